What follows belongs to an exercise in optimizing a design on an open flow for small area, a short achievable clock period and few clock cycles; a production flow would make more cautious choices. The RTL was checked by simulation tests, not by an equivalence proof against the original design. Runs are listed by start time; runs that overlapped did not see each other's results, and the first one shown may already differ from the original design. Some runs may be left out. An edit can pass the tests and still lose a function that they never use.

==> design.v <==
module ysyx_22041812_Multiplier(
  input         clock,
  input         reset,
  input         io_mul_valid,
  input         io_flush,
  input         io_mulw,
  input  [1:0]  io_mul_op,
  input  [63:0] io_multilicand,
  input  [63:0] io_multiplier,
  output        io_out_valid,
  output [63:0] io_result
);
  reg [1:0] mul_state;  
  reg [63:0] multiplicand_reg;  
  reg [63:0] multiplier_reg;  
  reg [63:0] mid_result_0;  
  reg [63:0] mid_result_1;  
  reg [63:0] mid_result_2;  
  reg [63:0] mid_result_3;  
  reg  out_sign;  
  reg  out_high;  
  reg  is_w;  
  wire  _T = mul_state == 2'h1;  
  reg [4:0] index;  
  wire  wrap_wrap = index == 5'h1f;  
  wire [4:0] _wrap_value_T_1 = index + 5'h1;  
  wire [4:0] _GEN_0 = _T ? _wrap_value_T_1 : index;  
  wire  last = _T & wrap_wrap;  
  wire [31:0] src1_lo = io_multilicand[31:0];  
  wire [63:0] _src1_T_3 = {32'h0,src1_lo};  
  wire [63:0] src1 = io_mulw ? $signed(_src1_T_3) : $signed(io_multilicand);  
  wire [31:0] src2_lo = io_multiplier[31:0];  
  wire [63:0] _src2_T_3 = {32'h0,src2_lo};  
  wire [63:0] src2 = io_mulw ? $signed(_src2_T_3) : $signed(io_multiplier);  
  wire  src1_sign = io_mulw ? src1[31] : src1[63];  
  wire  src2_sign = io_mulw ? src1[31] : src2[63];  
  wire  _T_5 = io_mul_valid & ~io_flush;  
  wire  _T_7 = io_mul_op == 2'h0;  
  wire [63:0] _multiplicand_reg_T = io_mulw ? $signed(_src1_T_3) : $signed(io_multilicand);  
  wire [63:0] _multiplier_reg_T = io_mulw ? $signed(_src2_T_3) : $signed(io_multiplier);  
  wire [63:0] _multiplicand_reg_T_4 = 64'sh0 - $signed(src1);  
  wire [63:0] _multiplicand_reg_T_6 = $signed(src1) < 64'sh0 ? $signed(_multiplicand_reg_T_4) : $signed(src1);  
  wire [63:0] _multiplier_reg_T_4 = 64'sh0 - $signed(src2);  
  wire [63:0] _multiplier_reg_T_6 = $signed(src2) < 64'sh0 ? $signed(_multiplier_reg_T_4) : $signed(src2);  
  wire  _GEN_8 = io_mul_op == 2'h2 ? 1'h0 : src1_sign;  
  wire [63:0] _GEN_10 = io_mul_op == 2'h2 ? _multiplicand_reg_T : _multiplicand_reg_T_6;  
  wire [63:0] _GEN_11 = io_mul_op == 2'h2 ? _multiplier_reg_T : _multiplier_reg_T;  
  wire [1:0] _GEN_20 = last ? 2'h2 : 2'h1;  
  wire [62:0] _GEN_1 = {{31'd0}, multiplicand_reg[31:0]};  
  wire [62:0] _mid_result_0_T_2 = _GEN_1 << index;  
  wire [63:0] _mid_result_0_T_3 = multiplier_reg[0] ? {{1'd0}, _mid_result_0_T_2} : 64'h0;  
  wire [63:0] _mid_result_0_T_5 = mid_result_0 + _mid_result_0_T_3;  
  wire [63:0] _mid_result_1_T_3 = multiplier_reg[32] ? {{1'd0}, _mid_result_0_T_2} : 64'h0;  
  wire [63:0] _mid_result_1_T_5 = mid_result_1 + _mid_result_1_T_3;  
  wire [62:0] _GEN_2 = {{31'd0}, multiplicand_reg[63:32]};  
  wire [62:0] _mid_result_2_T_2 = _GEN_2 << index;  
  wire [63:0] _mid_result_2_T_3 = multiplier_reg[0] ? {{1'd0}, _mid_result_2_T_2} : 64'h0;  
  wire [63:0] _mid_result_2_T_5 = mid_result_2 + _mid_result_2_T_3;  
  wire [63:0] _mid_result_3_T_3 = multiplier_reg[32] ? {{1'd0}, _mid_result_2_T_2} : 64'h0;  
  wire [63:0] _mid_result_3_T_5 = mid_result_3 + _mid_result_3_T_3;  
  wire [63:0] _multiplier_reg_T_11 = {1'h0,multiplier_reg[63:33],1'h0,multiplier_reg[31:1]};  
  wire [127:0] _result_u_T = {mid_result_3, 64'h0};  
  wire [95:0] _result_u_T_1 = {mid_result_2, 32'h0};  
  wire [127:0] _GEN_52 = {{32'd0}, _result_u_T_1};  
  wire [127:0] _result_u_T_3 = _result_u_T + _GEN_52;  
  wire [95:0] _result_u_T_4 = {mid_result_1, 32'h0};  
  wire [127:0] _GEN_53 = {{32'd0}, _result_u_T_4};  
  wire [127:0] _result_u_T_6 = _result_u_T_3 + _GEN_53;  
  wire [127:0] _GEN_54 = {{64'd0}, mid_result_0};  
  wire [127:0] _result_u_T_8 = _result_u_T_6 + _GEN_54;  
  wire [127:0] _GEN_24 = 2'h2 == mul_state ? _result_u_T_8 : 128'h0;  
  wire [127:0] _GEN_34 = 2'h1 == mul_state ? 128'h0 : _GEN_24;  
  wire [127:0] _result_s_T = 2'h0 == mul_state ? 128'h0 : _GEN_34;  
  wire [127:0] _result_s_T_3 = 128'sh0 - $signed(_result_s_T);  
  wire [127:0] _result_s_T_5 = out_sign ? $signed(_result_s_T_3) : $signed(_result_s_T);  
  wire [127:0] _GEN_25 = 2'h2 == mul_state ? $signed(_result_s_T_5) : $signed(128'sh0);  
  wire [127:0] _GEN_35 = 2'h1 == mul_state ? $signed(128'sh0) : $signed(_GEN_25);  
  wire [127:0] result_s = 2'h0 == mul_state ? $signed(128'sh0) : $signed(_GEN_35);  
  wire [31:0] _io_result_T_1 = result_s[63:32];  
  wire [31:0] _io_result_T_3 = result_s[31:0];  
  wire [31:0] _io_result_T_4 = out_high ? $signed(_io_result_T_1) : $signed(_io_result_T_3);  
  wire [63:0] _io_result_T_6 = result_s[127:64];  
  wire [63:0] _io_result_T_8 = result_s[63:0];  
  wire [63:0] _io_result_T_9 = out_high ? $signed(_io_result_T_6) : $signed(_io_result_T_8);  
  wire [63:0] _io_result_T_10 = is_w ? $signed({{32{_io_result_T_4[31]}},_io_result_T_4}) : $signed(_io_result_T_9);  
  wire [63:0] _GEN_26 = 2'h2 == mul_state ? $signed(_io_result_T_10) : $signed(64'sh0);  
  wire  _GEN_33 = 2'h1 == mul_state ? 1'h0 : 2'h2 == mul_state;  
  wire [63:0] _GEN_36 = 2'h1 == mul_state ? $signed(64'sh0) : $signed(_GEN_26);  
  assign io_out_valid = 2'h0 == mul_state ? 1'h0 : _GEN_33;  
  assign io_result = 2'h0 == mul_state ? $signed(64'sh0) : $signed(_GEN_36);  
  always @(posedge clock) begin
    if (reset) begin  
      mul_state <= 2'h0;  
    end else if (2'h0 == mul_state) begin  
      mul_state <= {{1'd0}, _T_5};
    end else if (2'h1 == mul_state) begin  
      if (io_flush) begin  
        mul_state <= 2'h0;  
      end else begin
        mul_state <= _GEN_20;
      end
    end else begin
      mul_state <= 2'h0;
    end
    if (reset) begin  
      multiplicand_reg <= 64'h0;  
    end else if (2'h0 == mul_state) begin  
      if (_T_7) begin  
        multiplicand_reg <= _multiplicand_reg_T;  
      end else if (io_mul_op == 2'h1) begin  
        multiplicand_reg <= _multiplicand_reg_T_6;  
      end else begin
        multiplicand_reg <= _GEN_10;
      end
    end
    if (reset) begin  
      multiplier_reg <= 64'h0;  
    end else if (2'h0 == mul_state) begin  
      if (_T_7) begin  
        multiplier_reg <= _multiplier_reg_T;  
      end else if (io_mul_op == 2'h1) begin  
        multiplier_reg <= _multiplier_reg_T_6;  
      end else begin
        multiplier_reg <= _GEN_11;
      end
    end else if (2'h1 == mul_state) begin  
      multiplier_reg <= _multiplier_reg_T_11;  
    end
    if (reset) begin  
      mid_result_0 <= 64'h0;  
    end else if (2'h0 == mul_state) begin  
      if (io_mul_valid & ~io_flush) begin  
        mid_result_0 <= 64'h0;  
      end
    end else if (2'h1 == mul_state) begin  
      mid_result_0 <= _mid_result_0_T_5;  
    end
    if (reset) begin  
      mid_result_1 <= 64'h0;  
    end else if (2'h0 == mul_state) begin  
      if (io_mul_valid & ~io_flush) begin  
        mid_result_1 <= 64'h0;  
      end
    end else if (2'h1 == mul_state) begin  
      mid_result_1 <= _mid_result_1_T_5;  
    end
    if (reset) begin  
      mid_result_2 <= 64'h0;  
    end else if (2'h0 == mul_state) begin  
      if (io_mul_valid & ~io_flush) begin  
        mid_result_2 <= 64'h0;  
      end
    end else if (2'h1 == mul_state) begin  
      mid_result_2 <= _mid_result_2_T_5;  
    end
    if (reset) begin  
      mid_result_3 <= 64'h0;  
    end else if (2'h0 == mul_state) begin  
      if (io_mul_valid & ~io_flush) begin  
        mid_result_3 <= 64'h0;  
      end
    end else if (2'h1 == mul_state) begin  
      mid_result_3 <= _mid_result_3_T_5;  
    end
    if (reset) begin  
      out_sign <= 1'h0;  
    end else if (2'h0 == mul_state) begin  
      if (_T_7) begin  
        out_sign <= 1'h0;  
      end else if (io_mul_op == 2'h1) begin  
        out_sign <= src1_sign ^ src2_sign;  
      end else begin
        out_sign <= _GEN_8;
      end
    end
    if (reset) begin  
      out_high <= 1'h0;  
    end else if (2'h0 == mul_state) begin  
      if (_T_7) begin  
        out_high <= 1'h0;  
      end else begin
        out_high <= 1'h1;
      end
    end
    if (reset) begin  
      is_w <= 1'h0;  
    end else if (2'h0 == mul_state) begin  
      is_w <= io_mulw;  
    end
    if (reset) begin  
      index <= 5'h0;  
    end else if (2'h0 == mul_state) begin  
      if (io_mul_valid & ~io_flush) begin  
        index <= 5'h0;  
      end else begin
        index <= _GEN_0;
      end
    end else begin
      index <= _GEN_0;
    end
  end
endmodule
module ysyx_22041812_Divider(
  input         clock,
  input         reset,
  input  [63:0] io_dividend,
  input  [63:0] io_divisor,
  input         io_div_valid,
  input         io_divw,
  input         io_div_signed,
  input         io_flush,
  output        io_out_valid,
  output [63:0] io_quotient,
  output [63:0] io_remainder
);
  reg [127:0] dividend;  
  reg [127:0] divisor;  
  reg [63:0] result;  
  reg  sign_a;  
  reg  sign_b;  
  reg [1:0] div_state;  
  reg  is_w;  
  reg  is_sign;  
  wire  _counter_enable_T = div_state == 2'h1;  
  wire  _counter_enable_T_1 = ~is_w;  
  wire  counter_enable = div_state == 2'h1 & ~is_w;  
  wire  w_counter_enable = _counter_enable_T & is_w;  
  reg [6:0] index;  
  wire  wrap_wrap = index == 7'h40;  
  wire [6:0] _wrap_value_T_1 = index + 7'h1;  
  wire [6:0] _GEN_0 = wrap_wrap ? 7'h0 : _wrap_value_T_1;  
  wire [6:0] _GEN_1 = counter_enable ? _GEN_0 : index;  
  wire  last_calc = counter_enable & wrap_wrap;  
  reg [5:0] windex;  
  wire  wrap_wrap_1 = windex == 6'h20;  
  wire [5:0] _wrap_value_T_3 = windex + 6'h1;  
  wire [5:0] _GEN_3 = wrap_wrap_1 ? 6'h0 : _wrap_value_T_3;  
  wire [5:0] _GEN_4 = w_counter_enable ? _GEN_3 : windex;  
  wire  w_last_calc = w_counter_enable & wrap_wrap_1;  
  wire  _T_4 = io_div_valid & ~io_flush;  
  wire [31:0] _dividend_T_1 = io_dividend[31:0];  
  wire [31:0] _dividend_T_5 = 32'sh0 - $signed(_dividend_T_1);  
  wire [31:0] _dividend_T_7 = $signed(_dividend_T_1) < 32'sh0 ? $signed(_dividend_T_5) : $signed(_dividend_T_1);  
  wire [127:0] _dividend_T_8 = {96'h0,_dividend_T_7};  
  wire [63:0] _dividend_T_12 = 64'sh0 - $signed(io_dividend);  
  wire [63:0] _dividend_T_14 = $signed(io_dividend) < 64'sh0 ? $signed(_dividend_T_12) : $signed(io_dividend);  
  wire [127:0] _dividend_T_15 = {64'h0,_dividend_T_14};  
  wire [127:0] _dividend_T_16 = io_divw ? _dividend_T_8 : _dividend_T_15;  
  wire [31:0] _divisor_T_1 = io_divisor[31:0];  
  wire [31:0] _divisor_T_5 = 32'sh0 - $signed(_divisor_T_1);  
  wire [31:0] _divisor_T_7 = $signed(_divisor_T_1) < 32'sh0 ? $signed(_divisor_T_5) : $signed(_divisor_T_1);  
  wire [127:0] _divisor_T_8 = {64'h0,_divisor_T_7,32'h0};  
  wire [63:0] _divisor_T_12 = 64'sh0 - $signed(io_divisor);  
  wire [63:0] _divisor_T_14 = $signed(io_divisor) < 64'sh0 ? $signed(_divisor_T_12) : $signed(io_divisor);  
  wire [127:0] _divisor_T_15 = {_divisor_T_14,64'h0};  
  wire [127:0] _divisor_T_16 = io_divw ? _divisor_T_8 : _divisor_T_15;  
  wire [127:0] _dividend_T_18 = {96'h0,io_dividend[31:0]};  
  wire [127:0] _dividend_T_20 = {64'h0,io_dividend};  
  wire [127:0] _dividend_T_21 = io_divw ? _dividend_T_18 : _dividend_T_20;  
  wire [127:0] _divisor_T_18 = {64'h0,io_divisor[31:0],32'h0};  
  wire [127:0] _divisor_T_20 = {io_divisor,64'h0};  
  wire [127:0] _divisor_T_21 = io_divw ? _divisor_T_18 : _divisor_T_20;  
  wire [63:0] _GEN_9 = io_div_valid & ~io_flush ? 64'h0 : result;  
  wire [1:0] _GEN_18 = w_last_calc | last_calc ? 2'h2 : 2'h1;  
  wire [127:0] _mid64_result_T_1 = dividend - divisor;  
  wire [63:0] _GEN_22 = is_w ? _mid64_result_T_1[63:0] : 64'h0;  
  wire [63:0] _GEN_39 = 2'h1 == div_state ? _GEN_22 : 64'h0;  
  wire [63:0] mid64_result = 2'h0 == div_state ? 64'h0 : _GEN_39;  
  wire [127:0] _dividend_T_22 = {64'h0,mid64_result};  
  wire [64:0] _result_T = {result, 1'h0};  
  wire [64:0] _result_T_1 = _result_T | 65'h1;  
  wire [127:0] _GEN_20 = ~mid64_result[63] ? _dividend_T_22 : dividend;  
  wire [64:0] _GEN_21 = ~mid64_result[63] ? _result_T_1 : _result_T;  
  wire [63:0] _divisor_T_23 = {{1'd0}, divisor[63:1]};  
  wire [127:0] _divisor_T_24 = {64'h0,_divisor_T_23};  
  wire [127:0] _GEN_23 = is_w ? _GEN_20 : dividend;  
  wire [64:0] _GEN_24 = is_w ? _GEN_21 : {{1'd0}, result};  
  wire [127:0] _GEN_25 = is_w ? _divisor_T_24 : divisor;  
  wire [127:0] _GEN_28 = _counter_enable_T_1 ? _mid64_result_T_1 : 128'h0;  
  wire [127:0] _GEN_43 = 2'h1 == div_state ? _GEN_28 : 128'h0;  
  wire [127:0] mid128_result = 2'h0 == div_state ? 128'h0 : _GEN_43;  
  wire [127:0] _GEN_26 = ~mid128_result[127] ? mid128_result : _GEN_23;  
  wire [64:0] _GEN_27 = ~mid128_result[127] ? _result_T_1 : _result_T;  
  wire [127:0] _divisor_T_25 = {{1'd0}, divisor[127:1]};  
  wire [64:0] _GEN_30 = _counter_enable_T_1 ? _GEN_27 : _GEN_24;  
  wire [63:0] _io_quotient_T_2 = 64'h0 - result;  
  wire [63:0] _io_quotient_T_5 = sign_a ^ sign_b ? _io_quotient_T_2 : result;  
  wire [127:0] _io_remainder_T_5 = 128'h0 - dividend;  
  wire [127:0] _io_remainder_T_6 = sign_a & sign_b | sign_a & ~sign_b ? _io_remainder_T_5 : dividend;  
  wire [63:0] _io_remainder_T_8 = _io_remainder_T_6[63:0];  
  wire [63:0] _io_remainder_T_10 = dividend[63:0];  
  wire [63:0] _GEN_32 = is_sign ? $signed(_io_quotient_T_5) : $signed(result);  
  wire [63:0] _GEN_33 = is_sign ? $signed(_io_remainder_T_8) : $signed(_io_remainder_T_10);  
  wire [63:0] _GEN_35 = 2'h2 == div_state ? $signed(_GEN_32) : $signed(64'sh0);  
  wire [63:0] _GEN_36 = 2'h2 == div_state ? $signed(_GEN_33) : $signed(64'sh0);  
  wire [64:0] _GEN_41 = 2'h1 == div_state ? _GEN_30 : {{1'd0}, result};  
  wire  _GEN_44 = 2'h1 == div_state ? 1'h0 : 2'h2 == div_state;  
  wire [63:0] _GEN_45 = 2'h1 == div_state ? $signed(64'sh0) : $signed(_GEN_35);  
  wire [63:0] _GEN_46 = 2'h1 == div_state ? $signed(64'sh0) : $signed(_GEN_36);  
  wire [64:0] _GEN_48 = 2'h0 == div_state ? {{1'd0}, _GEN_9} : _GEN_41;  
  wire [64:0] _GEN_64 = reset ? 65'h0 : _GEN_48;  
  assign io_out_valid = 2'h0 == div_state ? 1'h0 : _GEN_44;  
  assign io_quotient = 2'h0 == div_state ? $signed(64'sh0) : $signed(_GEN_45);  
  assign io_remainder = 2'h0 == div_state ? $signed(64'sh0) : $signed(_GEN_46);  
  always @(posedge clock) begin
    if (reset) begin  
      dividend <= 128'h0;  
    end else if (2'h0 == div_state) begin  
      if (io_div_valid & ~io_flush) begin  
        if (io_div_signed) begin  
          dividend <= _dividend_T_16;  
        end else begin
          dividend <= _dividend_T_21;  
        end
      end
    end else if (2'h1 == div_state) begin  
      if (_counter_enable_T_1) begin  
        dividend <= _GEN_26;
      end else begin
        dividend <= _GEN_23;
      end
    end
    if (reset) begin  
      divisor <= 128'h0;  
    end else if (2'h0 == div_state) begin  
      if (io_div_valid & ~io_flush) begin  
        if (io_div_signed) begin  
          divisor <= _divisor_T_16;  
        end else begin
          divisor <= _divisor_T_21;  
        end
      end
    end else if (2'h1 == div_state) begin  
      if (_counter_enable_T_1) begin  
        divisor <= _divisor_T_25;  
      end else begin
        divisor <= _GEN_25;
      end
    end
    result <= _GEN_64[63:0];  
    if (reset) begin  
      sign_a <= 1'h0;  
    end else if (2'h0 == div_state) begin  
      if (io_div_valid & ~io_flush) begin  
        if (io_divw) begin  
          sign_a <= io_dividend[31];
        end else begin
          sign_a <= io_dividend[63];
        end
      end
    end
    if (reset) begin  
      sign_b <= 1'h0;  
    end else if (2'h0 == div_state) begin  
      if (io_div_valid & ~io_flush) begin  
        if (io_divw) begin  
          sign_b <= io_divisor[31];
        end else begin
          sign_b <= io_divisor[63];
        end
      end
    end
    if (reset) begin  
      div_state <= 2'h0;  
    end else if (2'h0 == div_state) begin  
      div_state <= {{1'd0}, _T_4};
    end else if (2'h1 == div_state) begin  
      if (io_flush) begin  
        div_state <= 2'h0;  
      end else begin
        div_state <= _GEN_18;
      end
    end else begin
      div_state <= 2'h0;
    end
    if (reset) begin  
      is_w <= 1'h0;  
    end else if (2'h0 == div_state) begin  
      if (io_div_valid & ~io_flush) begin  
        is_w <= io_divw;  
      end
    end
    if (reset) begin  
      is_sign <= 1'h0;  
    end else if (2'h0 == div_state) begin  
      if (io_div_valid & ~io_flush) begin  
        is_sign <= io_div_signed;  
      end
    end
    if (reset) begin  
      index <= 7'h0;  
    end else if (2'h0 == div_state) begin  
      if (io_div_valid & ~io_flush) begin  
        index <= 7'h0;  
      end else begin
        index <= _GEN_1;
      end
    end else begin
      index <= _GEN_1;
    end
    if (reset) begin  
      windex <= 6'h0;  
    end else if (2'h0 == div_state) begin  
      if (io_div_valid & ~io_flush) begin  
        windex <= 6'h0;  
      end else begin
        windex <= _GEN_4;
      end
    end else begin
      windex <= _GEN_4;
    end
  end
endmodule
module nicore_mdu(
  input         clock,
  input         reset,
  input         flush,
  input         mul_valid,
  input         mulw,
  input  [1:0]  mul_op,
  input  [63:0] multiplicand,
  input  [63:0] multiplier,
  output        mul_out_valid,
  output [63:0] mul_result,
  input         div_valid,
  input         divw,
  input         div_signed,
  input  [63:0] dividend,
  input  [63:0] divisor,
  output        div_out_valid,
  output [63:0] quotient,
  output [63:0] remainder
);
  ysyx_22041812_Multiplier multiplier_unit (
    .clock(clock),
    .reset(reset),
    .io_mul_valid(mul_valid),
    .io_flush(flush),
    .io_mulw(mulw),
    .io_mul_op(mul_op),
    .io_multilicand(multiplicand),
    .io_multiplier(multiplier),
    .io_out_valid(mul_out_valid),
    .io_result(mul_result)
  );
  ysyx_22041812_Divider divider_unit (
    .clock(clock),
    .reset(reset),
    .io_dividend(dividend),
    .io_divisor(divisor),
    .io_div_valid(div_valid),
    .io_divw(divw),
    .io_div_signed(div_signed),
    .io_flush(flush),
    .io_out_valid(div_out_valid),
    .io_quotient(quotient),
    .io_remainder(remainder)
  );
endmodule
==> run.sh <==
#!/bin/bash
# synth_recipe.tcl (not shown) runs the flow's synth.tcl, then flattens the netlist and writes it again
# the make line also repeats each setting of config.mk as NAME=value (left out here)
make -C /OpenROAD-flow-scripts/flow DESIGN_CONFIG=/design/flow/config.mk WORK_HOME=/design/flow/orfs CLKGATE_MAP_FILE= SYNTH_SCRIPT=/design/flow/synth_recipe.tcl finish
==> config.mk <==
export PLATFORM = sky130hd
export DESIGN_NAME = nicore_mdu
export DESIGN_NICKNAME = nicore_mdu
export VERILOG_FILES = /design/flow/design.v
export SDC_FILE = /design/flow/constraint.sdc
export NUM_CORES = 4
export LEC_CHECK = 0
export CAP_MARGIN = 20
export CORE_MARGIN = 2
export CORE_UTILIZATION = 40
export SLEW_MARGIN = 20
==> constraint.sdc <==
create_clock -name core_clock -period 10.0 [get_ports {clock}]
set_input_delay 2.0000 -clock core_clock [delete_from_list [all_inputs] [get_ports {clock}]]
set_output_delay 2.0000 -clock core_clock [all_outputs]
set_load 0.01 [all_outputs]
==> out/results.ini, run 1 <==
[global_route]
grt_pass1_vias=73700
grt_pass1_wl_mm=465
grt_max_degree=199
grtUsageTotal=0.315
antenna_found_initial=6
grt_overflow=0

[critical_path]
crit_slowest_cell=or4b_4
worst-path-max-fanout=15
cp_slowest_stage_delay_ns=0.68
cpMostUsedCell=or3_4
cp-start-kind=register
required_ns=8.00
cp_cell_sequence=fa_1 -> ha_1 -> fa_1 -> a211o_1 -> o2111ai_1 -> a211oi_2 -> o21a_1 -> a221oi_2 -> mux2i_1 -> nand2_1 -> nand4b_4 -> or3_4 -> or3_4 -> or4b_4 -> or3_4 -> o311a_1 -> a211oi_2 -> clkdlybuf4s50_1
worst-setup-path-type=register to primary output
arrival_ns=7.60
crit_path_end_kind=primary output

[timing]
worstMarginPinSlew_ns=1.35
rsz0062_at_grt=true
finalCriticalPeriod_ns=9.60
setup_viol=0
slew_viol_final=0
hold_violations=0
setup_tns_ns=0
finClkSkew_ns=0.0533
fin_crit_sh=0.960
max_freq_ghz=0.104
relSlewSlack=0.0769

[yosys]
syn_inst=10300
avgSynthCellArea_sq_um=7.18
syn_nets=11100
ys_warn_count=2
async_flop_share=0
synth_edf_count=0
synth.distinct_cells=111
yosysTopAreaCell=dfxtp_1
ys_top_cells_by_area=dfxtp_1, ha_1, nor2_1, a21oi_1, xnor2_1
synth_top_cell_area_share=0.198
synth_ff_type=dfxtp_1
synth-seq-cells=733
ys_seq_area_frac=0.198
syn_area_sq_um=74200

[status]
status=finished clean

[floorplan]
die_w_um=435
core_area_sq_um=185000
die_h_um=435
dieArea_sq_um=189000
start_util=0.402
pin_count=460
std_cell_rows=158

[detailed_routing]
viasPerCell=6.11
wl_per_cell_um=24.3
wl_mm=314
drtPass1Iterations=9
drcViolationCount=0
first_iter_violations=7807
ant_nets=0
dr_total_vias=79000

[clocking]
clk_path_buf_depth=3
cts_tree=done
cts_sinks=733
cts_root_buf=clkbuf_16
h-tree-depth=3
path_clk_slew_ns=0.06
worstSkewPairLatency_ns=0.75
cts_made_buffers=93

[finish]
drive_gt1_frac=0.0529
layout.cells.most_common_list=nor2_1, a21oi_1, nand2_1
reg_top3=divider_unit.dividend (128), divider_unit.divisor (128)
area_growth_pct=13.1
finalNetCount=11200
final_common_cell=nor2_1
fillerInstances=18800

[hold_path]
holdCritPathClass=register to register

[placed_design]
portBuffers=459
dp_hpwl_mm=246
place_congestion=1.01

[flow_run]
cap_violations=0

==> what timing repair did <==
item,in CTS,in global routing
hold buffers,0,0
endpoints found under the setup margin,0,18
buffers inserted,0,0
gates resized for setup,0,4
==> path summary, 6_finish.rpt <==
| path | endpoint | startpoint | cells after the start | slack (ns) |
|---|---|---|---|---|
| setup / recovery | mul_result[60] | multiplier_unit.mid_result_1[1] | 18 | 0.40 |
| hold / removal | divider_unit.divisor[15] | divider_unit.divisor[16] | 2 | 0.46 |
| setup reg to reg | multiplier_unit.mid_result_3[62] | multiplier_unit.index[0] | 20 | 1.71 |
| hold reg to reg | divider_unit.divisor[15] | divider_unit.divisor[16] | 2 | 0.46 |
==> worst max-delay path, delay by kind of cell (launching register included) <==
family	cells	cell delay (ns)
flops	1	0.42
fa+ha+maj	3	1.16
buf+inv	1	0.59
simple gates	6	2.26
mux	1	0.28
compound gates	7	2.14
==> cells by family (layout without fill, tap and decap cells) <==
kind of cell / Yosys count / after routing / share of synthesized area
other: 0 / 12 / 0
xor gates and xnor gates: 872 / 872 / 0.103
AOI/OAI and AO/OA: 3373 / 3373 / 0.293
muxes: 214 / 214 / 0.0354
DFF: 733 / 733 / 0.198
and+or+nand+nor: 3642 / 3642 / 0.225
adders and majority gates: 528 / 528 / 0.0961
buffers and inverters: 971 / 1075 / 0.0500
==> layout make-up <==
type	instances	area [sq um]	share of cell area
Antenna cell	12	30.0	0.000358
Clock buffer	129	2660	0.0317
Clock inverter	46	732	0.00872
Inverter	320	1200	0.0143
Multi-Input combinational cell	8629	56000	0.667
Sequential cell	733	14700	0.175
Tap cell	2480	3100	0.0369
Timing Repair Buffer	580	5550	0.0660
==> synthesized netlist by cell type, drive strengths merged (243+ instances only) <==
master / number
nor2: 1378
a21oi: 1018
inv: 320
xor2: 391
nand2: 979
o21ai: 699
dfxtp: 733
a21o: 288
clkbuf: 567
a211oi: 243
nand3: 250
xnor2: 481
ha: 458
==> metrics by stage <==
stage | setup WS (ns) | util | instance area (sq um) | std cells | hold WS [ns]
CTS | 0.0853 | 0.454 | 83900 | 12900 | 0.464
floorplan | 1.07 | - | 74200 | 10300 | 0.429
finish | 0.396 | 0.454 | 84000 | 12900 | 0.462
detailed placement | 0.927 | 0.435 | 80500 | 12700 | 0.450
global route | -0.0609 | 0.454 | 84000 | 12900 | 0.478
global placement | 0.941 | 0.435 | 80500 | 12700 | 0.439
==> layer usage <==
metal  GRT usage  up-vias  share of wire
met1       0.415    37700           0.43
li1            -    37500              -
met2       0.502     3149           0.45
met5           0        -              0
met4       0.168        0          0.059
met3      0.0354      594          0.065
Testbench counts, summed over its fixed seeds: cycles 106,704.
Power of run 1 is not shown: the default activity estimate is doubtful for this run.
==> run 2, diff against run 1 <==
==> design.v (replaced) <==
module nicore_mdu(
  input         clock,
  input         reset,
  input         flush,
  input         mul_valid,
  input         mulw,
  input  [1:0]  mul_op,
  input  [63:0] multiplicand,
  input  [63:0] multiplier,
  output        mul_out_valid,
  output [63:0] mul_result,
  input         div_valid,
  input         divw,
  input         div_signed,
  input  [63:0] dividend,
  input  [63:0] divisor,
  output        div_out_valid,
  output [63:0] quotient,
  output [63:0] remainder
);
  localparam [3:0] S_IDLE   = 4'd0,
                   S_MUL    = 4'd1,
                   S_MCORR  = 4'd2,
                   S_DSETUP = 4'd3,
                   S_DSHIFT = 4'd4,
                   S_DITER  = 4'd5,
                   S_DCORR  = 4'd6,
                   S_DNEGR  = 4'd7,
                   S_DNEGQ  = 4'd8,
                   S_DONE   = 4'd9;
  reg [3:0]  st;
  reg [65:0] H;
  reg [63:0] L;
  reg [64:0] M;
  reg [6:0]  cnt;
  reg [6:0]  tsh;
  reg        prev;
  reg        isdiv, w, hi, sgn, corr, sa, sb, full, psign;
  function [6:0] lzc64(input [63:0] v);
    reg [31:0] z1; reg [31:0] c1;
    reg [15:0] z2; reg [31:0] c2;
    reg [7:0]  z3; reg [23:0] c3;
    reg [3:0]  z4; reg [15:0] c4;
    reg [1:0]  z5; reg [9:0]  c5;
    reg        z6; reg [5:0]  c6;
    integer k;
    begin
      for (k = 0; k < 32; k = k + 1) begin
        z1[k] = ~(v[2*k+1] | v[2*k]);
        c1[k] = ~v[2*k+1];
      end
      for (k = 0; k < 16; k = k + 1) begin
        z2[k] = z1[2*k+1] & z1[2*k];
        c2[2*k +: 2] = z1[2*k+1] ? {1'b1, c1[2*k]} : {1'b0, c1[2*k+1]};
      end
      for (k = 0; k < 8; k = k + 1) begin
        z3[k] = z2[2*k+1] & z2[2*k];
        c3[3*k +: 3] = z2[2*k+1] ? {1'b1, c2[2*(2*k) +: 2]} : {1'b0, c2[2*(2*k+1) +: 2]};
      end
      for (k = 0; k < 4; k = k + 1) begin
        z4[k] = z3[2*k+1] & z3[2*k];
        c4[4*k +: 4] = z3[2*k+1] ? {1'b1, c3[3*(2*k) +: 3]} : {1'b0, c3[3*(2*k+1) +: 3]};
      end
      for (k = 0; k < 2; k = k + 1) begin
        z5[k] = z4[2*k+1] & z4[2*k];
        c5[5*k +: 5] = z4[2*k+1] ? {1'b1, c4[4*(2*k) +: 4]} : {1'b0, c4[4*(2*k+1) +: 4]};
      end
      z6 = z5[1] & z5[0];
      c6 = z5[1] ? {1'b1, c5[4:0]} : {1'b0, c5[9:5]};
      lzc64 = z6 ? 7'd64 : {1'b0, c6};
    end
  endfunction
  reg  [69:0] X;
  reg         d0n, d0m1, d0m2, d1n, d1m1, d1m2;
  reg         cin;
  wire [69:0] Me  = {{5{M[64]}}, M};
  wire [69:0] Me2 = {Me[68:0], 1'b0};
  wire [69:0] pp0 = (({70{d0m1}} & Me) | ({70{d0m2}} & Me2)) ^ {70{d0n}};
  wire [69:0] pp1 = (({70{d1m1}} & Me) | ({70{d1m2}} & Me2)) ^ {70{d1n}};
  wire [69:0] p1s = {pp1[67:0], 2'b00};
  wire [69:0] cs_s = X ^ pp0 ^ p1s;
  wire [69:0] cs_c = {(X[68:0] & pp0[68:0]) | (X[68:0] & p1s[68:0]) | (pp0[68:0] & p1s[68:0]), 1'b0};
  wire [69:0] sum  = cs_s + cs_c + {69'd0, cin};
  wire b0n  = L[1];
  wire b0m1 = L[0] ^ prev;
  wire b0m2 = (L[1] & ~L[0] & ~prev) | (~L[1] & L[0] & prev);
  wire b1n  = L[3];
  wire b1m1 = L[2] ^ L[1];
  wire b1m2 = (L[3] & ~L[2] & ~L[1]) | (~L[3] & L[2] & L[1]);
  wire subM = ~psign ^ sb;    
  always @(*) begin
    X = 70'd0;
    d0n = 1'b0; d0m1 = 1'b0; d0m2 = 1'b0;
    d1n = 1'b0; d1m1 = 1'b0; d1m2 = 1'b0;
    cin = 1'b0;
    case (st)
      S_MUL: begin
        X = {{4{H[65]}}, H};
        d0n = b0n; d0m1 = b0m1; d0m2 = b0m2;
        d1n = b1n; d1m1 = b1m1; d1m2 = b1m2;
      end
      S_MCORR: begin
        X = {{4{H[65]}}, H};
        d0m1 = 1'b1;
      end
      S_DSETUP: begin
        if (sgn & L[63]) begin
          X = {6'h3f, ~L};
          cin = 1'b1;
        end else begin
          d0m1 = 1'b1; d0n = 1'b1;
          cin = 1'b1;
        end
      end
      S_DITER: begin
        X = {{4{H[64]}}, H[64:0], L[63]};
        d0m1 = 1'b1; d0n = subM;
        cin = subM;
      end
      S_DCORR: begin
        X = {{4{H[65]}}, H};
        d0m1 = 1'b1; d0n = sb;
        cin = sb;
      end
      S_DNEGR: begin
        X = ~{{4{H[65]}}, H};
        cin = 1'b1;
      end
      S_DNEGQ: begin
        X = {6'h3f, ~L};
        cin = 1'b1;
      end
      default: ;
    endcase
  end
  wire        sa_n  = sgn & L[63];
  wire        sb_n  = sgn & M[64];
  wire        bzero = (M[63:0] == 64'd0);
  wire        wrapU = ~sgn & (w ? (M[31] & (|M[30:0])) : (M[63] & (|M[62:0])));
  wire        full_n = bzero | wrapU;
  wire [6:0]  lzA   = lzc64(sa_n ? ~L : L);
  wire [6:0]  lzB   = lzc64(sb_n ? ~M[63:0] : M[63:0]);
  wire [6:0]  lzAe  = (sa_n && lzA != 7'd0) ? lzA - 7'd1 : lzA;
  wire [7:0]  dd    = {1'b0, lzB} - {1'b0, lzAe};           
  reg  [6:0]  t_n, n_n;
  always @(*) begin
    if (full_n) begin
      t_n = 7'd0; n_n = w ? 7'd32 : 7'd64;
    end else if (dd[7]) begin
      t_n = 7'd64; n_n = 7'd0;
    end else if (dd[6:0] >= 7'd63) begin
      t_n = 7'd0; n_n = 7'd64;
    end else begin
      t_n = 7'd63 - dd[6:0]; n_n = dd[6:0] + 7'd1;
    end
  end
  wire [63:0] r0 = tsh[0] ? {L[62:0],  L[63]}     : L;
  wire [63:0] r1 = tsh[1] ? {r0[61:0], r0[63:62]} : r0;
  wire [63:0] r2 = tsh[2] ? {r1[59:0], r1[63:60]} : r1;
  wire [63:0] r3 = tsh[3] ? {r2[55:0], r2[63:56]} : r2;
  wire [63:0] r4 = tsh[4] ? {r3[47:0], r3[63:48]} : r3;
  wire [63:0] r5 = tsh[5] ? {r4[31:0], r4[63:32]} : r4;
  reg  [63:0] lowmask;
  integer i;
  always @(*) begin
    for (i = 0; i < 64; i = i + 1) lowmask[i] = ({1'b0, tsh} > i);
  end
  wire negq = sa ^ sb;
  wire psn  = sum[65];
  reg [3:0] post_iter, post_corr, post_negr;
  always @(*) begin
    post_negr = negq ? S_DNEGQ : S_DONE;
    post_corr = sa ? S_DNEGR : post_negr;
    post_iter = psign ? S_DCORR : post_corr;
  end
  wire [63:0] kpre;
  genvar g;
  generate
    for (g = 0; g < 32; g = g + 1) begin : gk
      assign kpre[2*g]   = multiplier[2*g+1];
      assign kpre[2*g+1] = 1'b0;
    end
  endgenerate
  always @(posedge clock) begin
    if (reset) begin
      st <= S_IDLE;
    end else begin
      case (st)
        S_IDLE: begin
          if (mul_valid & ~flush) st <= S_MUL;
          else if (div_valid & ~flush) st <= S_DSETUP;
        end
        S_MUL:    if (flush) st <= S_IDLE;
                  else if (cnt == 7'd1) st <= corr ? S_MCORR : S_DONE;
        S_MCORR:  st <= flush ? S_IDLE : S_DONE;
        S_DSETUP: st <= flush ? S_IDLE : S_DSHIFT;
        S_DSHIFT: if (flush) st <= S_IDLE;
                  else if (cnt == 7'd0) st <= post_corr;
                  else st <= S_DITER;
        S_DITER:  if (flush) st <= S_IDLE;
                  else if (cnt == 7'd1) st <= psn ? S_DCORR : post_corr;
        S_DCORR:  st <= flush ? S_IDLE : post_corr;
        S_DNEGR:  st <= flush ? S_IDLE : post_negr;
        S_DNEGQ:  st <= flush ? S_IDLE : S_DONE;
        default:  st <= S_IDLE;
      endcase
    end
  end
  always @(posedge clock) begin
    case (st)
      S_IDLE: begin
        H <= {2'b00, kpre};
        prev <= 1'b0;
        if (mul_valid) begin
          isdiv <= 1'b0;
          w     <= mulw;
          hi    <= ~mulw & (mul_op != 2'd0);
          corr  <= ~mulw & mul_op[1] & multiplier[63];
          L     <= multiplier;
          M     <= {mul_op[0] & multiplicand[63], multiplicand};
          cnt   <= mulw ? 7'd8 : 7'd16;
        end else begin
          isdiv <= 1'b1;
          w     <= divw;
          sgn   <= div_signed;
          L     <= divw ? {{32{div_signed & dividend[31]}}, dividend[31:0]} : dividend;
          M     <= divw ? {{33{div_signed & divisor[31]}}, divisor[31:0]}
                        : {div_signed & divisor[63], divisor};
        end
      end
      S_MUL: begin
        H    <= sum[69:4];
        L    <= {sum[3:0], L[63:4]};
        prev <= L[3];
        cnt  <= cnt - 7'd1;
      end
      S_MCORR: begin
        H <= sum[65:0];
      end
      S_DSETUP: begin
        sa   <= sa_n;
        sb   <= sb_n;
        full <= full_n;
        tsh  <= t_n;
        cnt  <= n_n;
        if (sa_n) begin
          L <= sum[63:0];
          H <= 66'd0;
        end else begin
          H <= w ? {34'd0, sum[31:0]} : {2'b00, sum[63:0]};
        end
      end
      S_DSHIFT: begin
        psign <= 1'b0;
        if (full) begin
          if (w) L <= {L[31:0], 31'd0, 1'b1};
        end else begin
          H <= {2'b00, r5 & lowmask};
          L <= r5 & ~lowmask;
        end
      end
      S_DITER: begin
        H     <= sum[65:0];
        L     <= {L[62:0], ~psn};
        psign <= psn;
        cnt   <= cnt - 7'd1;
      end
      S_DCORR: H <= sum[65:0];
      S_DNEGR: H <= sum[65:0];
      S_DNEGQ: L <= sum[63:0];
      default: ;
    endcase
  end
  wire done = (st == S_DONE);
  assign mul_out_valid = done & ~isdiv;
  assign div_out_valid = done & isdiv;
  assign mul_result    = w ? {{32{L[63]}}, L[63:32]} : (hi ? H[63:0] : L);
  assign quotient      = L;
  assign remainder     = H[63:0];
endmodule
==> out/results.ini, run 2 <==
[critical_path]
rr_startpoint=st[0]  ; was multiplier_unit.index[0]
worst-setup-path-type=register to register  ; was register to primary output
required_ns=10.30  ; was 8.00 ns
arrival_ns=8.04  ; was 7.60 ns
cp-start-kind=register  ; unchanged
r2r-end=L[48]  ; was multiplier_unit.mid_result_3[62]
r2r_slack_ns=2.26  ; was 1.71 ns
worst-path-max-fanout=45  ; was 15
crit_path_end_kind=register  ; was primary output
reg2reg_depth=17  ; was 20

[timing]
finalCriticalPeriod_ns=7.74  ; was 9.60 ns
slew_viol_final=0  ; unchanged
setup_tns_ns=0  ; unchanged
fin_crit_sh=0.774  ; was 0.960
finClkSkew_ns=0.0491  ; was 0.0533 ns
hold_violations=0  ; unchanged
setup_viol=0  ; unchanged
relSlewSlack=0.180  ; was 0.0769
rsz0062_at_grt=false  ; was true
worstMarginPinSlew_ns=1.22  ; was 1.35 ns
max_freq_ghz=0.129  ; was 0.104 GHz

[finish]
area_growth_pct=18.0  ; was 13.1%
multiInputGateArea_sq_um=23900  ; was 56,000 sq um
finalNetCount=4576  ; was 11.2k
drive_gt1_frac=0.0962  ; was 0.0529
fillerInstances=8007  ; was 18.8k
final_common_cell=clkdlybuf4s50_1  ; was nor2_1
ff_latch_area_sq_um=6660  ; was 14,700 sq um
final_cell_area_sq_um=38900  ; was 84,000 sq um
stdcell_count=5194  ; was 12.9k
max_flop_register=H
largest_register_ff_count=66
layout.cells.most_common_list=clkdlybuf4s50_1, o21ai_0, nand2_1  ; was nor2_1, a21oi_1, nand2_1
final_util=0.475  ; was 0.454
reg_top3=H (66), M (65), L (64)  ; was divider_unit.dividend (128), divider_unit.divisor (128)

[clocking]
post_cts_buffers=0  ; unchanged
path_clk_slew_ns=0.06  ; about the same
worstSkewPairLatency_ns=0.63  ; was 0.75 ns
clk_path_buf_depth=3  ; unchanged
cts_resized=0  ; unchanged
h-tree-depth=1  ; was 3
cts_tree=done  ; unchanged
cts_made_buffers=29  ; was 93
cts_root_buf=clkbuf_16  ; unchanged
ctsHoldBuffers=0  ; unchanged
cts_sinks=223  ; was 733

[placed_design]
place_area_sq_um=37800  ; was 80,500 sq um
portBuffers=459  ; unchanged
dp_cells=5133  ; was 12.7k
dp_hpwl_mm=131  ; was 246 mm
place_congestion=1.12  ; was 1.01

[detailed_routing]
dr_total_vias=36300  ; was 79.0k
ant_nets=0  ; unchanged
viasPerCell=7.00  ; was 6.11
wl_per_cell_um=34.2  ; was 24.3 um
first_iter_violations=5729  ; was 7,807
drtPass1Iterations=9  ; unchanged
drcViolationCount=0  ; unchanged
wl_mm=178  ; was 314 mm

[yosys]
synth_most_common_cell=o21ai_0  ; was nor2_1
synth_top_cell_area_share=0.200  ; was 0.198
synth_ff_type=edfxtp_1  ; was dfxtp_1
synth_commonest_cells=o21ai_0, nand2_1, clkbuf_1, a21oi_1, nor2_1  ; was nor2_1, a21oi_1, nand2_1, dfxtp_1, o21ai_0
synth.distinct_cells=97  ; was 111
ys_top_cells_by_area=edfxtp_1, mux4_2, o21ai_0, ha_1, a22oi_1  ; was dfxtp_1, ha_1, nor2_1, a21oi_1, xnor2_1
avgSynthCellArea_sq_um=8.33  ; was 7.18 sq um
ys_warn_count=1  ; was 2
synth_edf_count=219  ; was 0
synth-seq-cells=223  ; was 733
syn_nets=4431  ; was 11.1k
syn_inst=3951  ; was 10.3k
yosysTopAreaCell=edfxtp_1  ; was dfxtp_1
async_flop_share=0  ; unchanged
syn_area_sq_um=32900  ; was 74,200 sq um
ys_seq_area_frac=0.202  ; was 0.198

[status]
status=finished clean  ; unchanged

[floorplan]
pin_count=460  ; unchanged
start_util=0.402  ; about the same
core_area_sq_um=81800  ; was 185,000 sq um
dieArea_sq_um=84600  ; was 189,000 sq um
std_cell_rows=105  ; was 158
die_w_um=291  ; was 435 um
die_h_um=291  ; was 435 um

[global_route]
grt_max_degree=120  ; was 199
grt_overflow=0  ; unchanged
grt_pass1_vias=33800  ; was 73.7k
grtUsageTotal=0.404  ; was 0.315
grt_pass1_wl_mm=250  ; was 465 mm
antenna_found_initial=8  ; was 6

[hold_path]
holdPathEnd=cnt[0]  ; was divider_unit.divisor[15]
hold_depth=1  ; was 2
holdCritPathClass=register to register  ; unchanged
min_from=cnt[0]  ; was divider_unit.divisor[16]

[flow_run]
cap_violations=0  ; unchanged

## run 2: cell count changes after synthesis, moves of 196 or more
cell / delta
a21o_1: -235
o21ai_0: -321
dfxtp_1: -729
xnor2_1: -362
nor2_1: -1157
edfxtp_1: +219
ha_1: -312
nand3_1: -196
nand2_1: -620
clkbuf_1: -267
a21oi_1: -721
xor2_1: -300
## run 2: final cells by class
cell class / instances / area share
Multi-Input combinational cell: 3132 / 0.614
Clock inverter: 15 / 0.00702
Timing Repair Buffer: 569 / 0.140
Sequential cell: 223 / 0.171
Clock buffer: 37 / 0.0194
Antenna cell: 7 / 0.000451
Inverter: 141 / 0.0137
Tap cell: 1070 / 0.0345
## run 2: through the flow
step                      hold WS (ns)  worst slack [ns]
final                            0.679              2.26
after global routing             0.759              1.90
after CTS                        0.681              2.49
after detailed placement         0.672              2.57
after global placement           0.670              2.56
after floorplan                  0.613             0.296
## run 2: logic make-up (layout without fill, tap and decap cells)
kind of cell / Yosys count / after routing / synth area share
XOR/XNOR: 211 / 211 / 0.0564
multiplexers: 290 / 290 / 0.136
other: 0 / 7 / 0
AND/OR/NAND/NOR: 999 / 999 / 0.145
AO/OA/AOI/OAI: 1418 / 1418 / 0.286
adder cells (fa/ha/maj): 214 / 214 / 0.0968
buffers and inverters: 596 / 762 / 0.0778
flip-flops: 223 / 223 / 0.202
## run 2: critical path, cell delays in order (launching register included)
cell and delay (ns):
dfxtp_1 0.76, nand3_1 0.46, inv_2 0.56, nand2b_1 0.31, o221ai_4 0.41, buf_4 0.71
xnor2_1 0.21, fa_1 0.50, ha_1 0.40, and2_1 0.27, and3_1 0.30, a221oi_1 0.71
o22ai_1 0.27, nor2_1 0.28, o21bai_1 0.13, xor2_1 0.24, a2111oi_0 0.70, a21oi_1 0.09
## run 2: how the worst max path moves through the flow
stage | from | to | slack [ns] | depth (start not counted)
final | st[0] | L[48] | 2.26 | 17
after global routing | st[0] | L[56] | 1.90 | 17
after CTS | st[0] | L[48] | 2.49 | 17
after detailed placement | st[0] | L[48] | 2.57 | 17
after global placement | st[0] | L[48] | 2.56 | 17
after floorplan | st[0] | L[0] | 0.30 | 4
## run 2: per-layer routing
layer	track usage	routed length, um	vias up	share of wire
met5	0.00340	62	-	0.00035
met4	0.243	13200	6	0.074
met3	0.129	24300	597	0.14
met2	0.580	72800	2928	0.41
met1	0.527	67100	17600	0.38
li1	-	-	15200	-
Testbench counts for the RTL of run 2, summed over its fixed seeds: cycles 42,515.
Power of run 2 is not shown: the default activity estimate is doubtful for this run.
==> run 3, diff against run 2 <==
==> design.v (replaced) <==
module nicore_mdu(
  input         clock,
  input         reset,
  input         flush,
  input         mul_valid,
  input         mulw,
  input  [1:0]  mul_op,
  input  [63:0] multiplicand,
  input  [63:0] multiplier,
  output        mul_out_valid,
  output [63:0] mul_result,
  input         div_valid,
  input         divw,
  input         div_signed,
  input  [63:0] dividend,
  input  [63:0] divisor,
  output        div_out_valid,
  output [63:0] quotient,
  output [63:0] remainder
);
  reg sMUL, sMCORR, sDSETUP, sDSHIFT, sDITER, sDCORR, sDNEGR, sDNEGQ, sDONE;
  reg [65:0] H;
  reg [63:0] L;
  reg [64:0] M;
  reg [6:0]  cnt;
  reg [6:0]  tsh;
  reg        prev;
  reg        isdiv, w, hi, sgn, corr, sa, sb, full, noit;
  reg cx_H, cx_HL, cx_nH, cx_nL;
  reg c0n, c0m1, c0m2, c1n, c1m1, c1m2, ccin, cinj0, cskip;
  function [6:0] lzc64(input [63:0] v);
    reg [31:0] z1; reg [31:0] c1;
    reg [15:0] z2; reg [31:0] c2;
    reg [7:0]  z3; reg [23:0] c3;
    reg [3:0]  z4; reg [15:0] c4;
    reg [1:0]  z5; reg [9:0]  c5;
    reg        z6; reg [5:0]  c6;
    integer k;
    begin
      for (k = 0; k < 32; k = k + 1) begin
        z1[k] = ~(v[2*k+1] | v[2*k]);
        c1[k] = ~v[2*k+1];
      end
      for (k = 0; k < 16; k = k + 1) begin
        z2[k] = z1[2*k+1] & z1[2*k];
        c2[2*k +: 2] = z1[2*k+1] ? {1'b1, c1[2*k]} : {1'b0, c1[2*k+1]};
      end
      for (k = 0; k < 8; k = k + 1) begin
        z3[k] = z2[2*k+1] & z2[2*k];
        c3[3*k +: 3] = z2[2*k+1] ? {1'b1, c2[2*(2*k) +: 2]} : {1'b0, c2[2*(2*k+1) +: 2]};
      end
      for (k = 0; k < 4; k = k + 1) begin
        z4[k] = z3[2*k+1] & z3[2*k];
        c4[4*k +: 4] = z3[2*k+1] ? {1'b1, c3[3*(2*k) +: 3]} : {1'b0, c3[3*(2*k+1) +: 3]};
      end
      for (k = 0; k < 2; k = k + 1) begin
        z5[k] = z4[2*k+1] & z4[2*k];
        c5[5*k +: 5] = z4[2*k+1] ? {1'b1, c4[4*(2*k) +: 4]} : {1'b0, c4[4*(2*k+1) +: 4]};
      end
      z6 = z5[1] & z5[0];
      c6 = z5[1] ? {1'b1, c5[4:0]} : {1'b0, c5[9:5]};
      lzc64 = z6 ? 7'd64 : {1'b0, c6};
    end
  endfunction
  function [2:0] booth(input [2:0] b);
    booth = {b[2], b[1] ^ b[0], (b[2] & ~b[1] & ~b[0]) | (~b[2] & b[1] & b[0])};
  endfunction
  wire [69:0] Hs  = {{4{H[65]}}, H};
  wire [69:0] X   = ({70{cx_H}}  &  Hs)
                  | ({70{cx_HL}} &  {{4{H[64]}}, H[64:0], L[63]})
                  | ({70{cx_nH}} & ~Hs)
                  | ({70{cx_nL}} &  {6'h3f, ~L});
  wire [69:0] Me  = {{5{M[64]}}, M};
  wire [69:0] Me2 = {Me[68:0], 1'b0};
  wire [69:0] pp0 = (({70{c0m1}} & Me) | ({70{c0m2}} & Me2)) ^ {70{c0n}};
  wire [69:0] pp1 = (({70{c1m1}} & Me) | ({70{c1m2}} & Me2)) ^ {70{c1n}};
  wire        inj1 = sMUL & c1n;
  wire        inj0 = (sMUL & c0n) | cinj0;
  wire [69:0] p1s = {pp1[67:0], inj1, inj1};
  wire [69:0] cs_s = X ^ pp0 ^ p1s;
  wire [69:0] cs_c = {(X[68:0] & pp0[68:0]) | (X[68:0] & p1s[68:0]) | (pp0[68:0] & p1s[68:0]), inj0};
  wire [70:0] sumx = {cs_s, 1'b1} + {cs_c, ccin};
  wire [69:0] sum  = sumx[70:1];
  wire        psn  = sum[65];
  wire        bzero  = (M[63:0] == 64'd0);
  wire        wrapU  = ~sgn & (w ? (M[31] & (|M[30:0])) : (M[63] & (|M[62:0])));
  wire        full_n = bzero | wrapU;
  wire [6:0]  lzAp   = lzc64(L);
  wire [6:0]  lzAn   = lzc64({~L[62:0], 1'b1});
  wire [6:0]  lzBp   = lzc64(M[63:0]);
  wire [6:0]  lzBn   = lzc64(~M[63:0]);
  wire [6:0]  lzA    = sa ? lzAn : lzAp;
  wire [6:0]  lzB    = sb ? lzBn : lzBp;
  wire [7:0]  dd     = {1'b0, lzB} - {1'b0, lzA};    
  wire        dbig   = dd[6] | (&dd[5:0]);
  reg  [6:0]  t_n, n_n;
  reg         noit_n;
  always @(*) begin
    noit_n = 1'b0;
    if (full_n) begin
      t_n = 7'd0; n_n = w ? 7'd31 : 7'd63;
    end else if (dd[7]) begin
      t_n = 7'd64; n_n = 7'd0; noit_n = 1'b1;
    end else if (dbig) begin
      t_n = 7'd0; n_n = 7'd63;
    end else begin
      t_n = {1'b0, ~dd[5:0]}; n_n = dd[6:0];
    end
  end
  wire [63:0] r0 = tsh[0] ? {L[62:0],  L[63]}     : L;
  wire [63:0] r1 = tsh[1] ? {r0[61:0], r0[63:62]} : r0;
  wire [63:0] r2 = tsh[2] ? {r1[59:0], r1[63:60]} : r1;
  wire [63:0] r3 = tsh[3] ? {r2[55:0], r2[63:56]} : r2;
  wire [63:0] r4 = tsh[4] ? {r3[47:0], r3[63:48]} : r3;
  wire [63:0] r5 = tsh[5] ? {r4[31:0], r4[63:32]} : r4;
  reg  [63:0] lowmask;
  integer i;
  always @(*) begin
    for (i = 0; i < 64; i = i + 1) lowmask[i] = ({1'b0, tsh} > i);
  end
  wire idle      = ~(sMUL | sMCORR | sDSETUP | sDSHIFT | sDITER | sDCORR | sDNEGR | sDNEGQ | sDONE);
  wire start_mul = idle & mul_valid & ~flush;
  wire start_div = idle & ~mul_valid & div_valid & ~flush;
  wire go        = ~flush;
  wire negq      = sa ^ sb;
  wire [6:0] cnt_m    = cnt - (cskip ? 7'd4 : 7'd1);
  wire       mul_last = (cnt_m == 7'd0);
  wire       cnt_z    = (cnt == 7'd0);
  wire       cnt_1    = (cnt == 7'd1);
  wire goto_post = go & ((sDSHIFT & noit) | (sDITER & cnt_z & ~psn));
  wire nMUL   = start_mul | (sMUL & go & ~mul_last);
  wire nMCORR = sMUL & go & mul_last & corr;
  wire nDSETUP = start_div;
  wire nDSHIFT = sDSETUP & go;
  wire nDITER = go & ((sDSHIFT & ~noit) | (sDITER & ~cnt_z));
  wire nDCORR = go & sDITER & cnt_z & psn;
  wire nDNEGR = goto_post & sa;
  wire post_q = (goto_post & ~sa) | (go & (sDNEGR | sDCORR));    
  wire nDNEGQ = post_q & negq;
  wire nDONE  = (sMUL & go & mul_last & ~corr) | (sMCORR & go) | (post_q & ~negq) | (go & sDNEGQ);
  wire [16:0] mwin = start_mul ? {multiplier[15:0], 1'b0}
                   : (cskip ? L[31:15] : L[19:3]);
  wire [2:0]  nb0  = booth(mwin[2:0]);
  wire [2:0]  nb1  = booth(mwin[4:2]);
  wire [6:0]  cnt_mn = start_mul ? (mulw ? 7'd8 : 7'd16) : cnt_m;
  wire        skip_n = (mwin == 17'd0 || mwin == {17{1'b1}}) && (cnt_mn >= 7'd4);
  wire psign_n = sDITER & psn;
  wire subM_n  = ~psign_n ^ sb;
  wire sa_in   = div_signed & (divw ? dividend[31] : dividend[63]);
  wire sb_in   = div_signed & (divw ? divisor[31] : divisor[63]);
  always @(posedge clock) begin
    if (reset) begin
      sMUL <= 1'b0; sMCORR <= 1'b0; sDSETUP <= 1'b0; sDSHIFT <= 1'b0; sDITER <= 1'b0;
      sDCORR <= 1'b0; sDNEGR <= 1'b0; sDNEGQ <= 1'b0; sDONE <= 1'b0;
    end else begin
      sMUL <= nMUL; sMCORR <= nMCORR; sDSETUP <= nDSETUP; sDSHIFT <= nDSHIFT; sDITER <= nDITER;
      sDCORR <= nDCORR; sDNEGR <= nDNEGR; sDNEGQ <= nDNEGQ; sDONE <= nDONE;
    end
  end
  always @(posedge clock) begin
    cx_H  <= nMUL | nMCORR | (nDCORR & ~sa);
    cx_HL <= nDITER;
    cx_nH <= nDNEGR | (nDCORR & sa);
    cx_nL <= nDNEGQ | (nDSETUP & sa_in);
    c0m1  <= (nMUL & nb0[1]) | nMCORR | nDITER | nDCORR | (nDSETUP & ~sa_in);
    c0m2  <= nMUL & nb0[0];
    c0n   <= (nMUL & nb0[2]) | (nDITER & subM_n) | (nDCORR & (sb ^ sa)) | (nDSETUP & ~sa_in);
    c1m1  <= nMUL & nb1[1];
    c1m2  <= nMUL & nb1[0];
    c1n   <= nMUL & nb1[2];
    ccin  <= (nMUL & nb1[2]) | (nDITER & subM_n) | (nDCORR & (sb | sa)) | nDSETUP | nDNEGR | nDNEGQ;
    cinj0 <= nDCORR & sa & ~sb;
    cskip <= nMUL & skip_n;
  end
  always @(posedge clock) begin
    if (idle) begin
      H    <= 66'd0;
      prev <= 1'b0;
      cnt  <= mulw ? 7'd8 : 7'd16;
      if (mul_valid) begin
        isdiv <= 1'b0;
        w     <= mulw;
        hi    <= ~mulw & (mul_op != 2'd0);
        corr  <= ~mulw & mul_op[1] & multiplier[63];
        L     <= multiplier;
        M     <= {mul_op[0] & multiplicand[63], multiplicand};
      end else begin
        isdiv <= 1'b1;
        w     <= divw;
        sgn   <= div_signed;
        sa    <= sa_in;
        sb    <= sb_in;
        L     <= divw ? {{32{div_signed & dividend[31]}}, dividend[31:0]} : dividend;
        M     <= divw ? {{33{div_signed & divisor[31]}}, divisor[31:0]}
                      : {div_signed & divisor[63], divisor};
      end
    end
    if (sMUL) begin
      if (cskip) begin
        H    <= {{16{H[65]}}, H[65:16]};
        L    <= {H[15:0], L[63:16]};
        prev <= L[15];
      end else begin
        H    <= sum[69:4];
        L    <= {sum[3:0], L[63:4]};
        prev <= L[3];
      end
      cnt <= cnt_m;
    end
    if (sMCORR | sDCORR | sDNEGR) H <= sum[65:0];
    if (sDSETUP) begin
      full <= full_n;
      noit <= noit_n;
      tsh  <= t_n;
      cnt  <= n_n;
      if (sa) begin
        L <= sum[63:0];
        H <= 66'd0;
      end else begin
        H <= w ? {34'd0, sum[31:0]} : {2'b00, sum[63:0]};
      end
    end
    if (sDSHIFT) begin
      if (full) begin
        if (w) L <= {L[31:0], 31'd0, 1'b1};
      end else begin
        H <= {2'b00, r5 & lowmask};
        L <= r5 & ~lowmask;
      end
    end
    if (sDITER) begin
      H     <= sum[65:0];
      L     <= {L[62:0], ~psn};
      cnt   <= cnt - 7'd1;
    end
    if (sDNEGQ) L <= sum[63:0];
  end
  assign mul_out_valid = sDONE & ~isdiv;
  assign div_out_valid = sDONE & isdiv;
  assign mul_result    = w ? {{32{L[63]}}, L[63:32]} : (hi ? H[63:0] : L);
  assign quotient      = L;
  assign remainder     = H[63:0];
endmodule
--- a/config.mk
+++ b/config.mk
@@ -5,7 +5,9 @@
 export SDC_FILE = /design/flow/constraint.sdc
 export NUM_CORES = 4
 export LEC_CHECK = 0
+export ABC_AREA = 1
 export CAP_MARGIN = 20
 export CORE_MARGIN = 2
-export CORE_UTILIZATION = 40
+export CORE_UTILIZATION = 30
+export SETUP_SLACK_MARGIN = 5
 export SLEW_MARGIN = 20
==> out/results.ini, run 3 <==
[status]
status=finished clean  ; unchanged

[clocking]
h-tree-depth=2  ; was 1
ctsHoldBuffers=0  ; unchanged
clk_path_buf_depth=3  ; unchanged
path_clk_slew_ns=0.06  ; about the same
cts_tree=done  ; unchanged
worstSkewPairLatency_ns=0.65  ; was 0.63 ns
cts_root_buf=clkbuf_16  ; unchanged
cts_made_buffers=35  ; was 29
cts_sinks=239  ; was 223

[yosys]
ys_seq_area_frac=0.147  ; was 0.202
yosysTopAreaCell=nand2_1  ; was edfxtp_1
ys_top_cells_by_area=nand2_1, o21ai_0, nand3_1, dfxtp_1, inv_1  ; was edfxtp_1, mux4_2, o21ai_0, ha_1, a22oi_1
avgSynthCellArea_sq_um=5.60  ; was 8.33 sq um
synth_edf_count=87  ; was 219
syn_area_sq_um=38500  ; was 32,900 sq um
synth_top_cell_area_share=0.188  ; was 0.200
synth.distinct_cells=55  ; was 97
synth_most_common_cell=nand2_1  ; was o21ai_0
ys_warn_count=1  ; unchanged
async_flop_share=0  ; unchanged
syn_nets=7288  ; was 4,431
synth-seq-cells=239  ; was 223
synth_ff_type=dfxtp_1  ; was edfxtp_1
syn_inst=6866  ; was 3,951
synth_commonest_cells=nand2_1, inv_1, o21ai_0, nand3_1, a21oi_1  ; was o21ai_0, nand2_1, clkbuf_1, a21oi_1, nor2_1

[detailed_routing]
dr_total_vias=56000  ; was 36.3k
wl_mm=332  ; was 178 mm
wl_per_cell_um=37.5  ; was 34.2 um
first_iter_violations=8941  ; was 5,729
drtPass1Iterations=7  ; was 9
ant_nets=0  ; unchanged
viasPerCell=6.32  ; was 7.00
drcViolationCount=0  ; unchanged

[finish]
area_growth_pct=24.8  ; was 18.0%
layout.cells.most_common_list=nand2_1, inv_1, o21ai_0  ; was clkdlybuf4s50_1, o21ai_0, nand2_1
finalNetCount=7554  ; was 4,576
reg_top3=H (66), M (65), L (64)  ; unchanged
largest_register_ff_count=66  ; unchanged
final_common_cell=nand2_1  ; was clkdlybuf4s50_1
drive_gt1_frac=0.0862  ; was 0.0962
max_flop_register=H  ; unchanged

[critical_path]
rr_startpoint=L[15]  ; was st[0]
worst-setup-path-type=register to register  ; unchanged
r2r-end=H[7]  ; was L[48]
cp-start-kind=register  ; unchanged
crit_path_end_kind=register  ; unchanged
required_ns=10.57  ; was 10.30 ns
arrival_ns=5.68  ; was 8.04 ns
worst-path-max-fanout=8  ; was 45
r2r_slack_ns=4.89  ; was 2.26 ns
reg2reg_depth=13  ; was 17

[placed_design]
portBuffers=459  ; unchanged
dp_slack_ns=3.53  ; was 2.57 ns
place_congestion=1.16  ; was 1.12
dp_hpwl_mm=257  ; was 131 mm

[floorplan]
die_h_um=362  ; was 291 um
die_w_um=362  ; was 291 um
start_util=0.302  ; was 0.402
pin_count=460  ; unchanged
core_area_sq_um=127000  ; was 81,800 sq um
std_cell_rows=131  ; was 105
dieArea_sq_um=131000  ; was 84,600 sq um

[hold_path]
holdPathEnd=sMCORR  ; was cnt[0]
min_from=corr  ; was cnt[0]
holdCritPathClass=register to register  ; unchanged
hold_depth=2  ; was 1

[timing]
holdWs_ns=0.582  ; was 0.679 ns
finalWorstSetupSlack_ns=4.89  ; was 2.26 ns
finalCriticalPeriod_ns=5.11  ; was 7.74 ns
rsz0062_at_grt=true  ; was false
hold_violations=0  ; unchanged
fin_crit_sh=0.511  ; was 0.774
max_freq_ghz=0.196  ; was 0.129 GHz
slew_viol_final=0  ; unchanged
worstMarginPinSlew_ns=1.29  ; was 1.22 ns
setup_tns_ns=0  ; unchanged
finClkSkew_ns=0.0417  ; was 0.0491 ns
setup_viol=0  ; unchanged
relSlewSlack=0.134  ; was 0.180

[global_route]
grt_max_degree=115  ; was 120
grtUsageTotal=0.487  ; was 0.404
grt_pass1_vias=50900  ; was 33.8k
antenna_found_initial=49  ; was 8
grt_overflow=0  ; unchanged
grt_pass1_wl_mm=439  ; was 250 mm

[flow_run]
cap_violations=0  ; unchanged

[run 3: area by class of cell]
cell class	count	area, sq um
antenna	38	95.1
clock buffer	45	995
clock inverter	17	185
fill	14400	79300
inverter	787	3070
multi-input combinational	5364	29000
sequential	239	5720
tap	1662	2080
timing repair buffer	704	6820
timing repair inverter	1	7.51
[run 3: how the worst max path moves through the flow]
stage,from,endpoint,slack [ns],depth (start not counted)
after floorplan,sDSETUP,H[1],5.98,11
final,L[15],H[7],4.89,13
after global placement,L[0],H[49],3.53,22
after CTS,hi,mul_result[21],4.96,6
after global routing,sMUL,c0m1,4.87,18
after detailed placement,cx_nL,L[49],3.53,21
[run 3: timing repair]
action	CTS	global route
cloned	2	2
setup buffers	17	33
resized for setup	169	207
endpoints found under the setup margin	210	125
pin swaps	2	15
[run 3: through the flow]
| step | cells | util | area (sq um) |
|---|---|---|---|
| floorplan | 6866 | - | 38500 |
| global placement | 8698 | 0.350 | 44500 |
| detailed placement | 8698 | 0.350 | 44500 |
| CTS | 8779 | 0.366 | 46600 |
| global route | 8823 | 0.376 | 47900 |
| finish | 8857 | 0.377 | 48000 |
[run 3: critical path: stages (launching register included)]
cell and delay, ns:
dfxtp_2 0.75, inv_1 0.49, o21ai_0 1.08, nor2_1 0.08, a31oi_1 0.82, nand2_1 0.18, nand3_1 0.17, nand2_1 0.06
o21a_1 0.23, nand2_1 0.07, o21ai_0 0.35, a21oi_1 0.55, nand2_1 0.10, nand2_1 0.07
[run 3: per-layer routing]
metal  vias to the layer above  global-route usage  wire length (um)
met1                     26600               0.567            119000
met5                         -                   0               109
met2                      4420               0.715            135000
li1                      23600                   -                 -
met3                      1284               0.154             39800
met4                        16               0.440             38000
[run 3: cells by family (layout without fill, tap and decap cells)]
group,Yosys count,count (layout),synth area share
simple gates,3222,3222,0.347
compound gates,1803,1803,0.268
buf+inv,1263,1554,0.131
flops,239,239,0.147
xor+xnor,168,168,0.0383
fa+ha+maj,156,156,0.0644
mux,15,15,0.00390
other cells,0,38,0
Testbench counts for the RTL of run 3, summed over its fixed seeds: cycles 39,640.
Power of run 3 is not shown: the default activity estimate is doubtful for this run.
==> run 4, diff against run 3 <==
==> design.v (replaced) <==
module nicore_mdu(
  input         clock,
  input         reset,
  input         flush,
  input         mul_valid,
  input         mulw,
  input  [1:0]  mul_op,
  input  [63:0] multiplicand,
  input  [63:0] multiplier,
  output        mul_out_valid,
  output [63:0] mul_result,
  input         div_valid,
  input         divw,
  input         div_signed,
  input  [63:0] dividend,
  input  [63:0] divisor,
  output        div_out_valid,
  output [63:0] quotient,
  output [63:0] remainder
);
  reg sMUL, sDSETUP, sDSHIFT, sDITER, sDCORR, sDNEGR, sDNEGQ, sDONE;
  reg [65:0] H;
  reg [65:0] L;
  reg [64:0] M;
  reg [6:0]  cnt;
  reg [6:0]  tsh;
  reg        prev;
  reg        isdiv, w, hi, sgn, sa, sb, full, noit;
  reg cx_H, cx_HL, cx_nH, cx_nL;
  reg c0n, c0m1, c0m2, c1n, c1m1, c1m2, c2n, c2m1, c2m2, ccin, cinj0, cskip;
  function [6:0] lzc64(input [63:0] v);
    reg [31:0] z1; reg [31:0] c1;
    reg [15:0] z2; reg [31:0] c2;
    reg [7:0]  z3; reg [23:0] c3;
    reg [3:0]  z4; reg [15:0] c4;
    reg [1:0]  z5; reg [9:0]  c5;
    reg        z6; reg [5:0]  c6;
    integer k;
    begin
      for (k = 0; k < 32; k = k + 1) begin
        z1[k] = ~(v[2*k+1] | v[2*k]);
        c1[k] = ~v[2*k+1];
      end
      for (k = 0; k < 16; k = k + 1) begin
        z2[k] = z1[2*k+1] & z1[2*k];
        c2[2*k +: 2] = z1[2*k+1] ? {1'b1, c1[2*k]} : {1'b0, c1[2*k+1]};
      end
      for (k = 0; k < 8; k = k + 1) begin
        z3[k] = z2[2*k+1] & z2[2*k];
        c3[3*k +: 3] = z2[2*k+1] ? {1'b1, c2[2*(2*k) +: 2]} : {1'b0, c2[2*(2*k+1) +: 2]};
      end
      for (k = 0; k < 4; k = k + 1) begin
        z4[k] = z3[2*k+1] & z3[2*k];
        c4[4*k +: 4] = z3[2*k+1] ? {1'b1, c3[3*(2*k) +: 3]} : {1'b0, c3[3*(2*k+1) +: 3]};
      end
      for (k = 0; k < 2; k = k + 1) begin
        z5[k] = z4[2*k+1] & z4[2*k];
        c5[5*k +: 5] = z4[2*k+1] ? {1'b1, c4[4*(2*k) +: 4]} : {1'b0, c4[4*(2*k+1) +: 4]};
      end
      z6 = z5[1] & z5[0];
      c6 = z5[1] ? {1'b1, c5[4:0]} : {1'b0, c5[9:5]};
      lzc64 = z6 ? 7'd64 : {1'b0, c6};
    end
  endfunction
  function [2:0] booth(input [2:0] b);
    booth = {b[2], b[1] ^ b[0], (b[2] & ~b[1] & ~b[0]) | (~b[2] & b[1] & b[0])};
  endfunction
  wire [71:0] Hs  = {{6{H[65]}}, H};
  wire [71:0] X   = ({72{cx_H}}  &  Hs)
                  | ({72{cx_HL}} &  {{6{H[64]}}, H[64:0], L[63]})
                  | ({72{cx_nH}} & ~Hs)
                  | ({72{cx_nL}} &  {8'hff, ~L[63:0]});
  wire [71:0] Me  = {{7{M[64]}}, M};
  wire [71:0] Me2 = {Me[70:0], 1'b0};
  wire [71:0] pp0 = (({72{c0m1}} & Me) | ({72{c0m2}} & Me2)) ^ {72{c0n}};
  wire [71:0] pp1 = (({72{c1m1}} & Me) | ({72{c1m2}} & Me2)) ^ {72{c1n}};
  wire [71:0] pp2 = (({72{c2m1}} & Me) | ({72{c2m2}} & Me2)) ^ {72{c2n}};
  wire        inj1 = sMUL & c1n;
  wire        inj2 = sMUL & c2n;
  wire [71:0] p1s = {pp1[69:0], inj1, inj1 | cinj0};
  wire [71:0] p2s = {pp2[67:0], {4{inj2}}};
  wire [71:0] s1  = pp0 ^ p1s ^ p2s;
  wire [71:0] c1  = {(pp0[70:0] & p1s[70:0]) | (pp0[70:0] & p2s[70:0]) | (p1s[70:0] & p2s[70:0]), inj1};
  wire [71:0] cs_s = X ^ s1 ^ c1;
  wire [71:0] cs_c = {(X[70:0] & s1[70:0]) | (X[70:0] & c1[70:0]) | (s1[70:0] & c1[70:0]), inj2};
  wire [72:0] sumx = {cs_s, 1'b1} + {cs_c, ccin};
  wire [71:0] sum  = sumx[72:1];
  wire        psn  = sum[65];
  wire        bzero  = (M[63:0] == 64'd0);
  wire        wrapU  = ~sgn & (w ? (M[31] & (|M[30:0])) : (M[63] & (|M[62:0])));
  wire        full_n = bzero | wrapU;
  wire [6:0]  lzAp   = lzc64(L[63:0]);
  wire [6:0]  lzAn   = lzc64({~L[62:0], 1'b1});
  wire [6:0]  lzBp   = lzc64(M[63:0]);
  wire [6:0]  lzBn   = lzc64(~M[63:0]);
  wire [6:0]  lzA    = sa ? lzAn : lzAp;
  wire [6:0]  lzB    = sb ? lzBn : lzBp;
  wire [7:0]  dd     = {1'b0, lzB} - {1'b0, lzA};    
  wire        dbig   = dd[6] | (&dd[5:0]);
  reg  [6:0]  t_n, n_n;
  reg         noit_n;
  always @(*) begin
    noit_n = 1'b0;
    if (full_n) begin
      t_n = 7'd0; n_n = w ? 7'd31 : 7'd63;
    end else if (dd[7]) begin
      t_n = 7'd64; n_n = 7'd0; noit_n = 1'b1;
    end else if (dbig) begin
      t_n = 7'd0; n_n = 7'd63;
    end else begin
      t_n = {1'b0, ~dd[5:0]}; n_n = dd[6:0];
    end
  end
  wire [63:0] r0 = tsh[0] ? {L[62:0],  L[63]}     : L[63:0];
  wire [63:0] r1 = tsh[1] ? {r0[61:0], r0[63:62]} : r0;
  wire [63:0] r2 = tsh[2] ? {r1[59:0], r1[63:60]} : r1;
  wire [63:0] r3 = tsh[3] ? {r2[55:0], r2[63:56]} : r2;
  wire [63:0] r4 = tsh[4] ? {r3[47:0], r3[63:48]} : r3;
  wire [63:0] r5 = tsh[5] ? {r4[31:0], r4[63:32]} : r4;
  reg  [63:0] lowmask;
  integer i;
  always @(*) begin
    for (i = 0; i < 64; i = i + 1) lowmask[i] = ({1'b0, tsh} > i);
  end
  wire idle      = ~(sMUL | sDSETUP | sDSHIFT | sDITER | sDCORR | sDNEGR | sDNEGQ | sDONE);
  wire start_mul = idle & mul_valid & ~flush;
  wire start_div = idle & ~mul_valid & div_valid & ~flush;
  wire go        = ~flush;
  wire negq      = sa ^ sb;
  wire [6:0] cnt_m    = cnt - (cskip ? 7'd3 : 7'd1);
  wire       mul_last = (cnt_m == 7'd0);
  wire       cnt_z    = (cnt == 7'd0);
  wire       cnt_1    = (cnt == 7'd1);
  wire goto_post = go & ((sDSHIFT & noit) | (sDITER & cnt_z & ~psn));
  wire nMUL   = start_mul | (sMUL & go & ~mul_last);
  wire nDSETUP = start_div;
  wire nDSHIFT = sDSETUP & go;
  wire nDITER = go & ((sDSHIFT & ~noit) | (sDITER & ~cnt_z));
  wire nDCORR = go & sDITER & cnt_z & psn;
  wire nDNEGR = goto_post & sa;
  wire post_q = (goto_post & ~sa) | (go & (sDNEGR | sDCORR));    
  wire nDNEGQ = post_q & negq;
  wire nDONE  = (sMUL & go & mul_last) | (post_q & ~negq) | (go & sDNEGQ);
  wire [18:0] mwin = start_mul ? {multiplier[17:0], 1'b0}
                   : (cskip ? L[35:17] : L[23:5]);
  wire [2:0]  nb0  = booth(mwin[2:0]);
  wire [2:0]  nb1  = booth(mwin[4:2]);
  wire [2:0]  nb2  = booth(mwin[6:4]);
  wire [6:0]  cnt_mn = start_mul ? (mulw ? 7'd6 : 7'd11) : cnt_m;
  wire        skip_n = (mwin == 19'd0 || mwin == {19{1'b1}}) && (cnt_mn >= 7'd3);
  wire psign_n = sDITER & psn;
  wire subM_n  = ~psign_n ^ sb;
  wire sa_in   = div_signed & (divw ? dividend[31] : dividend[63]);
  wire sb_in   = div_signed & (divw ? divisor[31] : divisor[63]);
  always @(posedge clock) begin
    if (reset) begin
      sMUL <= 1'b0; sDSETUP <= 1'b0; sDSHIFT <= 1'b0; sDITER <= 1'b0;
      sDCORR <= 1'b0; sDNEGR <= 1'b0; sDNEGQ <= 1'b0; sDONE <= 1'b0;
    end else begin
      sMUL <= nMUL; sDSETUP <= nDSETUP; sDSHIFT <= nDSHIFT; sDITER <= nDITER;
      sDCORR <= nDCORR; sDNEGR <= nDNEGR; sDNEGQ <= nDNEGQ; sDONE <= nDONE;
    end
  end
  always @(posedge clock) begin
    cx_H  <= nMUL | (nDCORR & ~sa);
    cx_HL <= nDITER;
    cx_nH <= nDNEGR | (nDCORR & sa);
    cx_nL <= nDNEGQ | (nDSETUP & sa_in);
    c0m1  <= (nMUL & nb0[1]) | nDITER | nDCORR | (nDSETUP & ~sa_in);
    c0m2  <= nMUL & nb0[0];
    c0n   <= (nMUL & nb0[2]) | (nDITER & subM_n) | (nDCORR & (sb ^ sa)) | (nDSETUP & ~sa_in);
    c1m1  <= nMUL & nb1[1];
    c1m2  <= nMUL & nb1[0];
    c1n   <= nMUL & nb1[2];
    c2m1  <= nMUL & nb2[1];
    c2m2  <= nMUL & nb2[0];
    c2n   <= nMUL & nb2[2];
    ccin  <= (nMUL & nb0[2]) | (nDITER & subM_n) | (nDCORR & (sb | sa)) | nDSETUP | nDNEGR | nDNEGQ;
    cinj0 <= nDCORR & sa & ~sb;
    cskip <= nMUL & skip_n;
  end
  always @(posedge clock) begin
    if (idle) begin
      H    <= 66'd0;
      prev <= 1'b0;
      cnt  <= mulw ? 7'd6 : 7'd11;
      if (mul_valid) begin
        isdiv <= 1'b0;
        w     <= mulw;
        hi    <= ~mulw & (mul_op != 2'd0);
        L     <= {{2{mul_op == 2'd1 & multiplier[63]}}, multiplier};
        M     <= {mul_op[0] & multiplicand[63], multiplicand};
      end else begin
        isdiv <= 1'b1;
        w     <= divw;
        sgn   <= div_signed;
        sa    <= sa_in;
        sb    <= sb_in;
        L     <= {2'b00, divw ? {{32{div_signed & dividend[31]}}, dividend[31:0]} : dividend};
        M     <= divw ? {{33{div_signed & divisor[31]}}, divisor[31:0]}
                      : {div_signed & divisor[63], divisor};
      end
    end
    if (sMUL) begin
      if (cskip) begin
        H    <= {{18{H[65]}}, H[65:18]};
        L    <= {H[17:0], L[65:18]};
        prev <= L[17];
      end else begin
        H    <= sum[71:6];
        L    <= {sum[5:0], L[65:6]};
        prev <= L[5];
      end
      cnt <= cnt_m;
    end
    if (sDCORR | sDNEGR) H <= sum[65:0];
    if (sDSETUP) begin
      full <= full_n;
      noit <= noit_n;
      tsh  <= t_n;
      cnt  <= n_n;
      if (sa) begin
        L[63:0] <= sum[63:0];
        H <= 66'd0;
      end else begin
        H <= w ? {34'd0, sum[31:0]} : {2'b00, sum[63:0]};
      end
    end
    if (sDSHIFT) begin
      if (full) begin
        if (w) L[63:0] <= {L[31:0], 31'd0, 1'b1};
      end else begin
        H <= {2'b00, r5 & lowmask};
        L[63:0] <= r5 & ~lowmask;
      end
    end
    if (sDITER) begin
      H     <= sum[65:0];
      L[63:0] <= {L[62:0], ~psn};
      cnt   <= cnt - 7'd1;
    end
    if (sDNEGQ) L[63:0] <= sum[63:0];
  end
  assign mul_out_valid = sDONE & ~isdiv;
  assign div_out_valid = sDONE & isdiv;
  assign mul_result    = w ? {{32{L[61]}}, L[61:30]} : (hi ? {H[61:0], L[65:64]} : L[63:0]);
  assign quotient      = L[63:0];
  assign remainder     = H[63:0];
endmodule
==> flow/run.sh (new file) <==
#!/bin/bash
# The standard layout, with a small buffer (buf_1) on every input and output
# port instead of the resizer's default choice. Everything else, synthesis
# included, is the standard flow (standard.sh).
set -euo pipefail
export BUFFER_PORTS_ARGS="-buffer_cell sky130_fd_sc_hd__buf_1"
bash standard.sh finish > standard.log 2>&1
==> standard.sh (new file) <==
#!/bin/bash
# synth_recipe.tcl (not shown) runs the flow's synth.tcl, then flattens the netlist and writes it again
# the make line also repeats each setting of config.mk as NAME=value (left out here)
make -C /OpenROAD-flow-scripts/flow DESIGN_CONFIG=/design/flow/config.mk WORK_HOME=/design/flow/orfs CLKGATE_MAP_FILE= SYNTH_SCRIPT=/design/flow/synth_recipe.tcl "${@:-finish}"
removed: run.sh
==> out/results.ini, run 4 <==
[detailed_routing]
drtPass1Iterations=9  ; was 7
dr_total_vias=59800  ; was 56.0k
first_iter_violations=10300  ; was 8,941
viasPerCell=6.16  ; was 6.32
drcViolationCount=0  ; unchanged
wl_per_cell_um=34.0  ; was 37.5 um
wl_mm=330  ; was 332 mm
ant_nets=0  ; unchanged

[placed_design]
place_congestion=1.13  ; was 1.16
place_area_sq_um=45900  ; was 44,500 sq um
dp_hpwl_mm=258  ; was 257 mm
portBuffers=459  ; unchanged
dp_cells=9522  ; was 8,698

[finish]
final_cell_area_sq_um=50400  ; was 48,000 sq um
drive_gt1_frac=0.104  ; was 0.0862
stdcell_count=9713  ; was 8,857
layout.cells.most_common_list=nand2_1, inv_1, nand3_1  ; was nand2_1, inv_1, o21ai_0
finalNetCount=8254  ; was 7,554
area_growth_pct=16.6  ; was 24.8%
fillerInstances=16400  ; was 14.4k
reg_top3=H (66), L (66), M (65)  ; was H (66), M (65), L (64)
final_common_cell=nand2_1  ; unchanged

[yosys]
ys_seq_area_frac=0.133  ; was 0.147
avgSynthCellArea_sq_um=5.72  ; was 5.60 sq um
syn_area_sq_um=43200  ; was 38,500 sq um
ys_top_cells_by_area=nand2_1, inv_1, nand3_1, o21ai_0, dfxtp_1  ; was nand2_1, o21ai_0, nand3_1, dfxtp_1, inv_1
synth_ff_type=dfxtp_1  ; unchanged
synth_commonest_cells=nand2_1, inv_1, nand3_1, o21ai_0, a21oi_1  ; was nand2_1, inv_1, o21ai_0, nand3_1, a21oi_1
yosysTopAreaCell=nand2_1  ; unchanged
synth-seq-cells=242  ; was 239
syn_inst=7559  ; was 6,866
syn_nets=8058  ; was 7,288
synth_top_cell_area_share=0.184  ; was 0.188
ys_warn_count=1  ; unchanged
synth_edf_count=88  ; was 87
synth.distinct_cells=60  ; was 55
async_flop_share=0  ; unchanged
synth_most_common_cell=nand2_1  ; unchanged

[flow_run]
cap_violations=0  ; unchanged

[timing]
setup_viol=0  ; unchanged
finalCriticalPeriod_ns=5.08  ; was 5.11 ns
setup_tns_ns=0  ; unchanged
finClkSkew_ns=0.0668  ; was 0.0417 ns
max_freq_ghz=0.197  ; was 0.196 GHz
rsz0062_at_grt=true  ; unchanged
slew_viol_final=0  ; unchanged
holdWs_ns=0.653  ; was 0.582 ns
worstMarginPinSlew_ns=1.36  ; was 1.29 ns
relSlewSlack=0.0830  ; was 0.134
hold_violations=0  ; unchanged
fin_crit_sh=0.508  ; was 0.511

[clocking]
path_clk_slew_ns=0.06  ; about the same
cts_tree=done  ; unchanged
cts_sinks=242  ; was 239
cts_root_buf=clkbuf_16  ; unchanged
clk_path_buf_depth=3  ; unchanged
worstSkewPairLatency_ns=0.66  ; was 0.65 ns
cts_made_buffers=38  ; was 35
h-tree-depth=2  ; unchanged

[global_route]
grt_pass1_vias=53100  ; was 50.9k
use_met3=0.163  ; was 0.154
antenna_found_initial=42  ; was 49
grt_max_degree=88  ; was 115
grt_overflow=0  ; unchanged
grt_most_used_layer=met2  ; unchanged
grt_pass1_wl_mm=436  ; was 439 mm
grtUsageMet2=0.574  ; was 0.715
grtUsageTotal=0.425  ; was 0.487
grtUsageMet1=0.558  ; was 0.567

[floorplan]
std_cell_rows=139  ; was 131
start_util=0.301  ; was 0.302
dieArea_sq_um=147000  ; was 131,000 sq um
core_area_sq_um=143000  ; was 127,000 sq um
pin_count=460  ; unchanged
die_h_um=383  ; was 362 um
die_w_um=383  ; was 362 um

[status]
status=finished clean  ; unchanged

[critical_path]
required_ns=8.00  ; was 10.57 ns
arrival_ns=3.08  ; was 5.68 ns
reg2reg_depth=17  ; was 13
worst-setup-path-type=register to primary output  ; was register to register
cp-start-kind=register  ; unchanged
crit_path_end_kind=primary output  ; was register
worst-path-max-fanout=64  ; was 8

[hold_path]
hold_depth=2  ; unchanged
holdCritPathClass=register to register  ; unchanged

run 4: changes by cell type after synthesis, sizes merged, moves of 54 or more:
cell / change
inv: +246
xor2: +65
o211ai: +56
nand2: +187
o22ai: +64
fa: +74
buf: +54
run 4: cells by family after synthesis:
logic type,share of synthesized area
flip-flops,0.133
AO/OA/AOI/OAI,0.244
multiplexers,0.000463
XOR/XNOR,0.0480
buffers and inverters,0.154
AND/OR/NAND/NOR,0.328
adder cells (fa/ha/maj),0.0925
run 4: per-layer routing:
metal	share of wire	routed length (um)	vias to the layer above
met2	0.38	127000	4870
li1	-	-	25300
met5	0.0011	366	-
met4	0.076	25100	18
met1	0.40	131000	28700
met3	0.14	47800	987
run 4: what timing repair did:
item                                   in CTS  in global routing
endpoints found under the hold margin       0                  0
setup endpoints to repair                 186                144
resized for setup                         187                336
hold buffers                                0                  0
buffers inserted                           22                 62
pin swaps                                   0                  9
gates cloned                                2                 10
run 4: final timing paths:
path | startpoint | to | slack [ns]
max | w | mul_result[28] | 4.92
min | sDITER | H[13] | 0.65
max reg2reg | L[48] | tsh[4] | 5.02
min reg2reg | sDITER | H[13] | 0.65
run 4: per-stage QoR:
| step | worst slack (ns) | util |
|---|---|---|
| floorplan | 5.55 | - |
| global placement | 3.79 | 0.320 |
| detailed placement | 3.95 | 0.320 |
| CTS | 4.90 | 0.336 |
| global route | 4.83 | 0.351 |
| finish | 4.92 | 0.351 |
run 4: final cells by class:
class | instances | area (sq um) | area share
multi-input cells | 5706 | 32500 | 0.645
flip-flops and latches | 242 | 5780 | 0.115
repair buffers | 722 | 4210 | 0.0837
inverters | 1044 | 4120 | 0.0817
well taps | 1903 | 2380 | 0.0473
clock buffers | 44 | 993 | 0.0197
clock inverters | 22 | 315 | 0.00626
diodes | 29 | 72.6 | 0.00144
repair inverters | 1 | 7.51 | 0.000149
run 4: worst max-delay path, stage by stage, from the launching register on:
cell      delay [ns]
edfxtp_1        0.41
inv_2           0.10
buf_4           0.62
o21ai_0         0.38
a21oi_1         0.50
a21oi_1         0.20
buf_1           0.19
Testbench counts for the RTL of run 4, summed over its fixed seeds: cycles 34,900.
Power of run 4 is not shown: the default activity estimate is doubtful for this run.
==> run 5, diff against run 4 <==
==> design.v (replaced) <==
module nicore_mdu(
  input         clock,
  input         reset,
  input         flush,
  input         mul_valid,
  input         mulw,
  input  [1:0]  mul_op,
  input  [63:0] multiplicand,
  input  [63:0] multiplier,
  output        mul_out_valid,
  output [63:0] mul_result,
  input         div_valid,
  input         divw,
  input         div_signed,
  input  [63:0] dividend,
  input  [63:0] divisor,
  output        div_out_valid,
  output [63:0] quotient,
  output [63:0] remainder
);
  reg sMUL, sMCORR, sDSETUP, sDSHIFT, sDITER, sDCORR, sDNEGR, sDNEGQ, sDONE;
  reg [65:0] H;
  reg [63:0] L;
  reg [64:0] M;
  reg [6:0]  cnt;
  reg [6:0]  tsh;
  reg        prev;
  reg        isdiv, w, hi, sgn, corr, sa, sb, full, noit;
  reg cx_H, cx_HL, cx_nH, cx_nL;
  reg c0n, c0m1, c0m2, c1n, c1m1, c1m2, ccin, cinj0, cskip;
  function [6:0] lzc64(input [63:0] v);
    reg [31:0] z1; reg [31:0] c1;
    reg [15:0] z2; reg [31:0] c2;
    reg [7:0]  z3; reg [23:0] c3;
    reg [3:0]  z4; reg [15:0] c4;
    reg [1:0]  z5; reg [9:0]  c5;
    reg        z6; reg [5:0]  c6;
    integer k;
    begin
      for (k = 0; k < 32; k = k + 1) begin
        z1[k] = ~(v[2*k+1] | v[2*k]);
        c1[k] = ~v[2*k+1];
      end
      for (k = 0; k < 16; k = k + 1) begin
        z2[k] = z1[2*k+1] & z1[2*k];
        c2[2*k +: 2] = z1[2*k+1] ? {1'b1, c1[2*k]} : {1'b0, c1[2*k+1]};
      end
      for (k = 0; k < 8; k = k + 1) begin
        z3[k] = z2[2*k+1] & z2[2*k];
        c3[3*k +: 3] = z2[2*k+1] ? {1'b1, c2[2*(2*k) +: 2]} : {1'b0, c2[2*(2*k+1) +: 2]};
      end
      for (k = 0; k < 4; k = k + 1) begin
        z4[k] = z3[2*k+1] & z3[2*k];
        c4[4*k +: 4] = z3[2*k+1] ? {1'b1, c3[3*(2*k) +: 3]} : {1'b0, c3[3*(2*k+1) +: 3]};
      end
      for (k = 0; k < 2; k = k + 1) begin
        z5[k] = z4[2*k+1] & z4[2*k];
        c5[5*k +: 5] = z4[2*k+1] ? {1'b1, c4[4*(2*k) +: 4]} : {1'b0, c4[4*(2*k+1) +: 4]};
      end
      z6 = z5[1] & z5[0];
      c6 = z5[1] ? {1'b1, c5[4:0]} : {1'b0, c5[9:5]};
      lzc64 = z6 ? 7'd64 : {1'b0, c6};
    end
  endfunction
  function [2:0] booth(input [2:0] b);
    booth = {b[2], b[1] ^ b[0], (b[2] & ~b[1] & ~b[0]) | (~b[2] & b[1] & b[0])};
  endfunction
  wire [69:0] Hs  = {{4{H[65]}}, H};
  wire [69:0] X   = ({70{cx_H}}  &  Hs)
                  | ({70{cx_HL}} &  {{4{H[64]}}, H[64:0], L[63]})
                  | ({70{cx_nH}} & ~Hs)
                  | ({70{cx_nL}} &  {6'h3f, ~L});
  wire [69:0] Me  = {{5{M[64]}}, M};
  wire [69:0] Me2 = {Me[68:0], 1'b0};
  wire [69:0] pp0 = (({70{c0m1}} & Me) | ({70{c0m2}} & Me2)) ^ {70{c0n}};
  wire [69:0] pp1 = (({70{c1m1}} & Me) | ({70{c1m2}} & Me2)) ^ {70{c1n}};
  wire        inj1 = sMUL & c1n;
  wire        inj0 = (sMUL & c0n) | cinj0;
  wire [69:0] p1s = {pp1[67:0], inj1, inj1};
  wire [69:0] cs_s = X ^ pp0 ^ p1s;
  wire [69:0] cs_c = {(X[68:0] & pp0[68:0]) | (X[68:0] & p1s[68:0]) | (pp0[68:0] & p1s[68:0]), inj0};
  wire [70:0] sumx = {cs_s, 1'b1} + {cs_c, ccin};
  wire [69:0] sum  = sumx[70:1];
  wire        psn  = sum[65];
  wire        bzero  = (M[63:0] == 64'd0);
  wire        wrapU  = ~sgn & (w ? (M[31] & (|M[30:0])) : (M[63] & (|M[62:0])));
  wire        full_n = bzero | wrapU;
  wire [6:0]  lzAp   = lzc64(L);
  wire [6:0]  lzAn   = lzc64({~L[62:0], 1'b1});
  wire [6:0]  lzBp   = lzc64(M[63:0]);
  wire [6:0]  lzBn   = lzc64(~M[63:0]);
  wire [6:0]  lzA    = sa ? lzAn : lzAp;
  wire [6:0]  lzB    = sb ? lzBn : lzBp;
  wire [7:0]  dd     = {1'b0, lzB} - {1'b0, lzA};    
  wire        dbig   = dd[6] | (&dd[5:0]);
  reg  [6:0]  t_n, n_n;
  reg         noit_n;
  always @(*) begin
    noit_n = 1'b0;
    if (full_n) begin
      t_n = 7'd0; n_n = w ? 7'd31 : 7'd63;
    end else if (dd[7]) begin
      t_n = 7'd64; n_n = 7'd0; noit_n = 1'b1;
    end else if (dbig) begin
      t_n = 7'd0; n_n = 7'd63;
    end else begin
      t_n = {1'b0, ~dd[5:2], 2'b00}; n_n = {dd[6:2], 2'b11};
    end
  end
  wire [63:0] r1 = L;
  wire [63:0] r2 = tsh[2] ? {r1[59:0], r1[63:60]} : r1;
  wire [63:0] r3 = tsh[3] ? {r2[55:0], r2[63:56]} : r2;
  wire [63:0] r4 = tsh[4] ? {r3[47:0], r3[63:48]} : r3;
  wire [63:0] r5 = tsh[5] ? {r4[31:0], r4[63:32]} : r4;
  reg  [63:0] lowmask;
  integer i;
  always @(*) begin
    for (i = 0; i < 64; i = i + 1) lowmask[i] = ({1'b0, tsh} > i);
  end
  wire idle      = ~(sMUL | sMCORR | sDSETUP | sDSHIFT | sDITER | sDCORR | sDNEGR | sDNEGQ | sDONE);
  wire start_mul = idle & mul_valid & ~flush;
  wire start_div = idle & ~mul_valid & div_valid & ~flush;
  wire go        = ~flush;
  wire negq      = sa ^ sb;
  wire [6:0] cnt_m    = cnt - (cskip ? 7'd4 : 7'd1);
  wire       mul_last = (cnt_m == 7'd0);
  wire       cnt_z    = (cnt == 7'd0);
  wire       cnt_1    = (cnt == 7'd1);
  wire goto_post = go & ((sDSHIFT & noit) | (sDITER & cnt_z & ~psn));
  wire nMUL   = start_mul | (sMUL & go & ~mul_last);
  wire nMCORR = sMUL & go & mul_last & corr;
  wire nDSETUP = start_div;
  wire nDSHIFT = sDSETUP & go;
  wire nDITER = go & ((sDSHIFT & ~noit) | (sDITER & ~cnt_z));
  wire nDCORR = go & sDITER & cnt_z & psn;
  wire nDNEGR = goto_post & sa;
  wire post_q = (goto_post & ~sa) | (go & (sDNEGR | sDCORR));    
  wire nDNEGQ = post_q & negq;
  wire nDONE  = (sMUL & go & mul_last & ~corr) | (sMCORR & go) | (post_q & ~negq) | (go & sDNEGQ);
  wire [16:0] mwin = start_mul ? {multiplier[15:0], 1'b0}
                   : (cskip ? L[31:15] : L[19:3]);
  wire [2:0]  nb0  = booth(mwin[2:0]);
  wire [2:0]  nb1  = booth(mwin[4:2]);
  wire [6:0]  cnt_mn = start_mul ? (mulw ? 7'd8 : 7'd16) : cnt_m;
  wire        skip_n = (mwin == 17'd0 || mwin == {17{1'b1}}) && (cnt_mn >= 7'd4);
  wire psign_n = sDITER & psn;
  wire subM_n  = ~psign_n ^ sb;
  wire sa_in   = div_signed & (divw ? dividend[31] : dividend[63]);
  wire sb_in   = div_signed & (divw ? divisor[31] : divisor[63]);
  always @(posedge clock) begin
    if (reset) begin
      sMUL <= 1'b0; sMCORR <= 1'b0; sDSETUP <= 1'b0; sDSHIFT <= 1'b0; sDITER <= 1'b0;
      sDCORR <= 1'b0; sDNEGR <= 1'b0; sDNEGQ <= 1'b0; sDONE <= 1'b0;
    end else begin
      sMUL <= nMUL; sMCORR <= nMCORR; sDSETUP <= nDSETUP; sDSHIFT <= nDSHIFT; sDITER <= nDITER;
      sDCORR <= nDCORR; sDNEGR <= nDNEGR; sDNEGQ <= nDNEGQ; sDONE <= nDONE;
    end
  end
  always @(posedge clock) begin
    cx_H  <= nMUL | nMCORR | (nDCORR & ~sa);
    cx_HL <= nDITER;
    cx_nH <= nDNEGR | (nDCORR & sa);
    cx_nL <= nDNEGQ | (nDSETUP & sa_in);
    c0m1  <= (nMUL & nb0[1]) | nMCORR | nDITER | nDCORR | (nDSETUP & ~sa_in);
    c0m2  <= nMUL & nb0[0];
    c0n   <= (nMUL & nb0[2]) | (nDITER & subM_n) | (nDCORR & (sb ^ sa)) | (nDSETUP & ~sa_in);
    c1m1  <= nMUL & nb1[1];
    c1m2  <= nMUL & nb1[0];
    c1n   <= nMUL & nb1[2];
    ccin  <= (nMUL & nb1[2]) | (nDITER & subM_n) | (nDCORR & (sb | sa)) | nDSETUP | nDNEGR | nDNEGQ;
    cinj0 <= nDCORR & sa & ~sb;
    cskip <= nMUL & skip_n;
  end
  always @(posedge clock) begin
    if (idle) begin
      H    <= 66'd0;
      prev <= 1'b0;
      cnt  <= mulw ? 7'd8 : 7'd16;
      if (mul_valid) begin
        isdiv <= 1'b0;
        w     <= mulw;
        hi    <= ~mulw & (mul_op != 2'd0);
        corr  <= ~mulw & mul_op[1] & multiplier[63];
        L     <= multiplier;
        M     <= {mul_op[0] & multiplicand[63], multiplicand};
      end else begin
        isdiv <= 1'b1;
        w     <= divw;
        sgn   <= div_signed;
        sa    <= sa_in;
        sb    <= sb_in;
        L     <= divw ? {{32{div_signed & dividend[31]}}, dividend[31:0]} : dividend;
        M     <= divw ? {{33{div_signed & divisor[31]}}, divisor[31:0]}
                      : {div_signed & divisor[63], divisor};
      end
    end
    if (sMUL) begin
      if (cskip) begin
        H    <= {{16{H[65]}}, H[65:16]};
        L    <= {H[15:0], L[63:16]};
        prev <= L[15];
      end else begin
        H    <= sum[69:4];
        L    <= {sum[3:0], L[63:4]};
        prev <= L[3];
      end
      cnt <= cnt_m;
    end
    if (sMCORR | sDCORR | sDNEGR) H <= sum[65:0];
    if (sDSETUP) begin
      full <= full_n;
      noit <= noit_n;
      tsh  <= t_n;
      cnt  <= n_n;
      if (sa) begin
        L <= sum[63:0];
        H <= 66'd0;
      end else begin
        H <= w ? {34'd0, sum[31:0]} : {2'b00, sum[63:0]};
      end
    end
    if (sDSHIFT) begin
      if (full) begin
        if (w) L <= {L[31:0], 31'd0, 1'b1};
      end else begin
        H <= {2'b00, r5 & lowmask};
        L <= r5 & ~lowmask;
      end
    end
    if (sDITER) begin
      H     <= sum[65:0];
      L     <= {L[62:0], ~psn};
      cnt   <= cnt - 7'd1;
    end
    if (sDNEGQ) L <= sum[63:0];
  end
  assign mul_out_valid = sDONE & ~isdiv;
  assign div_out_valid = sDONE & isdiv;
  assign mul_result    = w ? {{32{L[63]}}, L[63:32]} : (hi ? H[63:0] : L);
  assign quotient      = L;
  assign remainder     = H[63:0];
endmodule
--- a/config.mk
+++ b/config.mk
@@ -5,9 +5,8 @@
 export SDC_FILE = /design/flow/constraint.sdc
 export NUM_CORES = 4
 export LEC_CHECK = 0
-export ABC_AREA = 1
 export CAP_MARGIN = 20
 export CORE_MARGIN = 2
-export CORE_UTILIZATION = 30
+export CORE_UTILIZATION = 40
 export SETUP_SLACK_MARGIN = 5
 export SLEW_MARGIN = 20
==> out/results.ini, run 5 <==
[clocking]
worstSkewPairLatency_ns=0.60  ; was 0.66 ns
cts_tree=done  ; unchanged
clk_path_buf_depth=3  ; unchanged
cts_sinks=237  ; was 242
h-tree-depth=2  ; unchanged
cts_root_buf=clkbuf_16  ; unchanged
path_clk_slew_ns=0.06  ; about the same
cts_made_buffers=34  ; was 38

[timing]
max_freq_ghz=0.199  ; was 0.197 GHz
hold_violations=0  ; unchanged
slew_viol_final=0  ; unchanged
rsz0062_at_grt=true  ; unchanged
finalCriticalPeriod_ns=5.03  ; was 5.08 ns
relSlewSlack=0.0541  ; was 0.0830
fin_crit_sh=0.503  ; was 0.508
setup_tns_ns=0  ; unchanged
worstMarginPinSlew_ns=1.41  ; was 1.36 ns
finClkSkew_ns=0.0472  ; was 0.0668 ns
setup_viol=0  ; unchanged

[flow_run]
cap_violations=0  ; unchanged

[placed_design]
portBuffers=459  ; unchanged
dp_hpwl_mm=158  ; was 258 mm
place_congestion=1.14  ; was 1.13

[global_route]
grt_overflow=0  ; unchanged
grt_pass1_vias=38600  ; was 53.1k
antenna_found_initial=20  ; was 42
grt_max_degree=115  ; was 88
grt_pass1_wl_mm=294  ; was 436 mm
grtUsageTotal=0.459  ; was 0.425

[finish]
largest_register_ff_count=66
finalNetCount=5242  ; was 8,254
reg_top3=H (66), M (65), L (64)  ; was H (66), L (66), M (65)
drive_gt1_frac=0.158  ; was 0.104
area_growth_pct=15.5  ; was 16.6%
layout.cells.most_common_list=nand2_1, buf_1, a21oi_1  ; was nand2_1, inv_1, nand3_1
final_common_cell=nand2_1  ; unchanged
max_flop_register=H

[critical_path]
worst-path-max-fanout=7  ; was 64
crit_slowest_cell=dfxtp_1  ; was buf_4
rr_startpoint=L[54]  ; was L[48]
r2r_slack_ns=4.97  ; was 5.02 ns
cp_cell_sequence=inv_1 -> nor4_4 -> nor2b_4 -> nand2_1 -> a31oi_2 -> o32ai_4 -> o41ai_2 -> nand2_1 -> o21ai_2 -> ha_1 -> a21oi_2 -> o21ai_2 -> a21oi_1 -> o21bai_1 -> a21o_1 -> a21o_1 -> or2_1 -> and2_4 -> a221oi_2 -> a21oi_1  ; was inv_2 -> buf_4 -> o21ai_0 -> a21oi_1 -> a21oi_1 -> buf_1
critPathTopFamily=compound AO/OA/AOI/OAI gates  ; unchanged
required_ns=10.30  ; was 8.00 ns
reg2reg_depth=20  ; was 17
cp_slowest_stage_delay_ns=0.68  ; was 0.62 ns
cp-start-kind=register  ; unchanged
path_buf_inv=1  ; was 3
critPathLaunch=L[54]  ; was w
worst-setup-path-type=register to register  ; was register to primary output
arrival_ns=5.34  ; was 3.08 ns
crit_path_end_kind=register  ; was primary output
r2r-end=cnt[4]  ; was tsh[4]

[floorplan]
std_cell_rows=107  ; was 139
die_w_um=298  ; was 383 um
start_util=0.404  ; was 0.301
core_area_sq_um=85300  ; was 143,000 sq um
pin_count=460  ; unchanged
die_h_um=298  ; was 383 um
dieArea_sq_um=88600  ; was 147,000 sq um

[yosys]
synth_top_cell_area_share=0.0882  ; was 0.184
synth_ff_type=dfxtp_1  ; unchanged
ys_top_cells_by_area=dfxtp_1, edfxtp_1, a21oi_1, o21ai_0, mux2i_1  ; was nand2_1, inv_1, nand3_1, o21ai_0, dfxtp_1
synth.distinct_cells=97  ; was 60
synth_most_common_cell=nand2_1  ; unchanged
synth-seq-cells=237  ; was 242
yosysTopAreaCell=dfxtp_1  ; was nand2_1
ys_seq_area_frac=0.162  ; was 0.133
synth_edf_count=85  ; was 88
avgSynthCellArea_sq_um=7.45  ; was 5.72 sq um
syn_area_sq_um=34500  ; was 43,200 sq um
syn_inst=4626  ; was 7,559
synth_commonest_cells=nand2_1, a21oi_1, o21ai_0, clkbuf_1, nor2_1  ; was nand2_1, inv_1, nand3_1, o21ai_0, a21oi_1
syn_nets=5048  ; was 8,058
ys_warn_count=1  ; unchanged
async_flop_share=0  ; unchanged

[detailed_routing]
wl_mm=215  ; was 330 mm
viasPerCell=7.14  ; was 6.16
drcViolationCount=0  ; unchanged
first_iter_violations=7103  ; was 10.3k
wl_per_cell_um=35.9  ; was 34.0 um
drtPass1Iterations=9  ; unchanged
ant_nets=0  ; unchanged
dr_total_vias=42800  ; was 59.8k

[status]
status=finished clean  ; unchanged

[hold_path]
holdPathEnd=L[0]  ; was H[13]
min_from=sDNEGQ  ; was sDITER
holdCritPathClass=register to register  ; unchanged
hold_depth=1  ; was 2

==> run 5: cell count changes after synthesis, moves of 71 or more <==
cell	change
xnor2_1	+111
a221o_1	+71
nor2_1	-118
nand2_1	-1650
o22ai_1	-191
xor2_1	-131
inv_1	-787
mux2_2	+141
fa_1	-74
o21ai_0	-243
mux2i_1	+177
a22oi_1	+119
nand3_1	-603
==> run 5: through the flow <==
step / instances / worst slack [ns] / instance area (sq um) / utilization / hold slack, ns
2_1_floorplan: 4626 / 5.18 / 34500 / - / 0.537
3_3_place_gp: 5840 / 3.48 / 36600 / 0.429 / 0.544
3_5_place_dp: 5840 / 3.44 / 36600 / 0.429 / 0.517
4_1_cts: 5921 / 4.97 / 38500 / 0.451 / 0.529
5_1_grt: 5986 / 4.94 / 39800 / 0.467 / 0.569
6_report: 5995 / 4.97 / 39800 / 0.467 / 0.544
==> run 5: worst max path at each step <==
stage / endpoint / slack (ns) / cells past startpoint
floorplan: H[59] / 5.18 / 18
global placement: cnt[2] / 3.48 / 21
detailed placement: cnt[2] / 3.44 / 21
CTS: H[52] / 4.97 / 16
global route: H[46] / 4.94 / 16
finish: cnt[4] / 4.97 / 20
==> run 5: per-layer routing <==
| layer | vias to the layer above | track usage | routed length (um) |
|---|---|---|---|
| met5 | - | 0.00108 | 165 |
| met4 | 22 | 0.327 | 20200 |
| met3 | 1026 | 0.190 | 32600 |
| met2 | 3739 | 0.619 | 81900 |
| met1 | 20500 | 0.584 | 80400 |
| li1 | 17500 | - | - |
==> run 5: area by class of cell <==
type | count | area, sq um
Fill cell | 8872 | 45500
Multi-Input combinational cell | 3631 | 27000
Sequential cell | 237 | 5690
Timing Repair Buffer | 698 | 3820
Tap cell | 1144 | 1430
Clock buffer | 42 | 922
Inverter | 218 | 840
Clock inverter | 16 | 115
Antenna cell | 9 | 22.5
==> run 5: what timing repair did <==
action,in CTS,in global routing
cloned,0,1
setup endpoints to repair,149,81
pin swaps,11,28
gates resized for setup,137,171
hold buffers,0,0
buffers inserted,23,63
hold endpoints to repair,0,0
==> run 5: cells by family (layout without fill, tap and decap cells) <==
logic type,Yosys count,after routing,synth area share
AO/OA/AOI/OAI,1735,1735,0.331
flip-flops,237,237,0.162
XOR/XNOR,214,214,0.0546
buffers and inverters,758,974,0.0910
multiplexers,384,384,0.140
adder cells (fa/ha/maj),156,156,0.0718
other,0,9,0
AND/OR/NAND/NOR,1142,1142,0.150
Testbench counts for the RTL of run 5, summed over its fixed seeds: cycles 40,663.
Power of run 5 is not shown: the default activity estimate is doubtful for this run.
==> run 6, diff against run 5 <==
--- a/design.v
+++ b/design.v
@@ -18,14 +18,14 @@
   output [63:0] quotient,
   output [63:0] remainder
 );
-  reg sMUL, sMCORR, sDSETUP, sDSHIFT, sDITER, sDCORR, sDNEGR, sDNEGQ, sDONE;
+  reg sMUL, sMCORR, sDSETUP, sDSHR, sDITER, sDCORR, sDNEGR, sDNEGQ, sDONE;
   reg [65:0] H;
   reg [63:0] L;
   reg [64:0] M;
   reg [6:0]  cnt;
-  reg [6:0]  tsh;
+  reg [4:0]  rsh;      
   reg        prev;
-  reg        isdiv, w, hi, sgn, corr, sa, sb, full, noit;
+  reg        isdiv, w, hi, sgn, corr, sa, sb, full;
   reg cx_H, cx_HL, cx_nH, cx_nL;
   reg c0n, c0m1, c0m2, c1n, c1m1, c1m2, ccin, cinj0, cskip;
   function [6:0] lzc64(input [63:0] v);
@@ -93,31 +93,23 @@
   wire [6:0]  lzB    = sb ? lzBn : lzBp;
   wire [7:0]  dd     = {1'b0, lzB} - {1'b0, lzA};    
   wire        dbig   = dd[6] | (&dd[5:0]);
-  reg  [6:0]  t_n, n_n;
+  reg  [6:0]  n_n;
+  reg  [4:0]  rsh_n;
   reg         noit_n;
   always @(*) begin
     noit_n = 1'b0;
     if (full_n) begin
-      t_n = 7'd0; n_n = w ? 7'd31 : 7'd63;
+      n_n = w ? 7'd31 : 7'd63; rsh_n = 5'd0;
     end else if (dd[7]) begin
-      t_n = 7'd64; n_n = 7'd0; noit_n = 1'b1;
+      n_n = 7'd0; rsh_n = 5'd0; noit_n = 1'b1;
     end else if (dbig) begin
-      t_n = 7'd0; n_n = 7'd63;
+      n_n = 7'd63; rsh_n = 5'd16;
     end else begin
-      t_n = {1'b0, ~dd[5:2], 2'b00}; n_n = {dd[6:2], 2'b11};
-    end
-  end
-  wire [63:0] r1 = L;
-  wire [63:0] r2 = tsh[2] ? {r1[59:0], r1[63:60]} : r1;
-  wire [63:0] r3 = tsh[3] ? {r2[55:0], r2[63:56]} : r2;
-  wire [63:0] r4 = tsh[4] ? {r3[47:0], r3[63:48]} : r3;
-  wire [63:0] r5 = tsh[5] ? {r4[31:0], r4[63:32]} : r4;
-  reg  [63:0] lowmask;
-  integer i;
-  always @(*) begin
-    for (i = 0; i < 64; i = i + 1) lowmask[i] = ({1'b0, tsh} > i);
-  end
-  wire idle      = ~(sMUL | sMCORR | sDSETUP | sDSHIFT | sDITER | sDCORR | sDNEGR | sDNEGQ | sDONE);
+      n_n = {dd[6:2], 2'b11}; rsh_n = {1'b0, dd[5:2]} + 5'd1;
+    end
+  end
+  wire [4:0] rsh_m = rsh - (cskip ? 5'd4 : 5'd1);
+  wire idle      = ~(sMUL | sMCORR | sDSETUP | sDSHR | sDITER | sDCORR | sDNEGR | sDNEGQ | sDONE);
   wire start_mul = idle & mul_valid & ~flush;
   wire start_div = idle & ~mul_valid & div_valid & ~flush;
   wire go        = ~flush;
@@ -126,12 +118,12 @@
   wire       mul_last = (cnt_m == 7'd0);
   wire       cnt_z    = (cnt == 7'd0);
   wire       cnt_1    = (cnt == 7'd1);
-  wire goto_post = go & ((sDSHIFT & noit) | (sDITER & cnt_z & ~psn));
+  wire goto_post = go & ((sDSETUP & noit_n) | (sDITER & cnt_z & ~psn));
   wire nMUL   = start_mul | (sMUL & go & ~mul_last);
   wire nMCORR = sMUL & go & mul_last & corr;
   wire nDSETUP = start_div;
-  wire nDSHIFT = sDSETUP & go;
-  wire nDITER = go & ((sDSHIFT & ~noit) | (sDITER & ~cnt_z));
+  wire nDSHR  = go & ((sDSETUP & ~full_n & ~noit_n) | (sDSHR & (rsh_m != 5'd0)));
+  wire nDITER = go & ((sDSETUP & full_n) | (sDSHR & (rsh_m == 5'd0)) | (sDITER & ~cnt_z));
   wire nDCORR = go & sDITER & cnt_z & psn;
   wire nDNEGR = goto_post & sa;
   wire post_q = (goto_post & ~sa) | (go & (sDNEGR | sDCORR));    
@@ -149,15 +141,15 @@
   wire sb_in   = div_signed & (divw ? divisor[31] : divisor[63]);
   always @(posedge clock) begin
     if (reset) begin
-      sMUL <= 1'b0; sMCORR <= 1'b0; sDSETUP <= 1'b0; sDSHIFT <= 1'b0; sDITER <= 1'b0;
+      sMUL <= 1'b0; sMCORR <= 1'b0; sDSETUP <= 1'b0; sDSHR <= 1'b0; sDITER <= 1'b0;
       sDCORR <= 1'b0; sDNEGR <= 1'b0; sDNEGQ <= 1'b0; sDONE <= 1'b0;
     end else begin
-      sMUL <= nMUL; sMCORR <= nMCORR; sDSETUP <= nDSETUP; sDSHIFT <= nDSHIFT; sDITER <= nDITER;
+      sMUL <= nMUL; sMCORR <= nMCORR; sDSETUP <= nDSETUP; sDSHR <= nDSHR; sDITER <= nDITER;
       sDCORR <= nDCORR; sDNEGR <= nDNEGR; sDNEGQ <= nDNEGQ; sDONE <= nDONE;
     end
   end
   always @(posedge clock) begin
-    cx_H  <= nMUL | nMCORR | (nDCORR & ~sa);
+    cx_H  <= nMUL | nMCORR | nDSHR | (nDCORR & ~sa);
     cx_HL <= nDITER;
     cx_nH <= nDNEGR | (nDCORR & sa);
     cx_nL <= nDNEGQ | (nDSETUP & sa_in);
@@ -169,11 +161,11 @@
     c1n   <= nMUL & nb1[2];
     ccin  <= (nMUL & nb1[2]) | (nDITER & subM_n) | (nDCORR & (sb | sa)) | nDSETUP | nDNEGR | nDNEGQ;
     cinj0 <= nDCORR & sa & ~sb;
-    cskip <= nMUL & skip_n;
+    cskip <= (nMUL & skip_n) | (nDSHR & ((sDSETUP ? rsh_n : rsh_m) >= 5'd4));
   end
   always @(posedge clock) begin
     if (idle) begin
-      H    <= 66'd0;
+      H    <= mul_valid ? 66'd0 : {2'b00, divw ? {{32{div_signed & dividend[31]}}, dividend[31:0]} : dividend};
       prev <= 1'b0;
       cnt  <= mulw ? 7'd8 : 7'd16;
       if (mul_valid) begin
@@ -194,7 +186,7 @@
                       : {div_signed & divisor[63], divisor};
       end
     end
-    if (sMUL) begin
+    if (sMUL | sDSHR) begin
       if (cskip) begin
         H    <= {{16{H[65]}}, H[65:16]};
         L    <= {H[15:0], L[63:16]};
@@ -204,27 +196,25 @@
         L    <= {sum[3:0], L[63:4]};
         prev <= L[3];
       end
-      cnt <= cnt_m;
-    end
+    end
+    if (sMUL) cnt <= cnt_m;
+    if (sDSHR) rsh <= rsh_m;
     if (sMCORR | sDCORR | sDNEGR) H <= sum[65:0];
     if (sDSETUP) begin
       full <= full_n;
-      noit <= noit_n;
-      tsh  <= t_n;
+      rsh  <= rsh_n;
       cnt  <= n_n;
-      if (sa) begin
-        L <= sum[63:0];
-        H <= 66'd0;
+      if (full_n) begin
+        if (sa) begin
+          H <= 66'd0;
+          L <= w ? {sum[31:0], 31'd0, 1'b1} : sum[63:0];
+        end else begin
+          H <= w ? {34'd0, sum[31:0]} : {2'b00, sum[63:0]};
+          if (w) L <= {L[31:0], 31'd0, 1'b1};
+        end
       end else begin
-        H <= w ? {34'd0, sum[31:0]} : {2'b00, sum[63:0]};
-      end
-    end
-    if (sDSHIFT) begin
-      if (full) begin
-        if (w) L <= {L[31:0], 31'd0, 1'b1};
-      end else begin
-        H <= {2'b00, r5 & lowmask};
-        L <= r5 & ~lowmask;
+        if (sa) H <= {2'b00, sum[63:0]};
+        L <= 64'd0;
       end
     end
     if (sDITER) begin
==> out/results.ini, run 6 <==
[yosys]
synth_most_common_cell=nand2_1  ; unchanged
synth_commonest_cells=nand2_1, a21oi_1, clkbuf_1, nor2_1, o21ai_0  ; was nand2_1, a21oi_1, o21ai_0, clkbuf_1, nor2_1
syn_area_sq_um=30300  ; was 34,500 sq um
synth_top_cell_area_share=0.100  ; was 0.0882
syn_nets=4493  ; was 5,048
ys_seq_area_frac=0.184  ; was 0.162
synth_ff_type=dfxtp_1  ; unchanged
synth_edf_count=84  ; was 85
ys_warn_count=1  ; unchanged
yosysTopAreaCell=dfxtp_1  ; unchanged
synth-seq-cells=236  ; was 237
syn_inst=4067  ; was 4,626
async_flop_share=0  ; unchanged
synth.distinct_cells=89  ; was 97
avgSynthCellArea_sq_um=7.45  ; about the same
ys_top_cells_by_area=dfxtp_1, edfxtp_1, a21oi_1, mux2i_1, fa_1  ; was dfxtp_1, edfxtp_1, a21oi_1, o21ai_0, mux2i_1

[global_route]
antenna_found_initial=14  ; was 20
grt_pass1_wl_mm=241  ; was 294 mm
grtUsageTotal=0.427  ; was 0.459
grt_overflow=0  ; unchanged
grt_max_degree=78  ; was 115
grt_pass1_vias=32500  ; was 38.6k

[clocking]
clk_path_buf_depth=3  ; unchanged
cts_root_buf=clkbuf_16  ; unchanged
cts_sinks=236  ; was 237
ctsHoldBuffers=0  ; unchanged
cts_tree=done  ; unchanged
cts_made_buffers=31  ; was 34
h-tree-depth=1  ; was 2
path_clk_slew_ns=0.07  ; was 0.06 ns
worstSkewPairLatency_ns=0.66  ; was 0.60 ns

[finish]
max_flop_register=H  ; unchanged
fillerInstances=7657  ; was 8,872
largest_register_ff_count=66  ; unchanged
final_common_cell=buf_1  ; was nand2_1
finalNetCount=4690  ; was 5,242
drive_gt1_frac=0.145  ; was 0.158
final_cell_area_sq_um=35000  ; was 39,800 sq um
multiInputGateArea_sq_um=22900  ; was 27,000 sq um
layout.cells.most_common_list=buf_1, nand2_1, a21oi_1  ; was nand2_1, buf_1, a21oi_1
area_growth_pct=15.7  ; was 15.5%
ff_latch_area_sq_um=5690  ; about the same
reg_top3=H (66), M (65), L (64)  ; unchanged

[detailed_routing]
dr_total_vias=36300  ; was 42.8k
viasPerCell=6.89  ; was 7.14
ant_nets=0  ; unchanged
drcViolationCount=0  ; unchanged
wl_per_cell_um=33.5  ; was 35.9 um
wl_mm=176  ; was 215 mm
drtPass1Iterations=8  ; was 9
first_iter_violations=6163  ; was 7,103

[placed_design]
dp_hpwl_mm=133  ; was 158 mm
place_area_sq_um=31900  ; was 36,600 sq um
portBuffers=459  ; unchanged
place_congestion=1.12  ; was 1.14

[floorplan]
die_h_um=279  ; was 298 um
pin_count=460  ; unchanged
dieArea_sq_um=77900  ; was 88,600 sq um
core_area_sq_um=74700  ; was 85,300 sq um
std_cell_rows=100  ; was 107
start_util=0.405  ; was 0.404
die_w_um=279  ; was 298 um

[flow_run]
cap_violations=0  ; unchanged

[critical_path]
required_ns=10.48  ; was 10.30 ns
r2r_slack_ns=4.92  ; was 4.97 ns
cp-start-kind=register  ; unchanged
arrival_ns=5.56  ; was 5.34 ns
worst-path-max-fanout=8  ; was 7
worst-setup-path-type=register to register  ; unchanged
crit_path_end_kind=register  ; unchanged

[timing]
rsz0062_at_grt=true  ; unchanged
fin_crit_sh=0.508  ; was 0.503
worstMarginPinSlew_ns=1.33  ; was 1.41 ns
finClkSkew_ns=0.0472  ; about the same
slew_viol_final=0  ; unchanged
relSlewSlack=0.108  ; was 0.0541
max_freq_ghz=0.197  ; was 0.199 GHz
setup_viol=0  ; unchanged
finalCriticalPeriod_ns=5.08  ; was 5.03 ns
hold_violations=0  ; unchanged
setup_tns_ns=0  ; unchanged

[hold_path]
holdCritPathClass=register to register  ; unchanged

[status]
status=finished clean  ; unchanged

run 6: changes by cell type in the layout (fill, tap and decap cells not counted), sizes merged, moves of 48 or more:
cell | previous run | this run
o21ai | 421 | 258
nand2 | 466 | 371
a21oi | 433 | 352
mux4 | 64 | 0
buf | 696 | 645
and3 | 16 | 64
run 6: cell type report:
class	instances	area share
Multi-Input combinational cell	3132	0.652
Sequential cell	236	0.162
Timing Repair Buffer	648	0.0951
Tap cell	969	0.0346
Clock buffer	43	0.0263
Inverter	215	0.0232
Clock inverter	15	0.00589
Antenna cell	5	0.000357
run 6: timing repair:
| item | in CTS | in global routing |
|---|---|---|
| endpoints found under the hold margin | 0 | 0 |
| gates resized for setup | 114 | 166 |
| endpoints found under the setup margin | 116 | 99 |
| cloned | 0 | 1 |
| setup buffers | 21 | 72 |
| pin swaps | 4 | 17 |
run 6: worst paths after layout:
kind,endpoint,cells after the start,start
max,L[48],13,H[26]
min,L[23],2,L[22]
max reg2reg,L[48],13,H[26]
min reg2reg,L[23],2,L[22]
run 6: logic make-up (layout without fill, tap and decap cells):
| family | count (synthesis) | after routing | synth area share |
|---|---|---|---|
| compound gates | 1428 | 1428 | 0.320 |
| xor+xnor | 208 | 208 | 0.0602 |
| fa+ha+maj | 160 | 160 | 0.0835 |
| buf+inv | 699 | 921 | 0.0976 |
| flops | 236 | 236 | 0.184 |
| mux | 243 | 243 | 0.0843 |
| other cells | 0 | 5 | 0 |
| simple gates | 1093 | 1093 | 0.171 |
run 6: stage by stage:
| stage | hold WS (ns) | cells | setup WS, ns | util |
|---|---|---|---|---|
| after floorplan | 0.577 | 4067 | 5.30 | - |
| after global placement | 0.536 | 5106 | 3.42 | 0.427 |
| after detailed placement | 0.543 | 5106 | 3.52 | 0.427 |
| after CTS | 0.561 | 5185 | 4.90 | 0.451 |
| after global routing | 0.613 | 5258 | 4.86 | 0.469 |
| final | 0.564 | 5263 | 4.92 | 0.469 |
run 6: worst max-delay path, cell delays in order, from the launching register on:
cell and delay [ns]:
dfxtp_1 0.66, mux2_2 0.39, a221o_1 0.33, fa_1 0.45, ha_1 0.48, nand4_1 0.19
or2_2 0.36, o221ai_1 0.36, o22ai_1 0.16, nor2_1 0.15, a211oi_1 0.09, xnor2_1 0.65
a21oi_1 0.14, nor3_1 0.52
run 6: metal layers:
metal | share of wire | track usage
met5 | 0.00055 | 0
met4 | 0.083 | 0.268
met1 | 0.37 | 0.539
met2 | 0.40 | 0.604
met3 | 0.15 | 0.168
Testbench counts for the RTL of run 6, summed over its fixed seeds: cycles 40,753.
Power of run 6 is not shown: the default activity estimate is doubtful for this run.

[re-timing with driven ports]
The flow's constraints put no driver on any port. The routed layouts listed below were extracted and timed again, unchanged, in two steps. Step 1 (the two cells are an assumption about what drives the block):
set clk [get_ports {clock}]
set_driving_cell -lib_cell sky130_fd_sc_hd__clkbuf_16 $clk
set_driving_cell -lib_cell sky130_fd_sc_hd__buf_2 [delete_from_list [all_inputs] $clk]
Step 2 times the ports against the registers' clock, not the clock port: input delays grow and output delays shrink by t, the midpoint of the rising clock arrivals with the driver on. Slacks: ideal ports / drivers / drivers and shift; pairs: ideal ports / drivers.
run	t (ns)	setup WS [ns]	worst hold slack (ns)	latest minus earliest clock arrival (ns)
run 1	0.824	0.396 / 0.303 / 1.126	0.462 / 0.462 / 0.462	0.076 / 0.075
run 2	0.673	2.263 / 2.263 / 2.263	0.679 / 0.679 / 0.679	0.053 / 0.053
run 3	0.697	4.890 / 4.890 / 4.220	0.582 / 0.582 / 0.582	0.042 / 0.041
run 4	0.722	4.918 / 4.825 / 4.510	0.653 / 0.653 / 0.653	0.066 / 0.067
run 5	0.653	4.968 / 4.945 / 4.509	0.544 / 0.544 / 0.544	0.054 / 0.054
run 6	0.710	4.923 / 4.917 / 4.377	0.564 / 0.564 / 0.564	0.048 / 0.047
After both steps every run listed still meets setup and hold. For run 3, which loses most, drivers alone change the setup slack by 0.000 ns; drivers and shift together by -0.670 ns.
